This design comes from an exercise in tuning for a short achievable clock period and few clock cycles on the open sky130 flow, not from production work.
Only simulation tests tie the RTL to the original design; equivalence was not proved.
The runs stand in the order in which they began. Some may have run side by side, so a run need not build on the results above it, and the first need not be the original design.
Some runs may be left out. An edit can pass the tests and still lose a function that they never use.

--- run.sh ---
#!/bin/bash
# synth_recipe.tcl (not shown) runs the flow's synth.tcl, then flattens the netlist and writes it again
# the make line also repeats each setting of config.mk as NAME=value (left out here)
make -C /OpenROAD-flow-scripts/flow DESIGN_CONFIG=/design/flow/config.mk WORK_HOME=/design/flow/orfs CLKGATE_MAP_FILE= SYNTH_SCRIPT=/design/flow/synth_recipe.tcl finish
--- config.mk ---
export PLATFORM = sky130hd
export DESIGN_NAME = cpu
export DESIGN_NICKNAME = cpu
export VERILOG_FILES = /design/flow/design.v
export SDC_FILE = /design/flow/constraint.sdc
export NUM_CORES = 4
export LEC_CHECK = 0
export CAP_MARGIN = 20
export CORE_MARGIN = 2
export CORE_UTILIZATION = 30
export SLEW_MARGIN = 20
--- constraint.sdc ---
create_clock -name core_clock -period 10.0 [get_ports {clk}]
set_input_delay 2.0000 -clock core_clock [delete_from_list [all_inputs] [get_ports {clk}]]
set_output_delay 2.0000 -clock core_clock [all_outputs]
set_load 0.01 [all_outputs]
--- design.v ---
`timescale 1ns / 1ps
module reg_file (
    input  clk, reset,
    input  wen1,
    input  [2:0] AdrWrite1,
    input  [31:0] DATA1,
    input  wen2,
    input  [2:0] AdrWrite2,
    input  [31:0] DATA2,
    input  [2:0] AdrA,
    input  [2:0] AdrB,
    input  [2:0] AdrDbg,
    output [31:0] OperandA,
    output [31:0] OperandB,
    output [31:0] OperandDbg
    );
    reg [31:0] GPR [2:7];
    function [31:0] rd;
        input [2:0] a;
        begin
            if (a == 3'd0)
                rd = 32'd0;
            else if (a == 3'd1)
                rd = 32'd1;
            else
                rd = GPR[a];
        end
    endfunction
    integer i;
    always @(posedge clk)
        for (i = 2; i < 8; i = i + 1)
            if (reset)
                GPR[i] <= 32'd0;
            else if (wen1 && AdrWrite1 == i)
                GPR[i] <= DATA1;
            else if (wen2 && AdrWrite2 == i)
                GPR[i] <= DATA2;
    assign OperandA = rd(AdrA);
    assign OperandB = rd(AdrB);
    assign OperandDbg = rd(AdrDbg);
endmodule
`timescale 1ns / 1ps
module cpu(
    input clk, reset,
    output [5:0] imem_addr,
    input [38:0] imem_data,
    output reg halted,
    input [6:0] dbg_addr,
    output [31:0] dbg_data
    );
localparam NOP = 0, INCR = 1, LTR = 2, NTR = 3, LTM = 4, SUB = 5, JLZ = 6, PTR = 7, SWP = 8, JMP = 9, HLT = 15;
reg [5:0] pc;
assign imem_addr = pc;
reg [38:0] ir;
reg lz;
wire [3:0] op = ir[38:35];
wire [2:0] a1 = ir[34:32];
wire [2:0] a2 = ir[31:29];
wire [31:0] lit = ir[31:0];
wire is_incr = (op == INCR);
wire is_ltr  = (op == LTR);
wire is_ntr  = (op == NTR);
wire is_ltm  = (op == LTM);
wire is_sub  = (op == SUB);
wire is_ptr  = (op == PTR);
wire is_swp  = (op == SWP);
reg        wen1, wen2;
reg  [2:0] wa1, wa2;
reg [31:0] wd1, wd2;
wire [31:0] ra, rb, rdbg;
reg_file GPR (
    .clk(clk), .reset(reset),
    .wen1(wen1), .AdrWrite1(wa1), .DATA1(wd1),
    .wen2(wen2), .AdrWrite2(wa2), .DATA2(wd2),
    .AdrA(a1), .AdrB(a2), .AdrDbg(dbg_addr[2:0]),
    .OperandA(ra), .OperandB(rb), .OperandDbg(rdbg)
);
wire [32:0] diff = {1'b0, ra} - {1'b0, rb};
wire [31:0] inc = ra + 32'd1;
reg [31:0] mem [0:63];
wire [5:0] x = ra[5:0];
wire [4:0] xo = x[5:1];
wire [4:0] xe = x[5:1] + {4'd0, x[0]};
wire [31:0] me = mem[{xe, 1'b0}];
wire [31:0] mo = mem[{xo, 1'b1}];
wire [31:0] m0 = x[0] ? mo : me;    
wire [31:0] m1 = x[0] ? me : mo;    
wire [5:0] x1 = x + 6'd1;
integer i;
always @(posedge clk)
    if (!reset)
        for (i = 0; i < 64; i = i + 1)
            if (is_ltm && x == i)
                mem[i] <= lit;
            else if (is_swp && x == i)
                mem[i] <= m1;
            else if (is_swp && x1 == i)
                mem[i] <= m0;
always @(*) begin
    wen1 = 1'b0; wa1 = a1; wd1 = lit;
    wen2 = 1'b0; wa2 = a2 + 3'd1; wd2 = m1;
    case (op)
        INCR: begin wen1 = 1'b1; wd1 = inc; end
        LTR:  begin wen1 = 1'b1; wd1 = lit; end
        NTR:  begin wen1 = 1'b1; wd1 = 32'd0; end
        SUB:  begin wen1 = 1'b1; wa1 = 3'd4; wd1 = diff[31:0]; end
        PTR:  begin wen1 = 1'b1; wa1 = a2; wd1 = m0; wen2 = 1'b1; end
        default: ;
    endcase
end
wire lz_new = is_sub ? diff[32] : lz;
always @(posedge clk)
    if (reset)
        lz <= 1'b0;
    else
        lz <= lz_new;
wire [3:0] fop = imem_data[38:35];
wire [5:0] fja = imem_data[34:29];
always @(posedge clk)
    if (reset) begin
        pc <= 6'd0;
        ir <= 39'd0;
        halted <= 1'b0;
    end else if (halted) begin
        ir <= 39'd0;
    end else begin
        ir <= (fop == HLT) ? 39'd0 : imem_data;
        case (fop)
            JMP: pc <= fja;
            JLZ: pc <= lz_new ? pc + 6'd1 : fja;
            HLT: halted <= 1'b1;
            default: pc <= pc + 6'd1;
        endcase
    end
assign dbg_data = dbg_addr[6] ? mem[dbg_addr[5:0]] : rdbg;
endmodule
==> impl_metrics.toml, run 1 <==
[run_status]
outcome = "stopped before the end"
flow.stopped_at = "global routing"
error_line = "[ERROR GRT-0116] Global routing finished with congestion. Check the congestion regions in the DRC Viewer."

[clock_tree]
cts-root-buf = "clkbuf_16"
postCtsSetupBuffers = 0
ctsHtreeMaxLevel = 5
cts_buffer_depth = 4
cts-hold-fix-buffers = 0
clock_sinks = 2287
cts_resized = 0
cts_buffers = 302

[grt]
grt_pass1_vias = 223041
grt_usage_pct = 78.9
grt_pass1_wl_um = 2860000
grt-ovfl-total = 360
grt_max_degree = 128

[die]
pin_count = 87
start_util_pct = 30.1
rows = 273
die_h_um = 748
die_w_um = 748

[logic_synthesis]
syn_inst = 19022
syn_nets = 19111
seq_area_frac_synth_pct = 40.0
syn_area_per_cell_um2 = 8.72
synth_cell_types = 119
yosysWarnings = 68
netlist.area_leader.share_pct = 37.1
async_flop_share_pct = 0
ys_top_cells_by_area = "edfxtp_1 (37%), o221ai_1 (6.4%), nand2_1 (5.8%)"
synth_edf_count = 2048
synthFlopType = "edfxtp_1"
syn-cell-area_mm2 = 0.166
synth_top_area_cell = "edfxtp_1"
ys_ff_latch = 2287

[placement]
port_buffers = 86
placed_cell_area_mm2 = 0.190
dp_hpwl_um = 1570000
routabilityCongestion = 1.25
dp.cells = 25899
-- routing by layer --
layer / track usage [%] / overflow
met5: 39.0 / 2
met2: 90.0 / 200
met1: 81.3 / 5
met3: 66.9 / 12
met4: 77.2 / 141
-- cells by family after synthesis --
family,count (synthesis),synth area share (%)
adder cells (fa/ha/maj),41,0.314
XOR/XNOR,52,0.290
multiplexers,259,1.76
flip-flops,2287,40.0
AND/OR/NAND/NOR,5865,15.5
buffers and inverters,2752,6.71
AO/OA/AOI/OAI,7766,35.5
-- worst min path at each step --
stage	start	end	slack, ns	cells after the start
4_1_cts	GPR.GPR[6][10]	GPR.GPR[6][10]	0.50	2
3_5_place_dp	GPR.GPR[6][10]	GPR.GPR[6][10]	0.50	2
3_3_place_gp	GPR.GPR[6][8]	GPR.GPR[6][8]	0.49	2
2_1_floorplan	GPR.GPR[7][3]	GPR.GPR[7][3]	0.46	2
-- through the flow --
stage / setup TNS (ns) / setup WS, ns / hold WS, ns
after CTS: 0 / 0.420 / 0.504
after detailed placement: 0 / 0.411 / 0.497
after global placement: -1.06 / -0.443 / 0.494
after floorplan: 0 / 1.89 / 0.464
-- cells in the mapped netlist (364+ instances only) --
| cell type | instances |
|---|---|
| a211oi_1 | 1208 |
| a221oi_1 | 1029 |
| nand3_1 | 460 |
| nand2_1 | 2555 |
| edfxtp_1 | 2048 |
| buf_2 | 454 |
| clkbuf_1 | 2070 |
| a22o_1 | 468 |
| nand4_1 | 394 |
| a22oi_1 | 986 |
| o21ai_0 | 920 |
| a21oi_1 | 364 |
| nor2_1 | 1734 |
| o221ai_1 | 1213 |
Testbench counts, summed over its fixed seeds: cycles 70,277.
==> run 2, diff against run 1 <==
==> design.v (replaced) <==
`timescale 1ns / 1ps
module reg_file (
    input  clk, reset,
    input  wen0,
    input  [2:0] AdrWrite0,
    input  [31:0] DATA0,
    input  wenP,
    input  [2:0] AdrWriteP,
    input  [31:0] DATAP,
    input  wen1,
    input  [2:0] AdrWrite1,
    input  [31:0] DATA1,
    input  [2:0] AdrA0,
    input  [2:0] AdrB0,
    input  [2:0] AdrA1,
    input  [2:0] AdrB1,
    input  [2:0] AdrF,
    input  [2:0] AdrDbg,
    output [31:0] OperandA0,
    output [31:0] OperandB0,
    output [31:0] OperandA1,
    output [31:0] OperandB1,
    output [31:0] OperandF,
    output [31:0] OperandDbg
    );
    reg [31:0] GPR [2:7];
    function [31:0] rd;
        input [2:0] a;
        begin
            if (a == 3'd0)
                rd = 32'd0;
            else if (a == 3'd1)
                rd = 32'd1;
            else
                rd = GPR[a];
        end
    endfunction
    integer i;
    always @(posedge clk)
        for (i = 2; i < 8; i = i + 1)
            if (reset)
                GPR[i] <= 32'd0;
            else if (wen1 && AdrWrite1 == i)
                GPR[i] <= DATA1;
            else if (wen0 && AdrWrite0 == i)
                GPR[i] <= DATA0;
            else if (wenP && AdrWriteP == i)
                GPR[i] <= DATAP;
    assign OperandA0 = rd(AdrA0);
    assign OperandB0 = rd(AdrB0);
    assign OperandA1 = rd(AdrA1);
    assign OperandB1 = rd(AdrB1);
    assign OperandF = rd(AdrF);
    assign OperandDbg = rd(AdrDbg);
endmodule
`timescale 1ns / 1ps
module cpu(
    input clk, reset,
    output [5:0] imem_addr,
    input [38:0] imem_data,
    output reg halted,
    input [6:0] dbg_addr,
    output [31:0] dbg_data
    );
localparam NOP = 0, INCR = 1, LTR = 2, NTR = 3, LTM = 4, SUB = 5, JLZ = 6, PTR = 7, SWP = 8, JMP = 9, HLT = 15;
reg [5:0] pc;
reg [5:0] pc1, pc2;       
assign imem_addr = pc;
reg [38:0] ir0;           
reg [9:0]  ir1;           
reg        chk;           
reg [5:0]  jt, jt1, jt2;  
reg [4:0]  xo, xe;        
reg        x0;            
reg lz;
wire [3:0] op0 = ir0[38:35];
wire [2:0] a10 = ir0[34:32];
wire [2:0] a20 = ir0[31:29];
wire [31:0] lit = ir0[31:0];
wire [3:0] op1 = ir1[9:6];
wire [2:0] a11 = ir1[5:3];
wire [2:0] a21 = ir1[2:0];
wire [31:0] ra0, rb0, ra1, rb1, rdbg;
reg        wen0, wenp, wen1;
reg  [2:0] wa0, wap, wa1;
reg [31:0] wd0, wdp, wd1;
wire [31:0] fr;
wire [2:0] fa1;
reg_file GPR (
    .clk(clk), .reset(reset),
    .wen0(wen0), .AdrWrite0(wa0), .DATA0(wd0),
    .wenP(wenp), .AdrWriteP(wap), .DATAP(wdp),
    .wen1(wen1), .AdrWrite1(wa1), .DATA1(wd1),
    .AdrA0(a10), .AdrB0(a20), .AdrA1(a11), .AdrB1(a21), .AdrF(fa1), .AdrDbg(dbg_addr[2:0]),
    .OperandA0(ra0), .OperandB0(rb0), .OperandA1(ra1), .OperandB1(rb1), .OperandF(fr), .OperandDbg(rdbg)
);
wire [32:0] diff0 = {1'b0, ra0} - {1'b0, rb0};
wire [32:0] diff1 = {1'b0, ra1} - {1'b0, rb1};
reg [31:0] mem [0:63];
wire [4:0] rxo = halted ? dbg_addr[5:1] : xo;
wire [4:0] rxe = halted ? dbg_addr[5:1] : xe;
wire [31:0] me = mem[{rxe, 1'b0}];
wire [31:0] mo = mem[{rxo, 1'b1}];
wire [31:0] m0 = x0 ? mo : me;    
wire [31:0] m1 = x0 ? me : mo;    
wire [31:0] wd_even = (op0 == LTM) ? lit : mo;
wire [31:0] wd_odd  = (op0 == LTM) ? lit : me;
wire wr_even = (op0 == LTM && !x0) || op0 == SWP;
wire wr_odd  = (op0 == LTM && x0) || op0 == SWP;
integer i;
always @(posedge clk)
    if (!reset)
        for (i = 0; i < 32; i = i + 1) begin
            if (wr_even && xe == i)
                mem[2 * i] <= wd_even;
            if (wr_odd && xo == i)
                mem[2 * i + 1] <= wd_odd;
        end
always @(*) begin
    wen0 = 1'b0; wa0 = a10; wd0 = lit;
    wenp = 1'b0; wap = a20 + 3'd1; wdp = m1;
    case (op0)
        INCR: begin wen0 = 1'b1; wd0 = ra0 + 32'd1; end
        LTR:  begin wen0 = 1'b1; wd0 = lit; end
        NTR:  begin wen0 = 1'b1; wd0 = 32'd0; end
        SUB:  begin wen0 = 1'b1; wa0 = 3'd4; wd0 = diff0[31:0]; end
        PTR:  begin wen0 = 1'b1; wa0 = a20; wd0 = m0; wenp = 1'b1; end
        default: ;
    endcase
    wen1 = 1'b0; wa1 = a11; wd1 = ra1 + 32'd1;
    case (op1)
        INCR: begin wen1 = 1'b1; end
        NTR:  begin wen1 = 1'b1; wd1 = 32'd0; end
        SUB:  begin wen1 = 1'b1; wa1 = 3'd4; wd1 = diff1[31:0]; end
        default: ;
    endcase
end
wire lz_new = (op1 == SUB) ? diff1[32] : (op0 == SUB) ? diff0[32] : lz;
wire redirect = chk && !lz_new;
always @(posedge clk)
    if (reset)
        lz <= 1'b0;
    else
        lz <= lz_new;
reg [5:0] e0_lo, e1_lo;
always @(*) begin
    case (op0)
        INCR:    e0_lo = ra0[5:0] + 6'd1;
        LTR:     e0_lo = lit[5:0];
        SUB:     e0_lo = ra0[5:0] - rb0[5:0];
        default: e0_lo = 6'd0;
    endcase
    case (op1)
        INCR:    e1_lo = ra1[5:0] + 6'd1;
        SUB:     e1_lo = ra1[5:0] - rb1[5:0];
        default: e1_lo = 6'd0;
    endcase
end
wire e0_w = (op0 == INCR || op0 == LTR || op0 == NTR || op0 == SUB);
wire [2:0] e0_r = (op0 == SUB) ? 3'd4 : a10;
wire e1_w = (op1 == INCR || op1 == NTR || op1 == SUB);
wire [2:0] e1_r = (op1 == SUB) ? 3'd4 : a11;
reg [9:0] cw [0:63];
reg [63:0] cv;
wire [9:0] c1 = cw[pc1];
wire [9:0] c2 = cw[pc2];
wire v1 = cv[pc1];
wire v2 = cv[pc2];
always @(posedge clk)
    if (reset)
        cv <= 64'd0;
    else if (!halted) begin
        cv[pc] <= 1'b1;
        cw[pc] <= imem_data[38:29];
    end
wire [3:0] fop = imem_data[38:35];
assign     fa1 = imem_data[34:32];
wire [2:0] fa2 = imem_data[31:29];
wire [5:0] fja = imem_data[34:29];
wire f_br  = (fop == JMP) || (fop == JLZ);
wire f_hlt = (fop == HLT);
wire f_sub = (fop == SUB);
wire f_mem = (fop == LTM) || (fop == PTR) || (fop == SWP);
wire fa1_rw = fa1[2:1] != 2'b00;
wire stall = f_mem && fa1_rw && op0 == PTR && (a20 == fa1 || a20 + 3'd1 == fa1);
wire [5:0] fx = (fa1_rw && e1_w && e1_r == fa1) ? e1_lo :
                (fa1_rw && e0_w && e0_r == fa1) ? e0_lo :
                fr[5:0];
wire       fwa_v = (fop == INCR || fop == LTR || fop == NTR || fop == SUB || fop == PTR);
wire [2:0] fwa   = f_sub ? 3'd4 : (fop == PTR) ? fa2 : fa1;
wire       fwb_v = (fop == PTR);
wire [2:0] fwb   = fa2 + 3'd1;
wire [3:0] c1op = c1[9:6];
wire [2:0] c1a1 = c1[5:3];
wire [2:0] c1a2 = c1[2:0];
wire c1_alu = (c1op == NOP) || (c1op == INCR) || (c1op == NTR) || (c1op == SUB) ||
              (c1op >= 4'd10 && c1op <= 4'd14);
wire c1_ra = (c1op == INCR) || (c1op == SUB);
wire c1_rb = (c1op == SUB);
wire hz_a = c1_ra && c1a1[2:1] != 2'b00 && ((fwa_v && fwa == c1a1) || (fwb_v && fwb == c1a1));
wire hz_b = c1_rb && c1a2[2:1] != 2'b00 && ((fwa_v && fwa == c1a2) || (fwb_v && fwb == c1a2));
wire pair = v1 && c1_alu && !hz_a && !hz_b && !f_br && !f_hlt;
wire [9:0] bw = pair ? c2 : c1;
wire       bv = pair ? v2 : v1;
wire [3:0] bop = bw[9:6];
wire [5:0] bja = bw[5:0];
wire [5:0] bnext = pair ? pc2 + 6'd1 : pc2;    
wire fold = bv && (bop == JMP || bop == JLZ) && !f_br && !f_hlt;
wire g_sub = f_sub || (pair && c1op == SUB);
reg [5:0] npc;
always @(*) begin
    if (f_hlt || stall)
        npc = pc;
    else if (f_br)
        npc = (fop == JMP || !lz_new) ? fja : pc1;
    else if (fold) begin
        if (bop == JMP)
            npc = bja;
        else if (g_sub)
            npc = bnext;
        else
            npc = lz_new ? bnext : bja;
    end else
        npc = pair ? pc2 : pc1;
end
always @(posedge clk)
    if (reset) begin
        pc <= 6'd0;
        pc1 <= 6'd1;
        pc2 <= 6'd2;
    end else if (!halted) begin
        pc <= redirect ? jt : npc;
        pc1 <= redirect ? jt1 : npc + 6'd1;
        pc2 <= redirect ? jt2 : npc + 6'd2;
    end
always @(posedge clk)
    if (reset) begin
        ir0 <= 39'd0;
        ir1 <= 10'd0;
        chk <= 1'b0;
        halted <= 1'b0;
    end else if (halted || redirect || stall) begin
        ir0 <= 39'd0;
        ir1 <= 10'd0;
        chk <= 1'b0;
    end else begin
        ir0 <= (f_br || f_hlt) ? 39'd0 : imem_data;
        ir1 <= pair ? c1 : 10'd0;
        chk <= fold && bop == JLZ && g_sub;
        if (f_hlt)
            halted <= 1'b1;
    end
always @(posedge clk) begin
    jt <= bja;
    jt1 <= bja + 6'd1;
    jt2 <= bja + 6'd2;
    xo <= fx[5:1];
    xe <= fx[5:1] + {4'd0, fx[0]};
    x0 <= fx[0];
end
assign dbg_data = dbg_addr[6] ? (dbg_addr[0] ? mo : me) : rdbg;
endmodule
--- a/config.mk
+++ b/config.mk
@@ -5,7 +5,9 @@
 export SDC_FILE = /design/flow/constraint.sdc
 export NUM_CORES = 4
 export LEC_CHECK = 0
+export ABC_CLOCK_PERIOD_IN_PS = 4000
 export CAP_MARGIN = 20
 export CORE_MARGIN = 2
-export CORE_UTILIZATION = 30
+export CORE_UTILIZATION = 20
+export SETUP_SLACK_MARGIN = 5
 export SLEW_MARGIN = 20
==> run 2 against run 1 <==
The run now finishes clean. Synthesized cell count down 48%. Area after synthesis down 17%.
==> impl_metrics.toml, run 2 <==
[logic_synthesis]
ys_top_cells_by_area = "edfxtp_1 (59%), mux4_2 (6.7%), dfxtp_1 (5.3%)"
netlist.area_leader.share_pct = 58.8
syn_nets = 10047
syn-cell-area_mm2 = 0.137
ys_ff_latch = 3053
syn_inst = 9902
synth_edf_count = 2688
yosysWarnings = 68
synthFlopType = "edfxtp_1"
async_flop_share_pct = 0
synth_cell_types = 93
syn_area_per_cell_um2 = 13.9
synth_most_common_cell = "edfxtp_1"
seq_area_frac_synth_pct = 64.1
synth_top_area_cell = "edfxtp_1"
ys_top_cells_by_count = "edfxtp_1 (2688), nor2_1 (891), a22oi_1 (629)"

[clock_tree]
clkLatencyLatePin_ns = 1.02
ctsHtreeMaxLevel = 5
cts-hold-fix-buffers = 0
cts_buffers = 312
clock_sinks = 3053
cts_tree = "yes"
clk_pin_slew_worst_paths_ns = 0.06
cts-root-buf = "clkbuf_16"
cts_buffer_depth = 4

[run]
maxCapViolations = 0

[final_layout]
reg.largest.list = "mem x2048, cw x640, GPR.GPR x192"
final_common_cell = "edfxtp_1"
regArea_mm2 = 0.0881
largest_reg_flops = 2048
nFillCells = 69713
drive_above_1_share_pct = 29.0
multi_input_area_mm2 = 0.0530
nNetsFinal = 10862
area_growth_pct = 28.0
regMostFlops = "mem"
most-common-layout-cells = "edfxtp_1 (2688), nor2_1 (750), buf_4 (729)"

[sta]
fin_crit_ns = 7.12
slew_headroom_pct = 9.31
rsz0062_at_grt = "true"
hold_viol = 0
period_share_pct = 71.2
tightest_slew_ns = 1.32
finalSetupTns_ns = 0
max_freq_mhz = 141
setup_viol = 0
slew_violations = 0
clock-skew-final_ns = 0.156

[setup_path]
criticalPathCategory = "in -> out"
critPathRequiredTime_ns = 8.00
cp_cell_sequence = "buf_6 > nand3b_1 > buf_6 > buf_6 > a221oi_4 > buf_4 > clkbuf_16 > a22o_1 > a221oi_2 > nand4_1 > nor3_4 > buf_6 > a21oi_4 > mux2i_4 > o21ai_4 > buf_6"
ff2ff_path_depth = 25
crit_path_end_kind = "primary output"
cp-start-kind = "input pin"
cp_slowest_cell = "nor3_4"
slowest_delay_ns = 0.46
path_max_fanout = 9
crit_path_frequent_cell = "buf_6"
cp.arrival_ns = 5.12

[grt]
antenna_found_initial = 41
grt_pass1_vias = 99011
grt_usage_pct = 16.3
grt_max_degree = 92
grt_pass1_wl_um = 808000
grt-ovfl-total = 0

[hold_path]
whs_path_depth = 2
hp-class = "reg -> reg"

[drt]
viasPerCell = 5.28
first_iter_violations = 19476
detail_route.wl_per_cell_um = 30.0
postRouteAntennaNets = 0
drc_errors = 0
vias = 106538
drt_wl_total_um = 604000
first_pass_iters = 10

[die]
die-area_mm2 = 0.694
start_util_pct = 20.1
die_w_um = 833
pin_count = 87
rows = 304
coreArea_mm2 = 0.685
die_h_um = 833

[placement]
dp_hpwl_um = 354000
routabilityCongestion = 0.960
port_buffers = 86

[run_status]
outcome = "finished clean"
[run 2: logic make-up after synthesis]
| group | after synthesis | share of synthesized area [%] |
|---|---|---|
| AO/OA/AOI/OAI | 2590 | 13.7 |
| XOR/XNOR | 149 | 0.950 |
| adder cells (fa/ha/maj) | 97 | 0.905 |
| buffers and inverters | 805 | 2.40 |
| flip-flops | 3053 | 64.1 |
| multiplexers | 847 | 10.1 |
| AND/OR/NAND/NOR | 2361 | 7.88 |
[run 2: routing by layer]
metal	GRT usage (%)	part of all wire, %
met5	0	0.022
met4	9.09	7.4
met3	5.99	15
met2	24.1	42
met1	20.5	35
[run 2: area by class of cell]
class / instances / share of cell area [%]
timing repair buffer: 1211 / 7.31
sequential: 3053 / 50.1
clock inverter: 157 / 0.906
clock buffer: 396 / 4.76
tap: 9180 / 6.53
multi-input combinational: 6053 / 30.1
inverter: 86 / 0.204
antenna: 30 / 0.0427
[run 2: per-stage QoR]
stage               setup slack (ns)  area [µm²]  hold WS (ns)  utilization, %  instances
floorplan                       3.81      139000         0.444               -       9902
global placement               0.612      153000         0.457            22.3      18917
detailed placement             0.549      153000         0.451            22.3      18921
CTS                             2.97      172000         0.454            25.1      19966
global route                    2.92      176000         0.514            25.7      20140
finish                          2.88      176000         0.488            25.7      20166
[run 2: final timing paths]
path,from,end,slack (ns)
min,cv[35],cv[35],0.49
max reg2reg,ir0[30],flip-flop,3.32
min reg2reg,cv[35],cv[35],0.49
max,dbg_addr[4],dbg_data[5],2.88
[run 2: repair_timing]
item / 4_1_cts / 5_1_grt
pin swaps: 299 / 372
setup buffers: 462 / 158
resized for setup: 1044 / 501
endpoints found under the setup margin: 2376 / 306
hold endpoints to repair: 0 / 0
cloned: 30 / 9
[run 2: worst max-delay path: cells and delay by family]
family	cells	cell delay, ns
multiplexers	1	0.35
AND/OR/NAND/NOR	3	0.84
AO/OA/AOI/OAI	5	0.78
buffers and inverters	7	1.11
Testbench counts for the RTL of run 2, summed over its fixed seeds: cycles 38,212.
Power of run 2 is not shown: the default activity estimate is doubtful for this run.
==> run 3, diff against run 2 <==
==> design.v (replaced) <==
`timescale 1ns / 1ps
module reg_file (
    input  clk, reset,
    input  wenA,
    input  [2:0] AdrWriteA,
    input  [31:0] DATAA,
    input  wenB,
    input  [2:0] AdrWriteB,
    input  [31:0] DATAB,
    input  wenM,
    input  [2:0] AdrWriteM,
    input  [31:0] DATAM0,
    input  [31:0] DATAM1,
    input  [1:0] MPos,
    input  [2:0] AdrA0,
    input  [2:0] AdrA1,
    input  [2:0] AdrB0,
    input  [2:0] AdrB1,
    input  [2:0] AdrF,
    input  [2:0] AdrDbg,
    output [31:0] OperandA0,
    output [31:0] OperandA1,
    output [31:0] OperandB0,
    output [31:0] OperandB1,
    output [31:0] OperandF,
    output [31:0] OperandDbg
    );
    reg [31:0] GPR [2:7];
    function [31:0] rd;
        input [2:0] a;
        begin
            if (a == 3'd0)
                rd = 32'd0;
            else if (a == 3'd1)
                rd = 32'd1;
            else
                rd = GPR[a];
        end
    endfunction
    wire [2:0] AdrWriteM1 = AdrWriteM + 3'd1;
    integer i;
    always @(posedge clk)
        for (i = 2; i < 8; i = i + 1)
            if (reset)
                GPR[i] <= 32'd0;
            else if (wenM && MPos == 2'd2 && (AdrWriteM == i || AdrWriteM1 == i))
                GPR[i] <= (AdrWriteM == i) ? DATAM0 : DATAM1;
            else if (wenB && AdrWriteB == i)
                GPR[i] <= DATAB;
            else if (wenM && MPos == 2'd1 && (AdrWriteM == i || AdrWriteM1 == i))
                GPR[i] <= (AdrWriteM == i) ? DATAM0 : DATAM1;
            else if (wenA && AdrWriteA == i)
                GPR[i] <= DATAA;
            else if (wenM && (AdrWriteM == i || AdrWriteM1 == i))
                GPR[i] <= (AdrWriteM == i) ? DATAM0 : DATAM1;
    assign OperandA0 = rd(AdrA0);
    assign OperandA1 = rd(AdrA1);
    assign OperandB0 = rd(AdrB0);
    assign OperandB1 = rd(AdrB1);
    assign OperandF = rd(AdrF);
    assign OperandDbg = rd(AdrDbg);
endmodule
`timescale 1ns / 1ps
module cpu(
    input clk, reset,
    output [5:0] imem_addr,
    input [38:0] imem_data,
    output reg halted,
    input [6:0] dbg_addr,
    output [31:0] dbg_data
    );
localparam NOP = 0, INCR = 1, LTR = 2, NTR = 3, LTM = 4, SUB = 5, JLZ = 6, PTR = 7, SWP = 8, JMP = 9, HLT = 15;
reg [5:0] pc;
reg [5:0] pf;             
reg lz;
reg [38:0] ea, eb, em;    
reg ea_v, eb_v, em_v;     
reg ea_late, eb_late, em_late;    
reg [1:0] m_pos;          
reg        chk;           
reg        chk_sub;       
reg [5:0]  jt;            
reg [31:0] xo_oh, xe_oh;  
reg        x0;            
wire [3:0] opa = ea_v ? ea[38:35] : NOP;
wire [2:0] a1a = ea[34:32];
wire [2:0] a2a = ea[31:29];
wire [3:0] opb = eb_v ? eb[38:35] : NOP;
wire [2:0] a1b = eb[34:32];
wire [2:0] a2b = eb[31:29];
wire [3:0] opm = em_v ? em[38:35] : NOP;
wire [2:0] a2m = em[31:29];
wire [31:0] litm = em[31:0];
wire [31:0] raa, rba, rab, rbb, rf, rdbg;
wire [2:0] fa1;
wire       wena, wenb, wenm;
wire [2:0] waa, wab;
wire [31:0] wda, wdb, m0, m1;
reg_file GPR (
    .clk(clk), .reset(reset),
    .wenA(wena), .AdrWriteA(waa), .DATAA(wda),
    .wenB(wenb), .AdrWriteB(wab), .DATAB(wdb),
    .wenM(wenm), .AdrWriteM(a2m), .DATAM0(m0), .DATAM1(m1), .MPos(m_pos),
    .AdrA0(a1a), .AdrA1(a2a), .AdrB0(a1b), .AdrB1(a2b), .AdrF(fa1), .AdrDbg(dbg_addr[2:0]),
    .OperandA0(raa), .OperandA1(rba), .OperandB0(rab), .OperandB1(rbb), .OperandF(rf),
    .OperandDbg(rdbg)
);
wire [32:0] diffa = {1'b0, raa} - {1'b0, rba};
wire [32:0] diffb = {1'b0, rab} - {1'b0, rbb};
wire lz_chk = !chk_sub ? lz : (opa == SUB) ? diffa[32] : diffb[32];
wire redirect = chk && !lz_chk;
wire lz_new = (opa == SUB && !(ea_late && redirect)) ? diffa[32] :
              (opb == SUB && !(eb_late && redirect)) ? diffb[32] : lz;
wire e_sub = (opa == SUB) || (opb == SUB);
function [31:0] alu_res;
    input [3:0] op;
    input [31:0] ra, lit;
    input [32:0] diff;
    case (op)
        INCR:    alu_res = ra + 32'd1;
        LTR:     alu_res = lit;
        SUB:     alu_res = diff[31:0];
        default: alu_res = 32'd0;
    endcase
endfunction
function alu_w;
    input [3:0] op;
    alu_w = (op == INCR || op == LTR || op == NTR || op == SUB);
endfunction
assign wena = alu_w(opa) && !(ea_late && redirect);
assign wenb = alu_w(opb) && !(eb_late && redirect);
assign waa = (opa == SUB) ? 3'd4 : a1a;
assign wab = (opb == SUB) ? 3'd4 : a1b;
assign wda = alu_res(opa, raa, ea[31:0], diffa);
assign wdb = alu_res(opb, rab, eb[31:0], diffb);
assign wenm = (opm == PTR) && !(em_late && redirect);
always @(posedge clk)
    if (reset)
        lz <= 1'b0;
    else
        lz <= lz_new;
function [5:0] alu_lo;
    input [3:0] op;
    input [5:0] ra, rb, lit;
    case (op)
        INCR:    alu_lo = ra + 6'd1;
        LTR:     alu_lo = lit;
        SUB:     alu_lo = ra - rb;
        default: alu_lo = 6'd0;
    endcase
endfunction
wire [5:0] ea_lo = alu_lo(opa, raa[5:0], rba[5:0], ea[5:0]);
wire [5:0] eb_lo = alu_lo(opb, rab[5:0], rbb[5:0], eb[5:0]);
reg [31:0] mem [0:63];
wire dbg_mem = halted && dbg_addr[6];
wire [31:0] se, so;
genvar g;
generate
    for (g = 0; g < 32; g = g + 1) begin : bank_sel
        assign se[g] = xe_oh[g] || (dbg_mem && dbg_addr[5:0] == 2 * g);
        assign so[g] = xo_oh[g] || (dbg_mem && dbg_addr[5:0] == 2 * g + 1);
    end
endgenerate
integer j;
reg [31:0] me, mo;
always @(*) begin
    me = 32'd0;
    mo = 32'd0;
    for (j = 0; j < 32; j = j + 1) begin
        me = me | ({32{se[j]}} & mem[2 * j]);
        mo = mo | ({32{so[j]}} & mem[2 * j + 1]);
    end
end
assign m0 = x0 ? mo : me;    
assign m1 = x0 ? me : mo;    
wire m_go = !(em_late && redirect);
wire [31:0] wd_even = (opm == LTM) ? litm : mo;
wire [31:0] wd_odd  = (opm == LTM) ? litm : me;
wire wr_even = m_go && ((opm == LTM && !x0) || opm == SWP);
wire wr_odd  = m_go && ((opm == LTM && x0) || opm == SWP);
integer i;
always @(posedge clk)
    if (!reset)
        for (i = 0; i < 32; i = i + 1) begin
            if (wr_even && xe_oh[i])
                mem[2 * i] <= wd_even;
            if (wr_odd && xo_oh[i])
                mem[2 * i + 1] <= wd_odd;
        end
assign dbg_data = me | mo | (dbg_addr[6] ? 32'd0 : rdbg);
reg [38:0] cw [0:63];
reg [63:0] cv;
wire [3:0] pcq  = pc[5:2];
wire [3:0] pcq1 = pc[5:2] + 4'd1;
wire [38:0] bw [0:3];      
wire [3:0]  bv;
generate
    for (g = 0; g < 4; g = g + 1) begin : cache_bank
        wire [3:0] q = (g >= pc[1:0]) ? pcq : pcq1;
        assign bw[g] = cw[{q, g[1:0]}];
        assign bv[g] = cv[{q, g[1:0]}];
    end
endgenerate
wire [38:0] sw [0:3];
wire [3:0]  sv;
generate
    for (g = 0; g < 4; g = g + 1) begin : window
        wire [1:0] b = pc[1:0] + g[1:0];
        assign sw[g] = bw[b];
        assign sv[g] = bv[b];
    end
endgenerate
wire cached0 = sv[0];
assign imem_addr = cached0 ? pf : pc;
always @(posedge clk)
    if (reset) begin
        cv <= 64'd0;
        pf <= 6'd0;
    end else if (!halted) begin
        cv[imem_addr] <= 1'b1;
        cw[imem_addr] <= imem_data;
        if (cached0)
            pf <= pf + 6'd1;
    end
wire [38:0] w [0:3];
assign w[0] = cached0 ? sw[0] : imem_data;
assign w[1] = sw[1];
assign w[2] = sw[2];
assign w[3] = sw[3];
wire [3:0] op [0:3];
wire [3:0] is_alu, is_sub, is_mem, is_jlz, is_jmp, is_hlt;
wire [3:0] wa_v, wb_v, ra_v, rb_v;
wire [2:0] wa [0:3];
wire [2:0] wb [0:3];
wire [2:0] ra [0:3];
wire [2:0] rb [0:3];
generate
    for (g = 0; g < 4; g = g + 1) begin : dec
        wire [3:0] o = w[g][38:35];
        wire [2:0] a1 = w[g][34:32];
        wire [2:0] a2 = w[g][31:29];
        assign op[g] = o;
        assign is_alu[g] = (o == INCR || o == LTR || o == NTR || o == SUB);
        assign is_sub[g] = (o == SUB);
        assign is_mem[g] = (o == LTM || o == PTR || o == SWP);
        assign is_jlz[g] = (o == JLZ);
        assign is_jmp[g] = (o == JMP);
        assign is_hlt[g] = (o == HLT);
        assign wa[g] = (o == SUB) ? 3'd4 : (o == PTR) ? a2 : a1;
        assign wa_v[g] = (is_alu[g] || o == PTR) && wa[g][2:1] != 2'b00;
        assign wb[g] = a2 + 3'd1;
        assign wb_v[g] = (o == PTR) && wb[g][2:1] != 2'b00;
        assign ra[g] = a1;
        assign ra_v[g] = (o == INCR || o == SUB || is_mem[g]) && a1[2:1] != 2'b00;
        assign rb[g] = a2;
        assign rb_v[g] = (o == SUB) && a2[2:1] != 2'b00;
    end
endgenerate
function conflict;
    input       wa_e_v, wb_e_v;
    input [2:0] wa_e, wb_e;
    input       ra_k_v, rb_k_v;
    input [2:0] ra_k, rb_k;
    conflict = (wa_e_v && ((ra_k_v && ra_k == wa_e) || (rb_k_v && rb_k == wa_e))) ||
               (wb_e_v && ((ra_k_v && ra_k == wb_e) || (rb_k_v && rb_k == wb_e)));
endfunction
wire c01 = conflict(wa_v[0], wb_v[0], wa[0], wb[0], ra_v[1], rb_v[1], ra[1], rb[1]);
wire c02 = conflict(wa_v[0], wb_v[0], wa[0], wb[0], ra_v[2], rb_v[2], ra[2], rb[2]);
wire c12 = conflict(wa_v[1], wb_v[1], wa[1], wb[1], ra_v[2], rb_v[2], ra[2], rb[2]);
wire c03 = conflict(wa_v[0], wb_v[0], wa[0], wb[0], ra_v[3], rb_v[3], ra[3], rb[3]);
wire c13 = conflict(wa_v[1], wb_v[1], wa[1], wb[1], ra_v[3], rb_v[3], ra[3], rb[3]);
wire c23 = conflict(wa_v[2], wb_v[2], wa[2], wb[2], ra_v[3], rb_v[3], ra[3], rb[3]);
wire [1:0] nalu1 = {1'b0, is_alu[0]};
wire [1:0] nalu2 = nalu1 + {1'b0, is_alu[1]};
wire [1:0] nalu3 = nalu2 + {1'b0, is_alu[2]};
wire nsub1 = is_sub[0];
wire nsub2 = nsub1 || is_sub[1];
wire nsub3 = nsub2 || is_sub[2];
wire nmem1 = is_mem[0];
wire nmem2 = nmem1 || is_mem[1];
wire nmem3 = nmem2 || is_mem[2];
wire ck0 = is_jlz[0] && e_sub;
wire ck1 = is_jlz[1] && (nsub1 || e_sub);
wire ck2 = is_jlz[2] && (nsub2 || e_sub);
wire ck3 = is_jlz[3] && (nsub3 || e_sub);
wire ok1 = sv[1] && !is_hlt[1] && !c01 &&
           !(is_alu[1] && (nalu1 == 2'd2 || (is_sub[1] && nsub1))) && !(is_mem[1] && nmem1) &&
           !(ck1 && ck0);
wire ok2 = sv[2] && !is_hlt[2] && !c02 && !c12 &&
           !(is_alu[2] && (nalu2 == 2'd2 || (is_sub[2] && nsub2))) && !(is_mem[2] && nmem2) &&
           !(ck2 && (ck0 || ck1));
wire ok3 = sv[3] && !is_hlt[3] && !c03 && !c13 && !c23 &&
           !(is_alu[3] && (nalu3 == 2'd2 || (is_sub[3] && nsub3))) && !(is_mem[3] && nmem3) &&
           !(ck3 && (ck0 || ck1 || ck2));
wire jlz_taken = !lz;
wire end0 = is_jmp[0] || (is_jlz[0] && !ck0 && jlz_taken);
wire end1 = is_jmp[1] || (is_jlz[1] && !ck1 && jlz_taken);
wire end2 = is_jmp[2] || (is_jlz[2] && !ck2 && jlz_taken);
wire end3 = is_jmp[3] || (is_jlz[3] && !ck3 && jlz_taken);
wire in0 = !is_hlt[0];
wire in1 = in0 && !end0 && ok1;
wire in2 = in1 && !end1 && ok2;
wire in3 = in2 && !end2 && ok3;
wire mv0 = in0 && is_mem[0];
wire mv1 = in1 && is_mem[1];
wire mv2 = in2 && is_mem[2];
wire mv3 = in3 && is_mem[3];
wire f_mem = mv0 || mv1 || mv2 || mv3;
wire [38:0] fm = is_mem[0] ? w[0] : is_mem[1] ? w[1] : is_mem[2] ? w[2] : w[3];
assign fa1 = fm[34:32];
wire fa1_rw = fa1[2:1] != 2'b00;
wire ea_wr = alu_w(opa) && waa == fa1;
wire eb_wr = alu_w(opb) && wab == fa1;
wire [5:0] fx = (fa1_rw && eb_wr) ? eb_lo : (fa1_rw && ea_wr) ? ea_lo : rf[5:0];
wire stall = f_mem && fa1_rw && opm == PTR && (a2m == fa1 || a2m + 3'd1 == fa1);
wire sa0 = is_alu[0];
wire sa1 = !is_alu[0] && is_alu[1];
wire sa2 = !is_alu[0] && !is_alu[1] && is_alu[2];
wire sa3 = !is_alu[0] && !is_alu[1] && !is_alu[2] && is_alu[3];
wire [38:0] fa_w = sa0 ? w[0] : sa1 ? w[1] : sa2 ? w[2] : w[3];
wire fa_v = (sa0 && in0) || (sa1 && in1) || (sa2 && in2) || (sa3 && in3);
wire sb1 = is_alu[0] && is_alu[1];
wire sb2 = (is_alu[0] ^ is_alu[1]) && is_alu[2];
wire sb3 = ((is_alu[0] ^ is_alu[1] ^ is_alu[2]) && !(is_alu[0] && is_alu[1])) && is_alu[3];
wire [38:0] fb_w = sb1 ? w[1] : sb2 ? w[2] : w[3];
wire fb_v = (sb1 && in1) || (sb2 && in2) || (sb3 && in3);
wire sm0 = is_mem[0];
wire sm1 = !is_mem[0] && is_mem[1];
wire sm2 = !is_mem[0] && !is_mem[1] && is_mem[2];
wire sm3 = !is_mem[0] && !is_mem[1] && !is_mem[2] && is_mem[3];
wire kv0 = in0 && ck0;
wire kv1 = in1 && ck1;
wire kv2 = in2 && ck2;
wire kv3 = in3 && ck3;
wire f_chk = kv0 || kv1 || kv2 || kv3;
wire f_chk_sub = (kv1 && nsub1) || (kv2 && nsub2) || (kv3 && nsub3);
wire [5:0] f_jt = kv0 ? w[0][34:29] : kv1 ? w[1][34:29] : kv2 ? w[2][34:29] : w[3][34:29];
wire late1 = kv0;
wire late2 = kv0 || kv1;
wire late3 = kv0 || kv1 || kv2;
wire a_late = (sa1 && late1) || (sa2 && late2) || (sa3 && late3);
wire b_late = (sb1 && late1) || (sb2 && late2) || (sb3 && late3);
wire m_late = (sm1 && late1) || (sm2 && late2) || (sm3 && late3);
wire [1:0] f_m_pos = sm1 ? nalu1 : sm2 ? nalu2 : sm3 ? nalu3 : 2'd0;
wire [5:0] npc = (is_hlt[0] || stall) ? pc :
                 end0 ? w[0][34:29] :
                 !in1 ? pc + 6'd1 :
                 end1 ? w[1][34:29] :
                 !in2 ? pc + 6'd2 :
                 end2 ? w[2][34:29] :
                 !in3 ? pc + 6'd3 :
                 end3 ? w[3][34:29] : pc + 6'd4;
always @(posedge clk)
    if (reset)
        pc <= 6'd0;
    else if (!halted)
        pc <= redirect ? jt : npc;
always @(posedge clk)
    if (reset) begin
        ea_v <= 1'b0;
        eb_v <= 1'b0;
        em_v <= 1'b0;
        chk <= 1'b0;
        halted <= 1'b0;
    end else if (halted || redirect || stall) begin
        ea_v <= 1'b0;
        eb_v <= 1'b0;
        em_v <= 1'b0;
        chk <= 1'b0;
    end else begin
        ea_v <= fa_v;
        eb_v <= fb_v;
        em_v <= f_mem;
        chk <= f_chk;
        if (is_hlt[0])
            halted <= 1'b1;
    end
always @(posedge clk) begin
    ea <= fa_w;
    eb <= fb_w;
    em <= fm;
    jt <= f_jt;
    chk_sub <= f_chk_sub;
    ea_late <= a_late;
    eb_late <= b_late;
    em_late <= m_late;
    m_pos <= f_m_pos;
    x0 <= fx[0];
end
wire [4:0] fxe = fx[5:1] + {4'd0, fx[0]};
always @(posedge clk)
    if (halted || is_hlt[0]) begin
        xo_oh <= 32'd0;
        xe_oh <= 32'd0;
    end else begin
        xo_oh <= 32'd1 << fx[5:1];
        xe_oh <= 32'd1 << fxe;
    end
endmodule
==> config.mk (replaced) <==
export PLATFORM = sky130hd
export DESIGN_NAME = cpu
export DESIGN_NICKNAME = cpu
export VERILOG_FILES = /design/flow/design.v
export SDC_FILE = /design/flow/constraint.sdc
export NUM_CORES = 4
export LEC_CHECK = 0
export CAP_MARGIN = 20
export CELL_PAD_IN_SITES_DETAIL_PLACEMENT = 1
export CORE_MARGIN = 2
export CORE_UTILIZATION = 30
export PLACE_DENSITY = 0.45
export SETUP_SLACK_MARGIN = 3.5
export SLEW_MARGIN = 20
export TNS_END_PERCENT = 20
==> run 3 against run 2 <==
Setup slack worse by 0.44 ns. Sequential cell count increased by 1956. Critical endpoint is now xe_oh[26]. Routed wire length rose by 81%. Sequential share of layout area grew 2.5 points. Global-route usage increased by 11 points. Register-to-register slack got worse by 0.88 ns. Clock skew shrank 0.031 ns. Area after synthesis is 61% higher. Cell count up 38%. Count of clock-buffer cells in the layout up 368.
==> impl_metrics.toml, run 3 <==
[run_status]
outcome = "finished clean"

[sta]
slew_headroom_pct = 7.06
clock-skew-final_ns = 0.125
period_share_pct = 75.6
max_freq_mhz = 132
hold_viol = 0
setup_viol = 0
whs_ns = 0.465
slew_violations = 0
rsz0062_at_grt = "true"
finalSetupTns_ns = 0
fin_crit_ns = 7.56
tightest_slew_ns = 1.39

[setup_path]
slowest_delay_ns = 1.10
cp-start-kind = "flip-flop"
crit_path_end_kind = "flip-flop"
critPathRequiredTime_ns = 11.04
cp_slowest_cell = "a222oi_1"
ff2ff_path_depth = 31
cp.arrival_ns = 8.60
criticalPathCategory = "reg -> reg"
crit-reg2reg-launch = "pc[2]"
worst_r2r_endpoint = "xe_oh[26]"
reg2reg_setup_slack_ns = 2.44
path_max_fanout = 8

[placement]
placed_cell_area_mm2 = 0.241
port_buffers = 86
routabilityCongestion = 0.991
dp_hpwl_um = 680000

[hold_path]
whs_path_depth = 2
hp-class = "reg -> reg"
min_from = "cv[11]"
hold_end = "cv[11]"

[die]
rows = 315
die-area_mm2 = 0.745
start_util_pct = 30.1
die_h_um = 863
die_w_um = 863
coreArea_mm2 = 0.736
pin_count = 87

[clock_tree]
cts_buffer_depth = 4
ctsHtreeMaxLevel = 6
clkLatencyLatePin_ns = 1.18
clk_pin_slew_worst_paths_ns = 0.06
cts_tree = "yes"
clock_sinks = 5009
cts-hold-fix-buffers = 0
cts-root-buf = "clkbuf_16"
cts_buffers = 575

[final_layout]
reg.largest.list = "cw x2496, mem x2048, GPR.GPR x192"
area_growth_pct = 25.2
drive_above_1_share_pct = 26.7
nFillCells = 75567
nNetsFinal = 17652
final_cell_area_mm2 = 0.277
largest_reg_flops = 2496
regMostFlops = "cw"
multi_input_area_mm2 = 0.0783
regArea_mm2 = 0.146
most-common-layout-cells = "edfxtp_1 (4544), nand2_1 (1643), buf_4 (1368)"
final_common_cell = "edfxtp_1"

[logic_synthesis]
ys_ff_latch = 5009
ys_top_cells_by_area = "edfxtp_1 (62%), mux4_2 (5.0%), dfxtp_1 (4.2%)"
yosysWarnings = 68
syn_area_per_cell_um2 = 13.9
synth_edf_count = 4544
async_flop_share_pct = 0
synth_top_area_cell = "edfxtp_1"
synth_cell_types = 122
syn_inst = 15918
synthFlopType = "edfxtp_1"
syn-cell-area_mm2 = 0.221
synth_most_common_cell = "edfxtp_1"
seq_area_frac_synth_pct = 65.8
ys_top_cells_by_count = "edfxtp_1 (4544), nand2_1 (1681), a22oi_1 (854)"
netlist.area_leader.share_pct = 61.6
syn_nets = 16080

[drt]
postRouteAntennaNets = 0
drc_errors = 0
first_iter_violations = 23138
detail_route.wl_per_cell_um = 39.2
drt_wl_total_um = 1090000
first_pass_iters = 7
viasPerCell = 6.02
vias = 167708

[grt]
grt_pass1_vias = 162745
grt_usage_pct = 27.7
grt_pass1_wl_um = 1450000
grt-ovfl-total = 0
grt_max_degree = 146
antenna_found_initial = 94

[run]
maxCapViolations = 0
-- run 3: worst max-delay path, delay by kind of cell (launching register included) --
family                     cells  cell delay, ns
and+or+nand+nor                9            1.78
buffers and inverters          7            1.25
adders and majority gates      3            0.63
muxes                          1            0.18
xor gates and xnor gates       2            0.43
AOI/OAI and AO/OA              9            2.79
DFF                            1            0.39
-- run 3: kinds of logic after synthesis --
family	Yosys count	share of synthesized area (%)
AOI/OAI and AO/OA	3928	12.6
xor gates and xnor gates	203	0.847
adders and majority gates	114	0.661
buffers and inverters	1257	2.32
DFF	5009	65.8
muxes	1533	9.80
and+or+nand+nor	3874	7.97
-- run 3: routing by layer --
metal | part of all wire (%) | GRT usage (%) | up-vias
li1 | - | - | 66706
met3 | 9.7 | 6.13 | 2445
met1 | 40 | 37.5 | 88954
met5 | 0.022 | 0 | -
met2 | 43 | 41.8 | 9569
met4 | 6.4 | 14.4 | 34
-- run 3: worst max path at each step --
stage,cells after the start,end,from,slack (ns)
4_1_cts,34,xe_oh[3],pc[2],2.78
3_3_place_gp,29,xe_oh[7],pc[2],0.14
6_report,31,xe_oh[26],pc[2],2.44
2_1_floorplan,34,jt[3],pc[2],3.43
5_1_grt,31,xe_oh[14],pc[2],2.52
3_5_place_dp,28,xe_oh[17],pc[0],0.50
-- run 3: layout make-up --
class / instances / area share (%)
tap: 9827 / 4.43
clock inverter: 273 / 0.846
antenna: 64 / 0.0577
inverter: 145 / 0.212
multi-input combinational: 9674 / 28.2
timing repair buffer: 2085 / 8.05
sequential: 5009 / 52.6
clock buffer: 764 / 5.58
-- run 3: repair_timing --
item / in CTS / in global routing
pin swaps: 330 / 280
gates resized for setup: 1181 / 665
setup buffers: 629 / 302
endpoints found under the hold margin: 0 / 0
cloned: 50 / 29
setup endpoints to repair: 2582 / 2443
-- run 3: metrics by stage --
step	std cells	setup slack (ns)	utilization [%]
after global placement	25718	0.135	32.7
after global routing	27818	2.52	37.7
after detailed placement	25729	0.502	32.8
final	27841	2.44	37.7
after floorplan	15918	3.43	-
after CTS	27445	2.78	36.8
Testbench counts for the RTL of run 3, summed over its fixed seeds: cycles 25,956.
Power of run 3 is not shown: the default activity estimate is doubtful for this run.
==> run 4, diff against run 3 <==
--- a/design.v
+++ b/design.v
@@ -23,7 +23,8 @@
     output [31:0] OperandB0,
     output [31:0] OperandB1,
     output [31:0] OperandF,
-    output [31:0] OperandDbg
+    output [31:0] OperandDbg,
+    output [35:0] Low6           
     );
     reg [31:0] GPR [2:7];
     function [31:0] rd;
@@ -59,6 +60,7 @@
     assign OperandB1 = rd(AdrB1);
     assign OperandF = rd(AdrF);
     assign OperandDbg = rd(AdrDbg);
+    assign Low6 = {GPR[7][5:0], GPR[6][5:0], GPR[5][5:0], GPR[4][5:0], GPR[3][5:0], GPR[2][5:0]};
 endmodule
 `timescale 1ns / 1ps
 module cpu(
@@ -71,6 +73,7 @@
     );
 localparam NOP = 0, INCR = 1, LTR = 2, NTR = 3, LTM = 4, SUB = 5, JLZ = 6, PTR = 7, SWP = 8, JMP = 9, HLT = 15;
 reg [5:0] pc;
+reg [15:0] pq;            
 reg [5:0] pf;             
 reg lz;
 reg [38:0] ea, eb, em;    
@@ -92,6 +95,7 @@
 wire [2:0] a2m = em[31:29];
 wire [31:0] litm = em[31:0];
 wire [31:0] raa, rba, rab, rbb, rf, rdbg;
+wire [35:0] rlo;
 wire [2:0] fa1;
 wire       wena, wenb, wenm;
 wire [2:0] waa, wab;
@@ -102,7 +106,7 @@
     .wenB(wenb), .AdrWriteB(wab), .DATAB(wdb),
     .wenM(wenm), .AdrWriteM(a2m), .DATAM0(m0), .DATAM1(m1), .MPos(m_pos),
     .AdrA0(a1a), .AdrA1(a2a), .AdrB0(a1b), .AdrB1(a2b), .AdrF(fa1), .AdrDbg(dbg_addr[2:0]),
-    .OperandA0(raa), .OperandA1(rba), .OperandB0(rab), .OperandB1(rbb), .OperandF(rf),
+    .OperandA0(raa), .OperandA1(rba), .OperandB0(rab), .OperandB1(rbb), .OperandF(rf), .Low6(rlo),
     .OperandDbg(rdbg)
 );
 wire [32:0] diffa = {1'b0, raa} - {1'b0, rba};
@@ -152,23 +156,15 @@
 wire [5:0] ea_lo = alu_lo(opa, raa[5:0], rba[5:0], ea[5:0]);
 wire [5:0] eb_lo = alu_lo(opb, rab[5:0], rbb[5:0], eb[5:0]);
 reg [31:0] mem [0:63];
-wire dbg_mem = halted && dbg_addr[6];
-wire [31:0] se, so;
 genvar g;
-generate
-    for (g = 0; g < 32; g = g + 1) begin : bank_sel
-        assign se[g] = xe_oh[g] || (dbg_mem && dbg_addr[5:0] == 2 * g);
-        assign so[g] = xo_oh[g] || (dbg_mem && dbg_addr[5:0] == 2 * g + 1);
-    end
-endgenerate
 integer j;
 reg [31:0] me, mo;
 always @(*) begin
     me = 32'd0;
     mo = 32'd0;
     for (j = 0; j < 32; j = j + 1) begin
-        me = me | ({32{se[j]}} & mem[2 * j]);
-        mo = mo | ({32{so[j]}} & mem[2 * j + 1]);
+        me = me | ({32{xe_oh[j]}} & mem[2 * j]);
+        mo = mo | ({32{xo_oh[j]}} & mem[2 * j + 1]);
     end
 end
 assign m0 = x0 ? mo : me;    
@@ -187,16 +183,25 @@
             if (wr_odd && xo_oh[i])
                 mem[2 * i + 1] <= wd_odd;
         end
-assign dbg_data = me | mo | (dbg_addr[6] ? 32'd0 : rdbg);
+assign dbg_data = dbg_addr[6] ? mem[dbg_addr[5:0]] : rdbg;
 reg [38:0] cw [0:63];
 reg [63:0] cv;
-wire [3:0] pcq  = pc[5:2];
-wire [3:0] pcq1 = pc[5:2] + 4'd1;
+function [15:0] rows;
+    input [5:0] p;
+    reg [3:0] q, q1;
+    integer b;
+    begin
+        q = p[5:2];
+        q1 = p[5:2] + 4'd1;
+        for (b = 0; b < 4; b = b + 1)
+            rows[4 * b +: 4] = (b >= p[1:0]) ? q : q1;
+    end
+endfunction
 wire [38:0] bw [0:3];      
 wire [3:0]  bv;
 generate
     for (g = 0; g < 4; g = g + 1) begin : cache_bank
-        wire [3:0] q = (g >= pc[1:0]) ? pcq : pcq1;
+        wire [3:0] q = pq[4 * g +: 4];
         assign bw[g] = cw[{q, g[1:0]}];
         assign bv[g] = cv[{q, g[1:0]}];
     end
@@ -311,7 +316,20 @@
 wire fa1_rw = fa1[2:1] != 2'b00;
 wire ea_wr = alu_w(opa) && waa == fa1;
 wire eb_wr = alu_w(opb) && wab == fa1;
-wire [5:0] fx = (fa1_rw && eb_wr) ? eb_lo : (fa1_rw && ea_wr) ? ea_lo : rf[5:0];
+wire [191:0] rf_oh;       
+wire [5:0] rf_x0;
+generate
+    for (g = 0; g < 6; g = g + 1) begin : rdec
+        assign rf_oh[32 * g +: 32] = 32'd1 << rlo[6 * g + 1 +: 5];
+        assign rf_x0[g] = rlo[6 * g];
+    end
+endgenerate
+wire [31:0] ea_oh = 32'd1 << ea_lo[5:1];
+wire [31:0] eb_oh = 32'd1 << eb_lo[5:1];
+wire [31:0] f_rf_oh = fa1_rw ? rf_oh[32 * (fa1 - 3'd2) +: 32] : 32'd1;
+wire        f_rf_x0 = fa1_rw ? rf_x0[fa1 - 3'd2] : fa1[0];
+wire [31:0] f_xo_oh = (fa1_rw && eb_wr) ? eb_oh : (fa1_rw && ea_wr) ? ea_oh : f_rf_oh;
+wire        f_x0 = (fa1_rw && eb_wr) ? eb_lo[0] : (fa1_rw && ea_wr) ? ea_lo[0] : f_rf_x0;
 wire stall = f_mem && fa1_rw && opm == PTR && (a2m == fa1 || a2m + 3'd1 == fa1);
 wire sa0 = is_alu[0];
 wire sa1 = !is_alu[0] && is_alu[1];
@@ -342,19 +360,24 @@
 wire b_late = (sb1 && late1) || (sb2 && late2) || (sb3 && late3);
 wire m_late = (sm1 && late1) || (sm2 && late2) || (sm3 && late3);
 wire [1:0] f_m_pos = sm1 ? nalu1 : sm2 ? nalu2 : sm3 ? nalu3 : 2'd0;
-wire [5:0] npc = (is_hlt[0] || stall) ? pc :
-                 end0 ? w[0][34:29] :
-                 !in1 ? pc + 6'd1 :
-                 end1 ? w[1][34:29] :
-                 !in2 ? pc + 6'd2 :
-                 end2 ? w[2][34:29] :
-                 !in3 ? pc + 6'd3 :
-                 end3 ? w[3][34:29] : pc + 6'd4;
+function [21:0] with_rows;
+    input [5:0] p;
+    with_rows = {p, rows(p)};
+endfunction
+wire [21:0] npc = (is_hlt[0] || stall) ? {pc, pq} :
+                  end0 ? with_rows(w[0][34:29]) :
+                  !in1 ? with_rows(pc + 6'd1) :
+                  end1 ? with_rows(w[1][34:29]) :
+                  !in2 ? with_rows(pc + 6'd2) :
+                  end2 ? with_rows(w[2][34:29]) :
+                  !in3 ? with_rows(pc + 6'd3) :
+                  end3 ? with_rows(w[3][34:29]) : with_rows(pc + 6'd4);
+wire [21:0] jt_rows = with_rows(jt);
 always @(posedge clk)
     if (reset)
-        pc <= 6'd0;
+        {pc, pq} <= 22'd0;
     else if (!halted)
-        pc <= redirect ? jt : npc;
+        {pc, pq} <= redirect ? jt_rows : npc;
 always @(posedge clk)
     if (reset) begin
         ea_v <= 1'b0;
@@ -385,15 +408,10 @@
     eb_late <= b_late;
     em_late <= m_late;
     m_pos <= f_m_pos;
-    x0 <= fx[0];
+    x0 <= f_x0;
+end
+always @(posedge clk) begin
+    xo_oh <= f_xo_oh;
+    xe_oh <= f_x0 ? {f_xo_oh[30:0], f_xo_oh[31]} : f_xo_oh;
 end
-wire [4:0] fxe = fx[5:1] + {4'd0, fx[0]};
-always @(posedge clk)
-    if (halted || is_hlt[0]) begin
-        xo_oh <= 32'd0;
-        xe_oh <= 32'd0;
-    end else begin
-        xo_oh <= 32'd1 << fx[5:1];
-        xe_oh <= 32'd1 << fxe;
-    end
 endmodule
--- a/config.mk
+++ b/config.mk
@@ -10,6 +10,6 @@
 export CORE_MARGIN = 2
 export CORE_UTILIZATION = 30
 export PLACE_DENSITY = 0.45
-export SETUP_SLACK_MARGIN = 3.5
+export SETUP_SLACK_MARGIN = 3.8
 export SLEW_MARGIN = 20
-export TNS_END_PERCENT = 20
+export TNS_END_PERCENT = 25
==> run 4 against run 3 <==
Now fails the layout checks on antenna rules. Fmax rose by 3.7%. Synthesized cell count rose by 6.8%. Die area rose by 5.5%. Cell area rose by 4.8%. First-iteration DRC count rose by 77%. Register-to-register slack improved by 1.0 ns. Core utilization fell by 0.29 points. Sequential share of layout area fell by 2.1 points. Clock skew rose by 0.054 ns. Critical endpoint is now dbg_data[4]. Largest cell class unchanged. Highest routed layer unchanged.
==> impl_metrics.toml, run 4 <==
[run_status]
outcome = "finished with violations"
check.faults = "antenna rules"

[die]
pin_count = 87
start_util_pct = 30.1
coreArea_mm2 = 0.778
rows = 324
die-area_mm2 = 0.786
die_h_um = 887
die_w_um = 887

[logic_synthesis]
syn-cell-area_mm2 = 0.234
synth-xor-area-share_pct = 1.03
synth_most_common_cell = "edfxtp_1"
syn_nets = 17177
ys_top_cells_by_count = "edfxtp_1 (4544), a22oi_1 (1598), nor2_1 (1201)"
synth_fa_ha_area_share_pct = 0.711
synth-simple-area-share_pct = 7.44
synthFlopType = "edfxtp_1"
yosysWarnings = 68
syn_area_per_cell_um2 = 13.8
synth_top_area_cell = "edfxtp_1"
seq_area_frac_synth_pct = 62.6
ys_top_cells_by_area = "edfxtp_1 (58%), mux4_2 (7.1%), a22oi_1 (5.1%)"
ys_ff_latch = 5037
synth_cell_types = 132
synth_compound_area_share_pct = 14.8
synth_top_family_by_area = "compound AO/OA/AOI/OAI gates"
synth_mux_area_share_pct = 10.8
synth_edf_count = 4544
syn_inst = 17000
netlist.area_leader.share_pct = 58.4
async_flop_share_pct = 0

[grt]
grt_pass1_vias = 184472
grt_pass1_wl_um = 1860000
grt_max_degree = 104
antenna_found_initial = 195
grt_usage_pct = 35.3
grt-ovfl-total = 0

[placement]
routabilityCongestion = 1.09
dp_hpwl_um = 930000
port_buffers = 86
detailedPlace.worstSlack_ns = 0.792

[hold_path]
min_from = "cv[23]"
hp-class = "reg -> reg"
whs_path_depth = 2
hold_end = "cv[23]"

[sta]
rsz0062_at_grt = "true"
slew_violations = 0
setup_viol = 0
hold_viol = 0
max_freq_mhz = 137
tightest_slew_ns = 1.46
period_share_pct = 72.9
clock-skew-final_ns = 0.179
slew_headroom_pct = 2.46
setup_slack_ns = 2.71
fin_crit_ns = 7.29

[final_layout]
largest_reg_flops = 2496
fin_util_pct = 37.4
reg.largest.list = "cw x2496, mem x2048, GPR.GPR x192"
final_common_cell = "edfxtp_1"
regMostFlops = "cw"
drive_above_1_share_pct = 26.7
nNetsFinal = 18565
area_growth_pct = 24.4
most-common-layout-cells = "edfxtp_1 (4544), a22oi_1 (1492), buf_4 (1322)"

[setup_path]
crit-reg2reg-launch = "pq[8]"
path_max_fanout = 9
cp-start-kind = "input pin"
critPathRequiredTime_ns = 8.00
ff2ff_path_depth = 29
reg2reg_setup_slack_ns = 3.44
criticalPathCategory = "in -> out"
crit_path_end_kind = "primary output"
cp.arrival_ns = 5.29

[drt]
drc_errors = 0
highest_layer = "met5"
first_iter_violations = 40851
drt_wl_total_um = 1460000
wl_met1_um = 539000
first_pass_iters = 13
viasPerCell = 6.95
wl_met3_um = 217000
detail_route.wl_per_cell_um = 49.8
vias = 203856
route.met2.wl_um = 579000
postRouteAntennaNets = 1

[clock_tree]
clk_pin_slew_worst_paths_ns = 0.06
cts_buffer_depth = 4
clkLatencyLatePin_ns = 1.26
cts-root-buf = "clkbuf_16"
ctsHtreeMaxLevel = 6
clock_sinks = 5037
cts_buffers = 580
cts_tree = "yes"

[run]
maxCapViolations = 0
run 4: cell types whose count changed after synthesis, moves of 92 or more:
| cell | previous run | this run |
|---|---|---|
| a311oi_1 | 100 | 8 |
| mux4_2 | 488 | 740 |
| nand4_1 | 195 | 325 |
| a21oi_1 | 626 | 722 |
| nand2_1 | 1681 | 797 |
| nor2_1 | 819 | 1201 |
| mux2i_1 | 853 | 652 |
| a31oi_1 | 194 | 59 |
| nand3_1 | 341 | 445 |
| and3_1 | 177 | 58 |
| a22oi_1 | 854 | 1598 |
| clkbuf_1 | 793 | 1009 |
| a22o_1 | 230 | 365 |
run 4: how the worst max path moves through the flow:
stage | startpoint | endpoint | slack (ns) | cells after the start
floorplan | dbg_addr[0] | dbg_data[25] | 3.73 | 12
global placement | dbg_addr[5] | dbg_data[3] | -0.01 | 14
detailed placement | dbg_addr[5] | dbg_data[22] | 0.79 | 13
CTS | dbg_addr[2] | dbg_data[17] | 3.12 | 15
global route | dbg_addr[5] | dbg_data[4] | 2.90 | 14
finish | dbg_addr[2] | dbg_data[4] | 2.71 | 13
run 4: layout make-up:
type | instances | area, µm²
well taps | 10269 | 12800
flip-flops and latches | 5037 | 147000
clock buffers | 760 | 15600
clock inverters | 291 | 2760
repair buffers | 2122 | 23300
inverters | 207 | 862
multi-input cells | 10440 | 88300
fillers | 79506 | 487000
diodes | 226 | 566
run 4: cells by family after synthesis:
logic type               Yosys count
XOR/XNOR                         272
multiplexers                    1568
AND/OR/NAND/NOR                 3635
AO/OA/AOI/OAI                   4829
adder cells (fa/ha/maj)          130
flip-flops                      5037
buffers and inverters           1529
run 4: what timing repair did:
item / in CTS / in global routing
setup endpoints to repair: 2409 / 2162
pin swaps: 257 / 288
cloned: 35 / 19
resized for setup: 1106 / 753
setup buffers: 468 / 384
hold buffers: 0 / 0
run 4: critical path: stages:
cell	delay, ns
buf_16	0.16
clkinv_8	0.08
nand3_4	0.12
buf_4	0.15
nor2_4	0.05
buf_6	0.22
a22oi_2	0.20
nand4_1	0.14
or4_4	0.57
nor4_4	0.85
buf_4	0.28
o22ai_4	0.15
buf_6	0.22
run 4: through the flow:
| step | setup TNS, ns | cell area, µm² | hold slack [ns] | instances |
|---|---|---|---|---|
| after floorplan | 0 | 234000 | 0.429 | 17000 |
| after CTS | 0 | 283000 | 0.468 | 28718 |
| after global routing | 0 | 290000 | 0.483 | 29149 |
| after global placement | -0.0139 | 255000 | 0.444 | 27159 |
| after detailed placement | 0 | 255000 | 0.454 | 27164 |
| final | 0 | 291000 | 0.468 | 29352 |
run 4: routing by layer:
layer / global-route usage (%) / vias up
met5: 1.11 / -
met4: 22.7 / 126
met3: 15.8 / 6045
met2: 48.3 / 20182
met1: 44.8 / 105044
li1: - / 72459
Testbench counts for the RTL of run 4, summed over its fixed seeds: cycles 25,956.
Power of run 4 is not shown: the default activity estimate is doubtful for this run.
==> run 5, diff against run 4 <==
--- a/design.v
+++ b/design.v
@@ -7,6 +7,9 @@
     input  wenB,
     input  [2:0] AdrWriteB,
     input  [31:0] DATAB,
+    input  wenC,
+    input  [2:0] AdrWriteC,
+    input  [31:0] DATAC,
     input  wenM,
     input  [2:0] AdrWriteM,
     input  [31:0] DATAM0,
@@ -16,12 +19,16 @@
     input  [2:0] AdrA1,
     input  [2:0] AdrB0,
     input  [2:0] AdrB1,
+    input  [2:0] AdrC0,
+    input  [2:0] AdrC1,
     input  [2:0] AdrF,
     input  [2:0] AdrDbg,
     output [31:0] OperandA0,
     output [31:0] OperandA1,
     output [31:0] OperandB0,
     output [31:0] OperandB1,
+    output [31:0] OperandC0,
+    output [31:0] OperandC1,
     output [31:0] OperandF,
     output [31:0] OperandDbg,
     output [35:0] Low6           
@@ -44,6 +51,10 @@
         for (i = 2; i < 8; i = i + 1)
             if (reset)
                 GPR[i] <= 32'd0;
+            else if (wenM && MPos == 2'd3 && (AdrWriteM == i || AdrWriteM1 == i))
+                GPR[i] <= (AdrWriteM == i) ? DATAM0 : DATAM1;
+            else if (wenC && AdrWriteC == i)
+                GPR[i] <= DATAC;
             else if (wenM && MPos == 2'd2 && (AdrWriteM == i || AdrWriteM1 == i))
                 GPR[i] <= (AdrWriteM == i) ? DATAM0 : DATAM1;
             else if (wenB && AdrWriteB == i)
@@ -58,6 +69,8 @@
     assign OperandA1 = rd(AdrA1);
     assign OperandB0 = rd(AdrB0);
     assign OperandB1 = rd(AdrB1);
+    assign OperandC0 = rd(AdrC0);
+    assign OperandC1 = rd(AdrC1);
     assign OperandF = rd(AdrF);
     assign OperandDbg = rd(AdrDbg);
     assign Low6 = {GPR[7][5:0], GPR[6][5:0], GPR[5][5:0], GPR[4][5:0], GPR[3][5:0], GPR[2][5:0]};
@@ -76,9 +89,9 @@
 reg [15:0] pq;            
 reg [5:0] pf;             
 reg lz;
-reg [38:0] ea, eb, em;    
-reg ea_v, eb_v, em_v;     
-reg ea_late, eb_late, em_late;    
+reg [38:0] ea, eb, ec, em;    
+reg ea_v, eb_v, ec_v, em_v;   
+reg ea_late, eb_late, ec_late, em_late;    
 reg [1:0] m_pos;          
 reg        chk;           
 reg        chk_sub;       
@@ -91,31 +104,39 @@
 wire [3:0] opb = eb_v ? eb[38:35] : NOP;
 wire [2:0] a1b = eb[34:32];
 wire [2:0] a2b = eb[31:29];
+wire [3:0] opc = ec_v ? ec[38:35] : NOP;
+wire [2:0] a1c = ec[34:32];
+wire [2:0] a2c = ec[31:29];
 wire [3:0] opm = em_v ? em[38:35] : NOP;
 wire [2:0] a2m = em[31:29];
 wire [31:0] litm = em[31:0];
-wire [31:0] raa, rba, rab, rbb, rf, rdbg;
+wire [31:0] raa, rba, rab, rbb, rac, rbc, rf, rdbg;
 wire [35:0] rlo;
 wire [2:0] fa1;
-wire       wena, wenb, wenm;
-wire [2:0] waa, wab;
-wire [31:0] wda, wdb, m0, m1;
+wire       wena, wenb, wenc, wenm;
+wire [2:0] waa, wab, wac;
+wire [31:0] wda, wdb, wdc, m0, m1;
 reg_file GPR (
     .clk(clk), .reset(reset),
     .wenA(wena), .AdrWriteA(waa), .DATAA(wda),
     .wenB(wenb), .AdrWriteB(wab), .DATAB(wdb),
+    .wenC(wenc), .AdrWriteC(wac), .DATAC(wdc),
     .wenM(wenm), .AdrWriteM(a2m), .DATAM0(m0), .DATAM1(m1), .MPos(m_pos),
     .AdrA0(a1a), .AdrA1(a2a), .AdrB0(a1b), .AdrB1(a2b), .AdrF(fa1), .AdrDbg(dbg_addr[2:0]),
-    .OperandA0(raa), .OperandA1(rba), .OperandB0(rab), .OperandB1(rbb), .OperandF(rf), .Low6(rlo),
+    .AdrC0(a1c), .AdrC1(a2c),
+    .OperandA0(raa), .OperandA1(rba), .OperandB0(rab), .OperandB1(rbb),
+    .OperandC0(rac), .OperandC1(rbc), .OperandF(rf), .Low6(rlo),
     .OperandDbg(rdbg)
 );
 wire [32:0] diffa = {1'b0, raa} - {1'b0, rba};
 wire [32:0] diffb = {1'b0, rab} - {1'b0, rbb};
-wire lz_chk = !chk_sub ? lz : (opa == SUB) ? diffa[32] : diffb[32];
+wire [32:0] diffc = {1'b0, rac} - {1'b0, rbc};
+wire lz_chk = !chk_sub ? lz : (opa == SUB) ? diffa[32] : (opb == SUB) ? diffb[32] : diffc[32];
 wire redirect = chk && !lz_chk;
 wire lz_new = (opa == SUB && !(ea_late && redirect)) ? diffa[32] :
-              (opb == SUB && !(eb_late && redirect)) ? diffb[32] : lz;
-wire e_sub = (opa == SUB) || (opb == SUB);
+              (opb == SUB && !(eb_late && redirect)) ? diffb[32] :
+              (opc == SUB && !(ec_late && redirect)) ? diffc[32] : lz;
+wire e_sub = (opa == SUB) || (opb == SUB) || (opc == SUB);
 function [31:0] alu_res;
     input [3:0] op;
     input [31:0] ra, lit;
@@ -133,10 +154,13 @@
 endfunction
 assign wena = alu_w(opa) && !(ea_late && redirect);
 assign wenb = alu_w(opb) && !(eb_late && redirect);
+assign wenc = alu_w(opc) && !(ec_late && redirect);
 assign waa = (opa == SUB) ? 3'd4 : a1a;
 assign wab = (opb == SUB) ? 3'd4 : a1b;
+assign wac = (opc == SUB) ? 3'd4 : a1c;
 assign wda = alu_res(opa, raa, ea[31:0], diffa);
 assign wdb = alu_res(opb, rab, eb[31:0], diffb);
+assign wdc = alu_res(opc, rac, ec[31:0], diffc);
 assign wenm = (opm == PTR) && !(em_late && redirect);
 always @(posedge clk)
     if (reset)
@@ -155,16 +179,25 @@
 endfunction
 wire [5:0] ea_lo = alu_lo(opa, raa[5:0], rba[5:0], ea[5:0]);
 wire [5:0] eb_lo = alu_lo(opb, rab[5:0], rbb[5:0], eb[5:0]);
+wire [5:0] ec_lo = alu_lo(opc, rac[5:0], rbc[5:0], ec[5:0]);
 reg [31:0] mem [0:63];
+wire dbg_mem = halted && dbg_addr[6];
+wire [31:0] se, so;
 genvar g;
+generate
+    for (g = 0; g < 32; g = g + 1) begin : bank_sel
+        assign se[g] = xe_oh[g] || (dbg_mem && dbg_addr[5:0] == 2 * g);
+        assign so[g] = xo_oh[g] || (dbg_mem && dbg_addr[5:0] == 2 * g + 1);
+    end
+endgenerate
 integer j;
 reg [31:0] me, mo;
 always @(*) begin
     me = 32'd0;
     mo = 32'd0;
     for (j = 0; j < 32; j = j + 1) begin
-        me = me | ({32{xe_oh[j]}} & mem[2 * j]);
-        mo = mo | ({32{xo_oh[j]}} & mem[2 * j + 1]);
+        me = me | ({32{se[j]}} & mem[2 * j]);
+        mo = mo | ({32{so[j]}} & mem[2 * j + 1]);
     end
 end
 assign m0 = x0 ? mo : me;    
@@ -183,7 +216,7 @@
             if (wr_odd && xo_oh[i])
                 mem[2 * i + 1] <= wd_odd;
         end
-assign dbg_data = dbg_addr[6] ? mem[dbg_addr[5:0]] : rdbg;
+assign dbg_data = me | mo | (dbg_addr[6] ? 32'd0 : rdbg);
 reg [38:0] cw [0:63];
 reg [63:0] cv;
 function [15:0] rows;
@@ -277,7 +310,7 @@
 wire c23 = conflict(wa_v[2], wb_v[2], wa[2], wb[2], ra_v[3], rb_v[3], ra[3], rb[3]);
 wire [1:0] nalu1 = {1'b0, is_alu[0]};
 wire [1:0] nalu2 = nalu1 + {1'b0, is_alu[1]};
-wire [1:0] nalu3 = nalu2 + {1'b0, is_alu[2]};
+wire [1:0] nalu3 = nalu2 + {1'b0, is_alu[2]};    
 wire nsub1 = is_sub[0];
 wire nsub2 = nsub1 || is_sub[1];
 wire nsub3 = nsub2 || is_sub[2];
@@ -289,13 +322,13 @@
 wire ck2 = is_jlz[2] && (nsub2 || e_sub);
 wire ck3 = is_jlz[3] && (nsub3 || e_sub);
 wire ok1 = sv[1] && !is_hlt[1] && !c01 &&
-           !(is_alu[1] && (nalu1 == 2'd2 || (is_sub[1] && nsub1))) && !(is_mem[1] && nmem1) &&
+           !(is_alu[1] && is_sub[1] && nsub1) && !(is_mem[1] && nmem1) &&
            !(ck1 && ck0);
 wire ok2 = sv[2] && !is_hlt[2] && !c02 && !c12 &&
-           !(is_alu[2] && (nalu2 == 2'd2 || (is_sub[2] && nsub2))) && !(is_mem[2] && nmem2) &&
+           !(is_alu[2] && is_sub[2] && nsub2) && !(is_mem[2] && nmem2) &&
            !(ck2 && (ck0 || ck1));
 wire ok3 = sv[3] && !is_hlt[3] && !c03 && !c13 && !c23 &&
-           !(is_alu[3] && (nalu3 == 2'd2 || (is_sub[3] && nsub3))) && !(is_mem[3] && nmem3) &&
+           !(is_alu[3] && (nalu3 == 2'd3 || (is_sub[3] && nsub3))) && !(is_mem[3] && nmem3) &&
            !(ck3 && (ck0 || ck1 || ck2));
 wire jlz_taken = !lz;
 wire end0 = is_jmp[0] || (is_jlz[0] && !ck0 && jlz_taken);
@@ -316,6 +349,7 @@
 wire fa1_rw = fa1[2:1] != 2'b00;
 wire ea_wr = alu_w(opa) && waa == fa1;
 wire eb_wr = alu_w(opb) && wab == fa1;
+wire ec_wr = alu_w(opc) && wac == fa1;
 wire [191:0] rf_oh;       
 wire [5:0] rf_x0;
 generate
@@ -326,10 +360,13 @@
 endgenerate
 wire [31:0] ea_oh = 32'd1 << ea_lo[5:1];
 wire [31:0] eb_oh = 32'd1 << eb_lo[5:1];
+wire [31:0] ec_oh = 32'd1 << ec_lo[5:1];
 wire [31:0] f_rf_oh = fa1_rw ? rf_oh[32 * (fa1 - 3'd2) +: 32] : 32'd1;
 wire        f_rf_x0 = fa1_rw ? rf_x0[fa1 - 3'd2] : fa1[0];
-wire [31:0] f_xo_oh = (fa1_rw && eb_wr) ? eb_oh : (fa1_rw && ea_wr) ? ea_oh : f_rf_oh;
-wire        f_x0 = (fa1_rw && eb_wr) ? eb_lo[0] : (fa1_rw && ea_wr) ? ea_lo[0] : f_rf_x0;
+wire [31:0] f_xo_oh = (fa1_rw && ec_wr) ? ec_oh : (fa1_rw && eb_wr) ? eb_oh :
+                      (fa1_rw && ea_wr) ? ea_oh : f_rf_oh;
+wire        f_x0 = (fa1_rw && ec_wr) ? ec_lo[0] : (fa1_rw && eb_wr) ? eb_lo[0] :
+                   (fa1_rw && ea_wr) ? ea_lo[0] : f_rf_x0;
 wire stall = f_mem && fa1_rw && opm == PTR && (a2m == fa1 || a2m + 3'd1 == fa1);
 wire sa0 = is_alu[0];
 wire sa1 = !is_alu[0] && is_alu[1];
@@ -342,6 +379,10 @@
 wire sb3 = ((is_alu[0] ^ is_alu[1] ^ is_alu[2]) && !(is_alu[0] && is_alu[1])) && is_alu[3];
 wire [38:0] fb_w = sb1 ? w[1] : sb2 ? w[2] : w[3];
 wire fb_v = (sb1 && in1) || (sb2 && in2) || (sb3 && in3);
+wire sc2 = is_alu[0] && is_alu[1] && is_alu[2];
+wire sc3 = nalu3 == 2'd2 && is_alu[3];
+wire [38:0] fc_w = sc2 ? w[2] : w[3];
+wire fc_v = (sc2 && in2) || (sc3 && in3);
 wire sm0 = is_mem[0];
 wire sm1 = !is_mem[0] && is_mem[1];
 wire sm2 = !is_mem[0] && !is_mem[1] && is_mem[2];
@@ -358,6 +399,7 @@
 wire late3 = kv0 || kv1 || kv2;
 wire a_late = (sa1 && late1) || (sa2 && late2) || (sa3 && late3);
 wire b_late = (sb1 && late1) || (sb2 && late2) || (sb3 && late3);
+wire c_late = (sc2 && late2) || (sc3 && late3);
 wire m_late = (sm1 && late1) || (sm2 && late2) || (sm3 && late3);
 wire [1:0] f_m_pos = sm1 ? nalu1 : sm2 ? nalu2 : sm3 ? nalu3 : 2'd0;
 function [21:0] with_rows;
@@ -382,17 +424,20 @@
     if (reset) begin
         ea_v <= 1'b0;
         eb_v <= 1'b0;
+        ec_v <= 1'b0;
         em_v <= 1'b0;
         chk <= 1'b0;
         halted <= 1'b0;
     end else if (halted || redirect || stall) begin
         ea_v <= 1'b0;
         eb_v <= 1'b0;
+        ec_v <= 1'b0;
         em_v <= 1'b0;
         chk <= 1'b0;
     end else begin
         ea_v <= fa_v;
         eb_v <= fb_v;
+        ec_v <= fc_v;
         em_v <= f_mem;
         chk <= f_chk;
         if (is_hlt[0])
@@ -401,17 +446,23 @@
 always @(posedge clk) begin
     ea <= fa_w;
     eb <= fb_w;
+    ec <= fc_w;
     em <= fm;
     jt <= f_jt;
     chk_sub <= f_chk_sub;
     ea_late <= a_late;
     eb_late <= b_late;
+    ec_late <= c_late;
     em_late <= m_late;
     m_pos <= f_m_pos;
     x0 <= f_x0;
 end
-always @(posedge clk) begin
-    xo_oh <= f_xo_oh;
-    xe_oh <= f_x0 ? {f_xo_oh[30:0], f_xo_oh[31]} : f_xo_oh;
-end
+always @(posedge clk)
+    if (halted || is_hlt[0]) begin
+        xo_oh <= 32'd0;
+        xe_oh <= 32'd0;
+    end else begin
+        xo_oh <= f_xo_oh;
+        xe_oh <= f_x0 ? {f_xo_oh[30:0], f_xo_oh[31]} : f_xo_oh;
+    end
 endmodule
--- a/config.mk
+++ b/config.mk
@@ -10,6 +10,6 @@
 export CORE_MARGIN = 2
 export CORE_UTILIZATION = 30
 export PLACE_DENSITY = 0.45
-export SETUP_SLACK_MARGIN = 3.8
+export SETUP_SLACK_MARGIN = 3.5
 export SLEW_MARGIN = 20
-export TNS_END_PERCENT = 25
+export TNS_END_PERCENT = 20
==> run 5 against run 4 <==
The run now finishes clean. Core utilization decreased by 0.36 points. First-iteration DRC count decreased by 35%. Die area decreased by 0.66%.
==> impl_metrics.toml, run 5 <==
[sta]
tightest_slew_ns = 1.32
finalSetupTns_ns = 0
hold_viol = 0
setup_slack_ns = 3.03
setup_viol = 0
fin_crit_ns = 6.97
slew_headroom_pct = 12.1
rsz0062_at_grt = "true"
slew_violations = 0
period_share_pct = 69.7
clock-skew-final_ns = 0.103
whs_ns = 0.463
max_freq_mhz = 143

[clock_tree]
cts_buffers = 572
clk_pin_slew_worst_paths_ns = 0.05
cts_tree = "yes"
cts-root-buf = "clkbuf_16"
clkLatencyLatePin_ns = 1.16
cts-hold-fix-buffers = 0
cts_buffer_depth = 4
ctsHtreeMaxLevel = 6
clock_sinks = 5078

[placement]
detailedPlace.worstSlack_ns = 0.802
routabilityCongestion = 1.01
port_buffers = 86
dp_hpwl_um = 806000

[drt]
first_iter_violations = 26581
detail_route.wl_per_cell_um = 41.6
postRouteAntennaNets = 0
drc_errors = 0
viasPerCell = 6.18
first_pass_iters = 9
vias = 178658
drt_wl_total_um = 1200000

[final_layout]
area_growth_pct = 23.2
nNetsFinal = 18408
most-common-layout-cells = "edfxtp_1 (4544), buf_4 (1381), nor2_1 (1109)"
reg.largest.list = "cw x2496, mem x2048, GPR.GPR x192"
drive_above_1_share_pct = 26.6
largest_reg_flops = 2496
nFillCells = 79505
final_common_cell = "edfxtp_1"
regMostFlops = "cw"

[setup_path]
path_max_fanout = 37
cp.arrival_ns = 4.97
crit_path_end_kind = "primary output"
cp-start-kind = "input pin"
criticalPathCategory = "in -> out"
critPathRequiredTime_ns = 8.00

[grt]
antenna_found_initial = 103
grt-ovfl-total = 0
grt_pass1_vias = 173324
grt_pass1_wl_um = 1590000
grt_max_degree = 81
grt_usage_pct = 29.5

[hold_path]
hp-class = "reg -> reg"

[logic_synthesis]
syn-cell-area_mm2 = 0.232
syn_inst = 16827
ys_top_cells_by_count = "edfxtp_1 (4544), nor2_1 (1313), nand2_1 (980)"
synth_most_common_cell = "edfxtp_1"
synthFlopType = "edfxtp_1"
synth_cell_types = 120
synth_top_area_cell = "edfxtp_1"
async_flop_share_pct = 0
syn_nets = 17043
yosysWarnings = 68
netlist.area_leader.share_pct = 58.8
ys_top_cells_by_area = "edfxtp_1 (59%), mux4_2 (7.3%), dfxtp_1 (4.6%)"
seq_area_frac_synth_pct = 63.4
syn_area_per_cell_um2 = 13.8
ys_ff_latch = 5078
synth_edf_count = 4544

[die]
coreArea_mm2 = 0.773
pin_count = 87
start_util_pct = 30.1
die-area_mm2 = 0.781
die_w_um = 884
die_h_um = 884
rows = 323

[run_status]
outcome = "finished clean"

[run]
maxCapViolations = 0
-- run 5: changes by cell type in the layout (fill, tap and decap cells not counted), moves of 73 or more --
cell      change
a31oi_1      +92
a22o_1       -85
nor2_1      +149
and3_1       +73
nand2_1     +198
a21oi_1     -124
a221oi_1    -166
a22oi_1     -661
o22ai_1     +108
dfxtp_1      +92
nand3_1     -107
diode_2     -186
o21ai_0     +113
-- run 5: final timing paths --
check                                   start             end  slack [ns]  depth (start not counted)
worst max-delay path              dbg_addr[2]    dbg_data[25]        3.03                         11
worst min-delay path                    cv[5]           cv[5]        0.46                          2
worst max register to register  GPR.GPR[7][1]  GPR.GPR[6][14]        3.38                         30
worst min register to register          cv[5]           cv[5]        0.46                          2
-- run 5: metal layers --
metal,global-route usage [%],vias up,wire [µm]
met5,0.103,-,620
met4,15.7,46,80400
met3,7.85,2769,126000
met2,44.1,11251,519000
met1,39.1,94144,478000
li1,-,70448,-
-- run 5: worst max-delay path: stages --
cell and delay [ns]:
buf_16 0.11, buf_4 0.13, buf_12 0.13, buf_6 0.42, nor2_1 0.14, nor2_2 0.31, buf_4 0.37, o21ai_0 0.14
nor2_1 0.68, a211o_1 0.31, buf_2 0.16
-- run 5: stage by stage --
step                      cells  area (µm²)  utilization [%]
after detailed placement  27161      254000             32.9
after global routing      28896      286000             37.0
after CTS                 28713      283000             36.6
after floorplan           16827      232000                -
after global placement    27149      254000             32.9
final                     28929      286000             37.0
-- run 5: area by class of cell --
class	instances	area (µm²)	share of cell area, %
diodes	40	100	0.0350
multi-input cells	10352	86000	30.1
inverters	181	746	0.261
well taps	10237	12800	4.48
clock buffers	714	15200	5.30
flip-flops and latches	5078	147000	51.5
clock inverters	320	3180	1.11
repair buffers	2007	20900	7.30
-- run 5: cell families (layout without fill, tap and decap cells) --
kind of cell / after synthesis / in the layout / synth area share (%)
AND/OR/NAND/NOR: 3901 / 3906 / 7.84
adder cells (fa/ha/maj): 170 / 170 / 0.936
AO/OA/AOI/OAI: 4449 / 4461 / 13.6
other: 0 / 40 / 0
flip-flops: 5078 / 5078 / 63.4
multiplexers: 1499 / 1500 / 10.6
buffers and inverters: 1415 / 3222 / 2.41
XOR/XNOR: 315 / 315 / 1.20
-- run 5: timing repair --
action                      CTS  global route
cloned                       31            11
pin swaps                   258           153
setup endpoints to repair  3802          1794
buffers inserted            487           163
gates resized for setup    1182           360
Testbench counts for the RTL of run 5, summed over its fixed seeds: cycles 25,453.
Power of run 5 is not shown: the default activity estimate is doubtful for this run.
==> run 6, diff against run 5 <==
--- a/config.mk
+++ b/config.mk
@@ -8,7 +8,7 @@
 export CAP_MARGIN = 20
 export CELL_PAD_IN_SITES_DETAIL_PLACEMENT = 1
 export CORE_MARGIN = 2
-export CORE_UTILIZATION = 30
+export CORE_UTILIZATION = 25
 export PLACE_DENSITY = 0.45
 export SETUP_SLACK_MARGIN = 3.5
 export SLEW_MARGIN = 20
==> run 6 against run 5 <==
Critical path type unchanged. Critical path depth grew 3. Die area grew 20%. Clock skew grew 0.022 ns. Count of clock-buffer cells in the layout grew 15. Highest routed layer unchanged. Setup slack gained 0.047 ns. Global-route usage shrank 6.1 points. Still clean. Sequential cell count is the same.
==> impl_metrics.toml, run 6 <==
[run_status]
outcome = "finished clean"

[logic_synthesis]
netlist.area_leader.share_pct = 58.8
synthFlopType = "edfxtp_1"
seq_area_frac_synth_pct = 63.4
synth_fa_ha_area_share_pct = 0.936
synth-xor-area-share_pct = 1.20
async_flop_share_pct = 0
synth_edf_count = 4544
yosysWarnings = 68
synth_top_area_cell = "edfxtp_1"
synth_mux_area_share_pct = 10.6
synth_top_family_by_area = "compound AO/OA/AOI/OAI gates"
synth_cell_types = 120
synth_compound_area_share_pct = 13.6
synth-simple-area-share_pct = 7.84
syn_area_per_cell_um2 = 13.8
syn_inst = 16827
syn-cell-area_mm2 = 0.232
synth_most_common_cell = "edfxtp_1"
ys_top_cells_by_count = "edfxtp_1 (4544), nor2_1 (1313), nand2_1 (980)"
ys_top_cells_by_area = "edfxtp_1 (59%), mux4_2 (7.3%), dfxtp_1 (4.6%)"
ys_ff_latch = 5078
syn_nets = 17043

[clock_tree]
cts_buffers = 580
cts-hold-fix-buffers = 0
cts_buffer_depth = 5
cts-root-buf = "clkbuf_16"
clkLatencyLatePin_ns = 1.12
clock_sinks = 5078
clk_pin_slew_worst_paths_ns = 0.06
cts_tree = "yes"
ctsHtreeMaxLevel = 6

[setup_path]
crit_path_end_kind = "primary output"
cp_slowest_cell = "or4_4"
cp.arrival_ns = 4.93
cp_cell_sequence = "buf_12 > clkinvlp_4 > buf_6 > nor3_4 > buf_6 > a31o_4 > buf_4 > a22oi_2 > nand4_1 > or4_4 > nor2_4 > o21ai_4 > buf_6 > buf_6"
crit_start = "dbg_addr[2]"
cp_num_cells = 14
crit-reg2reg-launch = "pc[0]"
cp_num_buf_inv = 7
criticalPathCategory = "in -> out"
cp-start-kind = "input pin"
slowest_delay_ns = 0.69
critPathRequiredTime_ns = 8.00
path_max_fanout = 7
ff2ff_path_depth = 19
critPathTopFamily = "simple AND/OR/NAND/NOR gates"
crit_path_frequent_cell = "buf_6"

[die]
die_h_um = 968
die_w_um = 968
coreArea_mm2 = 0.927
rows = 354
pin_count = 87
die-area_mm2 = 0.937
start_util_pct = 25.0

[final_layout]
final_common_cell = "edfxtp_1"
nNetsFinal = 18217
drive_above_1_share_pct = 25.8
most-common-layout-cells = "edfxtp_1 (4544), buf_4 (1284), nor2_1 (1116)"
reg.largest.list = "cw x2496, mem x2048, GPR.GPR x192"
area_growth_pct = 22.8
regMostFlops = "cw"
largest_reg_flops = 2496

[sta]
max_freq_mhz = 144
clock-skew-final_ns = 0.125
period_share_pct = 69.3
hold_viol = 0
fin_crit_ns = 6.93
slew_violations = 0
rsz0062_at_grt = "true"
slew_headroom_pct = 7.69
setup_viol = 0
tightest_slew_ns = 1.38
finalSetupTns_ns = 0

[grt]
grt-ovfl-total = 0
grt_pass1_wl_um = 1530000
grt_pass1_vias = 171618
antenna_found_initial = 71
grt_usage_pct = 23.4
grt_max_degree = 89

[hold_path]
min_from = "cv[4]"
whs_path_depth = 2
hp-class = "reg -> reg"

[placement]
port_buffers = 86
routabilityCongestion = 0.991
dp_hpwl_um = 735000

[drt]
postRouteAntennaNets = 0
first_iter_violations = 26047
drc_errors = 0
detail_route.wl_per_cell_um = 37.2
vias = 176834
first_pass_iters = 9
viasPerCell = 5.76
drt_wl_total_um = 1140000

[run]
maxCapViolations = 0
-- run 6: logic make-up after synthesis --
family / count (synthesis)
xor+xnor: 315
mux: 1499
simple gates: 3901
fa+ha+maj: 170
flops: 5078
buf+inv: 1415
compound gates: 4449
-- run 6: area by class of cell --
cell class	instances	area [µm²]
diodes	49	123
inverters	181	739
clock buffers	729	15500
multi-input cells	10360	86100
flip-flops and latches	5078	147000
clock inverters	245	2210
fillers	98374	642000
repair buffers	1800	17800
well taps	12282	15400
-- run 6: metrics by stage --
| stage | hold slack [ns] | utilization [%] | area, µm² | instances | setup slack (ns) |
|---|---|---|---|---|---|
| 6_report | 0.467 | 30.7 | 285000 | 30724 | 3.07 |
| 5_1_grt | 0.485 | 30.7 | 285000 | 30681 | 3.09 |
| 4_1_cts | 0.471 | 30.5 | 283000 | 30544 | 3.16 |
| 3_5_place_dp | 0.455 | 27.3 | 253000 | 28915 | 0.746 |
| 3_3_place_gp | 0.441 | 27.3 | 253000 | 28904 | 0.687 |
| 2_1_floorplan | 0.431 | - | 232000 | 16827 | 3.41 |
-- run 6: metal layers --
layer	track usage, %	vias up	share of wire, %
li1	-	70060	-
met1	31.8	93960	41
met2	36.0	10647	44
met3	5.64	2139	10
met4	9.19	28	4.8
met5	0	-	0.016
-- run 6: timing repair --
item | in CTS | in global routing
setup endpoints to repair | 3149 | 1432
gates cloned | 45 | 4
pin swaps | 304 | 135
resized for setup | 1260 | 271
setup buffers | 610 | 123
-- run 6: path summary, 6_finish.rpt --
check | to | slack (ns)
min | cv[4] | 0.47
min reg2reg | cv[4] | 0.47
max | dbg_data[22] | 3.07
max reg2reg | flip-flop | 3.48
-- run 6: worst register-to-register path, stage by stage, from the launching register on --
cell	delay, ns
dfxtp_1	0.30
buf_6	0.17
clkinvlp_4	0.16
ha_4	0.37
nand2b_2	0.26
nor4_1	0.89
o31ai_2	0.31
a31oi_4	0.67
inv_1	0.39
o311a_1	0.44
or3_1	0.41
nand4b_4	0.18
nor2_2	0.05
buf_6	0.15
a41o_2	0.34
o31ai_4	0.34
buf_12	0.21
o311ai_1	0.20
o221a_2	0.33
buf_12	0.15
Power of run 6 is not shown: the default activity estimate is doubtful for this run.

-- static timing again, ports no longer ideal --
The results above use ideal ports. As a check the final layouts listed here were re-extracted and re-timed, cells and wires unchanged. Step 1, drivers: a clkbuf_16 drives clk and a buf_2 each remaining input, both assumed. Step 2 also shifts input and output timing later by t, the mid clock arrival at the registers, as if the neighbouring blocks saw the same clock. Slacks: ideal / step 1 / step 2; pairs: ideal / step 1.
| run | shift t [ns] | slack for setup (ns) | worst register clock-pin slew, ns | worst data-port slew with drivers (ns) |
|---|---|---|---|---|
| run 2 | 1.033 | 2.884 / 2.572 / 2.572 | 0.07 / 0.07 | 0.39 |
| run 3 | 1.252 | 2.443 / 2.443 / 2.443 | 0.07 / 0.07 | 0.26 |
| run 4 | 1.308 | 2.711 / 2.427 / 2.427 | 0.08 / 0.08 | 0.37 |
| run 5 | 1.252 | 3.026 / 2.866 / 2.511 | 0.07 / 0.07 | 0.27 |
| run 6 | 1.216 | 3.073 / 2.795 / 2.795 | 0.08 / 0.08 | 0.34 |
The setup slack of run 5, which loses most, moves by -0.160 ns with the drivers and by -0.515 ns with both steps.
